This design comes from an exercise in tuning for small area on the open sky130 flow, not from production work.
At most, simulation tests tie the RTL to the original design; equivalence was not proved.
Runs are listed by start time; runs that overlapped did not see each other's results, and the first one shown may already differ from the original design.
The series may have gaps, and a smaller design here may also do less where the tests do not look.
The RTL of runs 2 to 4 was laid out without a check of its function.
Power figures rest on the tool's default switching activity, not on a simulated workload.

===== config.mk =====
export PLATFORM = sky130hd
export DESIGN_NAME = mips
export DESIGN_NICKNAME = mips
export VERILOG_FILES = /design/flow/design.v
export SDC_FILE = /design/flow/constraint.sdc
export NUM_CORES = 4
export LEC_CHECK = 0
export CAP_MARGIN = 20
export CORE_MARGIN = 2
export CORE_UTILIZATION = 40
export SETUP_SLACK_MARGIN = 0.4
export SLEW_MARGIN = 20

===== constraint.sdc =====
create_clock -name core_clock -period 12.0 [get_ports {clk}]
set_input_delay 2.4000 -clock core_clock [delete_from_list [all_inputs] [get_ports {clk}]]
set_output_delay 2.4000 -clock core_clock [all_outputs]
set_load 0.01 [all_outputs]

===== design.v =====
module mips_control(clk, reset, instr, dmem_rdata, PC_val, WD_val, dmem_addr, dmem_wdata, dmem_we, dmem_re);
input clk;
input reset;
input [31:0] instr;
input [31:0] dmem_rdata;
output [31:0] PC_val;
output [31:0] WD_val;
output [31:0] dmem_addr;
output [31:0] dmem_wdata;
output dmem_we;
output dmem_re;
wire [31:0] PC, readData1, readData2, alu_data2, alu_result, readData, instr_imm, writeData, newpc;
wire regWrite, zero, regDst, aluSrc, branch, memWrite, memRead, jump;
wire [1:0] aluop;
wire [3:0] alucontrol;
wire [4:0] writeReg;
assign PC_val = PC;
assign WD_val = writeData;
assign dmem_addr = alu_result;
assign dmem_wdata = readData2;
assign dmem_we = memWrite;
assign dmem_re = memRead;
assign readData = (memRead == 1'b1) ? dmem_rdata : 32'b0;
registers		rm(reset, clk, regWrite, instr[25:21], instr[20:16], writeReg, writeData, readData1, readData2);
alu_control		ac(instr[5:0], aluop, alucontrol);
alu_mips		am(readData1, alu_data2, instr[10:6], alucontrol, alu_result, zero);
main_control	ct(instr[31:26], regWrite, regDst, aluSrc, branch, memWrite, memRead, jump, aluop);
sign_ex			se(instr[15:0], instr_imm);
pc_adder		pa(PC, instr[25:0], instr_imm, branch, zero, jump, newpc);
pc				pu(reset, clk, newpc, PC);
mux_5b			m1(instr[20:16],instr[15:11],regDst, writeReg);
mux_32b			m2(readData2, instr_imm, aluSrc, alu_data2);
mux_32b			m3(alu_result, readData, memRead, writeData);
endmodule
module alu_control(func, aluop, alucontrol);
input [5:0] func;
input [1:0] aluop;
output reg [3:0] alucontrol;
always @(aluop, func)
begin
	case(aluop)
		2'b00: alucontrol <= 4'b0010;   
		2'b01: alucontrol <= 4'b0110;   
		2'b11: alucontrol <= 4'b0001;	 
		2'b10: case(func)           
			6'b100000: alucontrol <= 4'b0010;  
			6'b100010: alucontrol <= 4'b0110;  
			6'b100100: alucontrol <= 4'b0000;  
			6'b100101: alucontrol <= 4'b0001;  
			6'b000000: alucontrol <= 4'b1010;  
			default:   alucontrol <= 4'bxxxx;  
		endcase
	endcase
end
endmodule
module alu_mips(a, b, shamt, control, outalu, zero);
input [31:0] a, b;
input [4:0] shamt;
input [3:0]	control;
output reg [31:0] outalu;
output zero;
assign zero = (outalu==0?1:0);
always@(*)
begin
	case(control)
		4'b0010: outalu = a + b;
		4'b0110: outalu = a - b;
		4'b0000: outalu = a & b;
		4'b0001: outalu = a | b;
		4'b1001: outalu = a ^ b;
		4'b1010: outalu = b << shamt;
		4'b1100: outalu = b >> shamt;
		default : outalu = 0;
	endcase
end
endmodule
module main_control(op, regwrite, regdst, alusrc, branch, memWrite, memRead, jump, aluop);
input [5:0] op;
output regwrite, regdst, alusrc, branch, memWrite, memRead, jump;
output [1:0] aluop;
reg [8:0] controls;
assign {regwrite, regdst, alusrc, branch, memWrite, memRead, jump, aluop} = controls;
always@(*)
begin
	case(op)
		6'b000000 : controls = 9'b110000010;	 
		6'b100011 : controls = 9'b101001000;	 
		6'b101011 : controls = 9'b001010000;	 
		6'b000100 : controls = 9'b000100001;	 
		6'b001000 : controls = 9'b101000000;	 
		6'b001101 : controls = 9'b101000011;	 
		6'b000010 : controls = 9'b0xx0001xx;	 
		default : controls = 9'bxxxxxxxxx;		 
	endcase
end
endmodule
module mux_5b(zero, one, S, out);
input [4:0] zero;
input [4:0] one;
input S;
output reg [4:0] out;
always@(*)
begin
	if(S) out = one;
	else out = zero;
end
endmodule
module mux_32b(zero, one, S, out);
input [31:0] zero;
input [31:0] one;
input S;
output reg [31:0] out;
always@(*)
begin
	if(S) out <= one;
	else out <= zero;
end
endmodule
module pc(rst, clk, newpc, pc);
input rst, clk;
input [31:0] newpc;
output reg [31:0] pc;
always@(negedge rst or posedge clk)
begin
	if(!rst)
		pc <= 0;
	else
		pc <= newpc;
end
endmodule
module pc_adder(pc, instr, instr_address, branch, zero, jump, newpc);
input [31:0] pc;
input [25:0] instr;
input [31:0] instr_address;
input branch, zero, jump;
output [31:0] newpc;
wire [31:0] jump_address;
wire [3:0] dump;
wire [31:0] pc4;
wire [31:0] instr_address4;
wire [31:0] a3;
wire [31:0] m1;
wire bnz;
assign pc4 = pc + 4;
assign jump_address[31:28] = pc4[31:28];
assign a3 = pc4 + instr_address4;
assign bnz = branch & zero;
shift_left_two	sl2_1(instr, jump_address[27:0]);
shift_left_two	sl2_2(instr_address, instr_address4);
mux_32b			mx1(pc4,a3,bnz, m1);
mux_32b			mx2(m1, jump_address, jump, newpc);
endmodule
module registers(rst, clk, regWrite, readReg1, readReg2, writeReg, writeData, readData1, readData2);
	input rst, clk;
	input regWrite;
	input  [4:0]  readReg1, readReg2, writeReg;
	input  [31:0] writeData; 
	output [31:0] readData1, readData2;
	wire [31:0] reg_mem[31:0];
	assign readData1 = (readReg1 != 0) ? reg_mem[readReg1] : 0;
	assign readData2 = (readReg2 != 0) ? reg_mem[readReg2] : 0;
	assign reg_mem[0] = 0;
	genvar gi;
	generate
	for (gi = 1; gi < 32; gi = gi + 1) begin : regs
		reg [31:0] r;
		assign reg_mem[gi] = r;
		always@(negedge rst, posedge clk)
		begin
		if(!rst)
			r <= 0;
		else if (regWrite)if(writeReg == gi)
			r <= writeData;
		end
	end
	endgenerate
endmodule
module shift_left_two(a, b);
	input  [31:0] a;
	output [31:0] b;
	assign b = {a[29:0], 2'b00};
endmodule
module sign_ex(in, out);
input [15:0] in;
output [31:0] out;
assign out = {{16{in[15]}} , in};
endmodule
module mips(clk, reset, instr, dmem_rdata, PC_val, WD_val, dmem_addr, dmem_wdata, dmem_we, dmem_re);
input clk;
input reset;
input [31:0] instr;
input [31:0] dmem_rdata;
output [31:0] PC_val;
output [31:0] WD_val;
output [31:0] dmem_addr;
output [31:0] dmem_wdata;
output dmem_we;
output dmem_re;
mips_control mc(clk, reset, instr, dmem_rdata, PC_val, WD_val, dmem_addr, dmem_wdata, dmem_we, dmem_re);
endmodule

===== run.sh =====
#!/bin/bash
# synth_recipe.tcl (not shown) runs the flow's synth.tcl, then flattens the netlist and writes it again
# the make line also repeats each setting of config.mk as NAME=value (left out here)
make -C /OpenROAD-flow-scripts/flow DESIGN_CONFIG=/design/flow/config.mk WORK_HOME=/design/flow/orfs CLKGATE_MAP_FILE= SYNTH_SCRIPT=/design/flow/synth_recipe.tcl finish

==> summary.md, run 1 <==
| Metric | Value |
|---|---|
| Status | no timing/DRC/antenna violations |
| Pwr dens | around 280 nW/um^2 |
| Clock Tree Root | clkbuf_16 |
| Peak VDD IR | roughly 0.28 mV |
| Combinational fraction of design power | 49.4% |
| Critical path's most frequent cell | buf_4 |
| Internal cell power | 10.94 mW |
| WL met3 | 53,060 microns |
| Startpoint types | input pin |
| Share of post-route cells with drive strength above 1 | 19.61% |
| RSZ-0062 raised after global routing | yes |
| Total gr overflow | 0 |
| Reg2reg path depth | 34 |
| Nets | 7,430 |
| Clock transition at the registers of the reported paths | 0.06 ns |
| First DRT Iteration DRCs | 10.80k |
| Slew HR | 2.302% |
| Vert. Die Dim | 387.6 microns |
| Final hold violations | 0 |
| WL met2 | 140,700 microns |
| DRT Pass-1 Iters | 12 |
| Top cells by area, synth | dfrtp_1 43%, o21ai_0 8.3%, nand2_1 6.8%, a22oi_1 5.4%, and3_1 5.2% |
| Total net switching power | ~9.4 mW |
| Max FO, Critical Path | 16 |
| Largest net degree at the start of global routing | 165 |
| WHS Path Cells | 2 |
| CTS tree | done |
| Clk buf depth | 3 |
| Tot GR Track Use | 45.61% |
| Core Rows | 140 |
| Area growth syn-to-layout | 25.07% |
| Fmax | 86.27 MHz |
| Synth area leader | dfrtp_1 |
| CTS Buf Count | 110 |
| Critical path endpoint category | output pin |
| Max-cap violations | 0 |
| Min-Delay Path Class | reg -> reg |
| Netlist Area Pre-Place | 58,840 sq um |
| Starting Density | 40.33% |
| Crit Path Class | in -> out |
| Post-synth ARST share | between 90% and 100% |
| Final Max Slew Viols | 0 |
| Adder-cell area share of the yosys netlist | 2.747% |
| Largest stage delay, worst path | 0.35 ns |
| Die area | between 150,000 and 200,000 sq um |
| Synthesized instance count | 6,716 |
| Place WS | -0.6666 ns |
| First-pass GRT wire length | 483,100 microns |
| Crit path DAT | ~9.2 ns |
| # H-tree levels | 3 |
| Core Footprint | 145,900 sq um |
| Initial antenna violation count | 25 |
| Post-route ant nets | 0 |
| Worst-skew pair later-pin latency | about 0.80 ns |
| Gpl congestion | 1.069 |
| Clk sinks | 1,022 |
| Total negative setup slack | 0 ns |
| Vias in the first global route | 59.67k |
| Post-synth top cells | 1,066 x nand2_1, 1,022 x dfrtp_1, 970 x o21ai_0, 574 x clkbuf_1, 487 x and3_1 |
| Combinational family with the most area after synthesis | compound AO/OA/AOI/OAI gates |
| Final min period | around 12 ns |
| Avg Inst Size Synth | 8.762 sq um |
| Number of synthesized flops with an enable pin | 0 |
| DRC Markers | 0 |
| Final setup fails | 0 |
| Port Buffer Count | 193 |
| YS warnings | 9 |
| Seq pwr share | 32.5% |
| Most common cell in the netlist | nand2_1 |
| Non-Filler Instances | between 9k and 10k |
| Data required time of the worst path | 9.60 ns |
| Yosys reg bits | 1,022 |
| Fin crit share | 96.60% |
| Post-Synth XOR/XNOR Area | 1.533% |
| Count of cell types in the netlist | 97 |
| Worst-Margin Slew | 1.460 ns |
| Mux cell area share after synthesis | 3.802% |
| HPWL after DPL | 239,300 microns |
| Post-Route WL | around 350,000 microns |
| Net Sw Frac | 46.14% |
| Clock network power share | between 10% and 20% |
| Slowest stage cell, crit path | nand4_1 |
| DR vias | 63.76k |
| Synth top area share | a little over two fifths |
| Simple-gate area share of the yosys netlist | 19.63% |
| Placed Cells | 8,996 |
| Final setup skew | 0.08876 ns |
| Register area share after synthesis | 43.46% |
| Leak Pwr | 35.11 nW |
| M1 WL | 127,500 microns |
| Vias/cell | 6.881 |
| Setup WS post-layout | between 0.4 and 0.5 ns |
| Top layer in use | met5 |
| I/O pin count | 196 |
| Prevailing post-synth register cell | dfrtp_1 |
| Die width | roughly 390 microns |
| DR WL/cell | 38.07 microns |
| Synth Area in Compound Gates | 23.73% |
area by class of cell:
cell class              instances  area, sq um
multi-input cells            4922        32040
well taps                    1917         2399
clock inverters                49        686.9
inverters                     154        578.1
diodes                         27        67.56
flip-flops and latches       1022        25570
fillers                     13730        72320
repair buffers               1026         9100
clock buffers                 149         3152
flip-flops by register name (all words and copies together) (netlist names):
name and cells:
mc.rm.regs.r 992, mc.pu.pc 30
placed cells by master, fill, tap and decap left out, drive strengths merged, types with 39 or more instances in the layout:
cell type,instances
buf,838
a2111oi,128
a21oi,98
nand3,168
xnor2,72
dfrtp,1022
a22oi,425
a221oi,119
ha,126
mux2,104
nand4,98
and3,487
inv,155
a222oi,39
a22o,69
nand2,1066
nand2b,48
nor4,59
o21ai,976
clkdlybuf4s50,170
clkbuf,149
mux2i,81
nor2,245
through the flow:
stage                     area [sq um]  util (%)  power, mW  hold WS, ns
final                            73590     50.44      20.32       0.5045
after global routing             73530     50.39      21.12       0.5205
after CTS                        72850     49.93      19.73       0.5030
after detailed placement         68570     46.99      15.93       0.4888
after global placement           68540     46.97      15.85       0.4792
after floorplan                  58850         -      10.24       0.4622
worst max-delay path: cells and delay by family:
kind	cells	cell delay [ns]
buf+inv	11	2.10
simple gates	11	1.67
fa+ha+maj	1	0.31
compound gates	10	2.16
mux	1	0.33
xor+xnor	1	0.13
final timing paths:
path / from / endpoint / slack (ns)
worst min register to register: mc.rm.regs[8].r[4]$_DFFE_PN0P_ / mc.rm.regs[8].r[4]$_DFFE_PN0P_ / 0.50
worst max register to register: mc.rm.regs[8].r[8]$_DFFE_PN0P_ / mc.pu.pc[3]$_DFF_PN0_ / 4.55
min in group asynchronous: reset / mc.rm.regs[3].r[5]$_DFFE_PN0P_ / 1.69
max in group asynchronous: reset / mc.pu.pc[16]$_DFF_PN0_ / 7.86
worst max-delay path: instr[17] / WD_val[29] / 0.41
worst min-delay path: mc.rm.regs[8].r[4]$_DFFE_PN0P_ / mc.rm.regs[8].r[4]$_DFFE_PN0P_ / 0.50
power groups by stage:
stage | registers [mW] | clock network, mW | logic (mW)
final | 6.60 | 3.68 | 10.0
after global routing | 6.69 | 3.82 | 10.6
after CTS | 6.48 | 3.67 | 9.57
after detailed placement | 6.52 | 0 | 9.42
after global placement | 6.52 | 0 | 9.33
after floorplan | 5.83 | 0 | 4.41
kinds of logic (layout without fill, tap and decap cells):
| kind of cell | Yosys count | after routing |
|---|---|---|
| buffers and inverters | 774 | 1378 |
| DFF | 1022 | 1022 |
| other | 1 | 29 |
| AOI/OAI and AO/OA | 2119 | 2119 |
| xor gates and xnor gates | 103 | 103 |
| adders and majority gates | 128 | 128 |
| and+or+nand+nor | 2373 | 2374 |
| muxes | 196 | 196 |
routing by layer:
metal | global-route usage (%) | vias to the layer above
met5 | 0.8931 | -
met4 | 32.91 | 34
met1 | 55.76 | 30840
met2 | 62.94 | 5423
met3 | 20.74 | 1694
li1 | - | 25770
timing repair:
action | CTS | global route
hold buffers | 0 | 0
buffers inserted | 18 | 25
resized for setup | 84 | 87
hold endpoints to repair | 0 | 0
pin swaps | 29 | 47
endpoints found under the setup margin | 38 | 34
cloned | 1 | 0
==> run 2, diff against run 1 <==
==> design.v (replaced) <==
module rf_hold(en, en_n, wd, q, d);
input en, en_n, wd, q;
output d;
assign d = (en & wd) | (en_n & q);
endmodule
module rf_aoi3(s0, d0, s1, d1, s2, d2, y);
input s0, d0, s1, d1, s2, d2;
output y;
assign y = ~((s0 & d0) | (s1 & d1) | (s2 & d2));
endmodule
module mips(clk, reset, instr, dmem_rdata, PC_val, WD_val, dmem_addr, dmem_wdata, dmem_we, dmem_re);
input clk;
input reset;
input [31:0] instr;
input [31:0] dmem_rdata;
output [31:0] PC_val;
output [31:0] WD_val;
output [31:0] dmem_addr;
output [31:0] dmem_wdata;
output dmem_we;
output dmem_re;
wire [5:0] op = instr[31:26];
wire [5:0] funct = instr[5:0];
wire [4:0] rs = instr[25:21];
wire [4:0] rt = instr[20:16];
wire immop  = op[5] | op[3];               
wire is_lw  = op[5] & ~op[3];
wire is_sw  = op[5] & op[3];
wire is_beq = ~op[5] & ~op[3] & op[2];
wire is_j   = ~op[5] & op[1];
wire rtype  = ~op[5] & ~op[3] & ~op[2];
wire reg_write = ~(is_sw | is_beq | is_j);
wire [4:0] wa = immop ? rt : rd_f;
wire [4:0] rd_f = instr[15:11];
wire [31:0] simm = {{16{instr[15]}}, instr[15:0]};
wire [31:0] wd;
wire [31:0] wsel = reg_write ? (32'd1 << wa) : 32'd0;
wire [31:0] vld;
wire [31:0] sel1 = (32'd1 << rs) & vld;
wire [31:0] sel2 = (32'd1 << rt) & vld;
wire [31:0] q [0:31];
assign q[0] = 32'd0;
assign vld[0] = 1'b0;
genvar i, j;
generate
for (i = 1; i < 32; i = i + 1) begin : regs
  reg [31:0] r;
  reg v;
  wire [31:0] d;
  wire en = wsel[i];
  wire en_n = ~wsel[i];
  for (j = 0; j < 32; j = j + 1) begin : b
    rf_hold h(.en(en), .en_n(en_n), .wd(wd[j]), .q(r[j]), .d(d[j]));
  end
  always @(posedge clk)
    r <= d;
  always @(posedge clk or negedge reset)
    if (!reset) v <= 1'b0;
    else if (en) v <= 1'b1;
  assign q[i] = r;
  assign vld[i] = v;
end
endgenerate
wire [31:0] rd1, rd2;
generate
for (j = 0; j < 32; j = j + 1) begin : rdb
  wire [10:0] n1, n2;
  for (i = 0; i < 10; i = i + 1) begin : g
    rf_aoi3 a1(.s0(sel1[3*i+1]), .d0(q[3*i+1][j]), .s1(sel1[3*i+2]), .d1(q[3*i+2][j]),
               .s2(sel1[3*i+3]), .d2(q[3*i+3][j]), .y(n1[i]));
    rf_aoi3 a2(.s0(sel2[3*i+1]), .d0(q[3*i+1][j]), .s1(sel2[3*i+2]), .d1(q[3*i+2][j]),
               .s2(sel2[3*i+3]), .d2(q[3*i+3][j]), .y(n2[i]));
  end
  assign n1[10] = ~(sel1[31] & q[31][j]);
  assign n2[10] = ~(sel2[31] & q[31][j]);
  assign rd1[j] = ~&n1;
  assign rd2[j] = ~&n2;
end
endgenerate
reg [29:0] pc;
wire [31:0] a = is_beq ? {2'b00, pc} : rd1;       
wire [31:0] b = (op[5] | op[3] | op[2]) ? simm : rd2;
wire sub = rtype & funct[1];
wire [31:0] sum = a + (b ^ {32{sub}}) + {31'd0, sub | is_beq};
wire [31:0] shl = b << instr[10:6];
wire do_shift = ~immop & ~funct[5];
wire do_logic = (~immop & funct[2]) | (op[3] & op[2]);
wire [31:0] logic_r = (funct[0] | op[3]) ? (a | b) : (a & b);
wire [31:0] res = do_shift ? shl : do_logic ? logic_r : sum;
wire eq = (rd1 == rd2);
assign wd = is_lw ? dmem_rdata : res;
assign WD_val = wd;
assign dmem_addr = res;
assign dmem_wdata = rd2;
assign dmem_we = is_sw;
assign dmem_re = is_lw;
wire [29:0] pc4 = pc + 30'd1;
wire [29:0] npc = is_j ? {pc4[29:26], instr[25:0]} : (is_beq & eq) ? sum[29:0] : pc4;
always @(posedge clk or negedge reset)
  if (!reset) pc <= 30'd0;
  else pc <= npc;
assign PC_val = {pc, 2'b00};
endmodule
--- a/config.mk
+++ b/config.mk
@@ -12 +12,2 @@
 export SLEW_MARGIN = 20
+export SYNTH_HIERARCHICAL = 1
==> run 2 against run 1 <==
  * Still clean on timing, DRC and antenna
  * Critical path type unchanged
  * Cell count decreased by 28%
  * Worst hold slack got worse by 0.025 ns
  * Fmax increased by 0.98%
==> summary.md, run 2 <==
| Metric | Value |
|---|---|
| Count of cell types in the netlist | 88 (-9.3%) |
| YS warnings | 7 (-2) |
| Area growth syn-to-layout | 23.93% |
| Final setup fails | 0 (unchanged) |
| Worst-skew pair later-pin latency | 0.75 ns (-0.05 ns) |
| Synth area leader | dfxtp_1 |
| Starting Density | 40.30% (about the same) |
| Clk buf depth | 3 (unchanged) |
| Clk sinks | 1,053 (+3.0%) |
| Place WS | 0.09393 ns (+0.7605 ns) |
| Largest stage delay, worst path | 0.54 ns (+0.19 ns) |
| Avg Inst Size Synth | 10.71 sq um (+22%) |
| Clock transition at the registers of the reported paths | 0.06 ns (about the same) |
| Number of synthesized flops with an enable pin | 0 (unchanged) |
| Status | no timing/DRC/antenna violations |
| Min-Delay Path Class | reg -> reg |
| Max FO, Critical Path | 13 (-3) |
| Biggest regs | regs.r (992), regs.v (31), pc (30) |
| Synthesized instance count | 4,442 (-34%) |
| Fmax | 87.11 MHz (+0.98%) |
| CTS tree | done |
| Vert. Die Dim | 348.9 microns (-10%) |
| Slew HR | 16.50% (+14 points) |
| Crit path DAT | 9.08 ns (-0.11 ns) |
| Die width | 348.9 microns (-10%) |
| Slowest stage cell, crit path | clkdlybuf4s50_1 |
| HPWL after DPL | 176,100 microns (-26%) |
| Post-synth top cells | 997 x a22o_1, 992 x dfxtp_1, 640 x a222oi_1, 200 x nor2_1, 194 x nand2_1 |
| Setup WS post-layout | 0.5208 ns (+0.1125 ns) |
| Post-synth ARST share | 5.793% (-94 points) |
| Final hold violations | 0 (unchanged) |
| Vias/cell | 7.617 (+11%) |
| Clock Tree Root | clkbuf_16 |
| Critical path's most frequent cell | buf_4 |
| DRC Markers | 0 (unchanged) |
| Max-cap violations | 0 (unchanged) |
| Data required time of the worst path | 9.60 ns (about the same) |
| DR WL/cell | 39.33 microns (+3.3%) |
| Peak VDD IR | 0.1332 mV (-53%) |
| Final setup skew | 0.06389 ns (-0.02487 ns) |
| RSZ-0062 raised after global routing | no |
| Met3 usage | 13.33% (-7.4 points) |
| Core Footprint | 118,100 sq um (-19%) |
| Share of post-route cells with drive strength above 1 | 16.26% (-3.4 points) |
| Nets | 5,168 (-30%) |
| Leak Pwr | 23.88 nW (-32%) |
| Largest net degree at the start of global routing | 62 (-62%) |
| Top delay family on crit path | compound AO/OA/AOI/OAI gates |
| Core Rows | 126 (-10%) |
| Critical path endpoint category | output pin |
| # H-tree levels | 3 (unchanged) |
| Fin crit share | 95.66% (-0.94 points) |
| Pwr dens | 211.0 nW/um^2 (-24%) |
| Met2 GRT Util | 59.22% (-3.7 points) |
| CTS Buf Count | 110 (unchanged) |
| Synth top area share | 41.73% (-1.7 points) |
| Max reg flops | 992 (unchanged) |
| Filler cells | 10.73k (-22%) |
| Netlist Area Pre-Place | 47,590 sq um (-19%) |
| Crit Path Class | in -> out |
| Tot GR Track Use | 41.38% (-4.2 points) |
| Total negative setup slack | 0 ns (unchanged) |
| Final min period | 11.48 ns (-0.1125 ns) |
| Commonest non-fill, non-tap cell in the layout | a22o_1 |
| Busiest layer in global routing | met2 |
| Post-Route WL | 264,000 microns (-25%) |
| Yosys reg bits | 1,053 (+3.0%) |
| Most frequent cells in the layout | 997 x a22o_1, 992 x dfxtp_1, 640 x a222oi_1 |
| First DRT Iteration DRCs | 12.19k (+13%) |
| Startpoint types | input pin |
| Most common cell in the netlist | a22o_1 |
| Total gr overflow | 0 (unchanged) |
| Final Max Slew Viols | 0 (unchanged) |
| Die area | 121,800 sq um (-19%) |
| Count of buffer and inverter cells on the critical path | 8 (-3) |
| Post-route ant nets | 0 (unchanged) |
| Top cells by area, synth | dfxtp_1 42%, a22o_1 18%, a222oi_1 13%, dfrtp_1 3.2%, nand4_1 1.9% |
| Gpl congestion | 1.040 (-2.7%) |
| DRT Pass-1 Iters | 13 (+1) |
| Vias in the first global route | 46.87k (-21%) |
| DR vias | 51.12k (-20%) |
| Worst-Margin Slew | 1.248 ns (-0.2121 ns) |
| Prevailing post-synth register cell | dfxtp_1 |
| First-pass GRT wire length | 363,800 microns (-25%) |
| Port Buffer Count | 191 (-1.0%) |
| Biggest register | regs.r |
| Initial antenna violation count | 9 (-64%) |
| Met1 Usage GRT | 52.56% (-3.2 points) |
| Register area share after synthesis | 44.94% (+1.5 points) |
| I/O pin count | 196 (unchanged) |
run 2: changes by cell type after synthesis, sizes merged, moves of 107 or more:
cell	previous run	this run
a221oi	119	8
a222oi	39	640
a22o	69	997
a22oi	425	12
and3	487	76
clkbuf	576	76
dfrtp	1022	61
dfxtp	0	992
nand2	1066	194
nand3	168	61
o21ai	976	105
run 2: Yosys stat by module, one instance, submodules excluded:
| module | flip-flops and latches | cells inside |
|---|---|---|
| mips | 1053 | 2810 |
| rf_aoi3 | 0 | 1 |
| rf_hold | 0 | 1 |
run 2: area by class of cell:
type	instances	area [sq um]	share of cell area, %
clock buffers	160	3202	5.429
diodes	16	40.04	0.06788
repair buffers	626	5688	9.644
inverters	55	206.4	0.3500
clock inverters	43	544.3	0.9228
flip-flops and latches	1053	21390	36.26
multi-input cells	3223	25990	44.07
well taps	1536	1922	3.258
run 2: cell families (layout without fill, tap and decap cells):
group / count (synthesis) / in the layout / synth area share [%]
buf+inv: 167 / 884 / 1.535
mux: 90 / 90 / 2.329
xor+xnor: 116 / 116 / 2.135
other cells: 1 / 18 / 0.007879
compound gates: 2089 / 2089 / 38.50
fa+ha+maj: 56 / 56 / 1.383
simple gates: 870 / 870 / 9.173
flops: 1053 / 1053 / 44.94
run 2: timing repair:
action / 4_1_cts / 5_1_grt
resized for setup: 14 / 31
pin swaps: 3 / 15
buffers inserted: 0 / 2
hold buffers: 0 / 0
endpoints found under the setup margin: 15 / 31
run 2: through the flow:
step	cells	hold WS (ns)	util, %	power [mW]	cell area (sq um)
2_1_floorplan	4443	0.4403	-	6.973	47600
3_5_place_dp	6491	0.4599	46.62	8.711	55050
3_3_place_gp	6491	0.4552	46.62	8.652	55050
6_report	6712	0.4798	49.95	12.44	58980
4_1_cts	6694	0.4768	49.82	12.24	58830
5_1_grt	6698	0.4950	49.92	12.79	58950
run 2: per-layer routing:
| layer | share of wire [%] | wire, microns |
|---|---|---|
| met1 | 37 | 96570 |
| met2 | 40 | 106600 |
| met3 | 14 | 38190 |
| met4 | 8.5 | 22540 |
| met5 | 0.018 | 48 |
run 2: worst paths after layout:
path	start	to	slack [ns]	cells after the start
min in group asynchronous	reset	pc[29]$_DFF_PN0_	1.89	2
setup reg to reg	regs[12].v$_DFFE_PN0P_	regs[4].r[31]$_DFF_P_	5.33	23
hold / removal	regs[25].v$_DFFE_PN0P_	regs[25].v$_DFFE_PN0P_	0.48	1
max in group asynchronous	reset	regs[29].v$_DFFE_PN0P_	9.51	2
setup / recovery	instr[17]	WD_val[29]	0.52	25
hold reg to reg	regs[25].v$_DFFE_PN0P_	regs[25].v$_DFFE_PN0P_	0.48	1
run 2: power by group:
part / total (mW) / leakage (nW) / switching (mW) / internal [mW]
combinational: 3.42 / 13.1 / 1.89 / 1.53
sequential: 5.45 / 8.92 / 0.910 / 4.54
clock: 3.57 / 1.86 / 1.55 / 2.02
==> run 3, diff against run 2 <==
--- a/design.v
+++ b/design.v
@@ -1,5 +1,5 @@
-module rf_hold(en, en_n, wd, q, d);
-input en, en_n, wd, q;
+module rf_cell(en, en_n, w, q, d);
+input en, en_n, w, q;
 output d;
-assign d = (en & wd) | (en_n & q);
+assign d = ~((q | en) & (w | en_n));
 endmodule
@@ -9,2 +9,74 @@
 assign y = ~((s0 & d0) | (s1 & d1) | (s2 & d2));
+endmodule
+module rf_or11(n, x, y);
+input [10:0] n;
+input x;
+output y;
+assign y = (~&n) ^ x;
+endmodule
+module rf_dec(we, wa, ra1, ra2, vld, wsel, sel1, sel2, any1, any2);
+input we;
+input [4:0] wa, ra1, ra2;
+input [31:0] vld;
+output [31:0] wsel, sel1, sel2;
+output any1, any2;
+wire [3:0] wl, l1, l2;
+wire [7:0] wh, h1, h2;
+predec2 pw(.a(wa[1:0]), .e(we), .y(wl));
+predec2 p1(.a(ra1[1:0]), .e(1'b1), .y(l1));
+predec2 p2(.a(ra2[1:0]), .e(1'b1), .y(l2));
+predec3 qw(.a(wa[4:2]), .y(wh));
+predec3 q1(.a(ra1[4:2]), .y(h1));
+predec3 q2(.a(ra2[4:2]), .y(h2));
+genvar i;
+generate
+for (i = 0; i < 32; i = i + 1) begin : w
+  assign wsel[i] = wl[i % 4] & wh[i / 4];
+  assign sel1[i] = l1[i % 4] & h1[i / 4] & vld[i];
+  assign sel2[i] = l2[i % 4] & h2[i / 4] & vld[i];
+end
+endgenerate
+assign any1 = |sel1;
+assign any2 = |sel2;
+endmodule
+module predec2(a, e, y);
+input [1:0] a;
+input e;
+output [3:0] y;
+assign y = e ? (4'd1 << a) : 4'd0;
+endmodule
+module predec3(a, y);
+input [2:0] a;
+output [7:0] y;
+assign y = 8'd1 << a;
+endmodule
+module alu(op, funct, shamt, simm, pc, rd1, rd2, res, sum, eq);
+input [5:0] op, funct;
+input [4:0] shamt;
+input [15:0] simm;
+input [29:0] pc;
+input [31:0] rd1, rd2;
+output [31:0] res, sum;
+output eq;
+wire immop  = op[5] | op[3];
+wire is_beq = ~op[5] & ~op[3] & op[2];
+wire rtype  = ~op[5] & ~op[3] & ~op[2];
+wire [31:0] a = is_beq ? {2'b00, pc} : rd1;
+wire [31:0] b = (op[5] | op[3] | op[2]) ? {{16{simm[15]}}, simm} : rd2;
+wire sub = rtype & funct[1];
+assign sum = a + (b ^ {32{sub}}) + {31'd0, sub | is_beq};
+wire [31:0] shl = b << shamt;
+wire do_shift = ~immop & ~funct[5];
+wire do_logic = (~immop & funct[2]) | (op[3] & op[2]);
+wire [31:0] logic_r = (funct[0] | op[3]) ? (a | b) : (a & b);
+assign res = do_shift ? shl : do_logic ? logic_r : sum;
+assign eq = (rd1 == rd2);
+endmodule
+module pcnext(pc, target, jt, is_j, taken, npc);
+input [29:0] pc, target;
+input [25:0] jt;
+input is_j, taken;
+output [29:0] npc;
+wire [29:0] pc4 = pc + 30'd1;
+assign npc = is_j ? {pc4[29:26], jt} : taken ? target : pc4;
 endmodule
@@ -25,2 +97,3 @@
 wire [4:0] rt = instr[20:16];
+wire [4:0] rd_f = instr[15:11];
 wire immop  = op[5] | op[3];               
@@ -30,12 +103,14 @@
 wire is_j   = ~op[5] & op[1];
-wire rtype  = ~op[5] & ~op[3] & ~op[2];
 wire reg_write = ~(is_sw | is_beq | is_j);
 wire [4:0] wa = immop ? rt : rd_f;
-wire [4:0] rd_f = instr[15:11];
-wire [31:0] simm = {{16{instr[15]}}, instr[15:0]};
 wire [31:0] wd;
-wire [31:0] wsel = reg_write ? (32'd1 << wa) : 32'd0;
+reg ph;
+always @(posedge clk)
+  ph <= ~ph;
+wire [31:0] wsel, sel1, sel2;
 wire [31:0] vld;
-wire [31:0] sel1 = (32'd1 << rs) & vld;
-wire [31:0] sel2 = (32'd1 << rt) & vld;
+wire any1, any2;
+rf_dec dec(.we(reg_write), .wa(wa), .ra1(rs), .ra2(rt), .vld(vld),
+           .wsel(wsel), .sel1(sel1), .sel2(sel2), .any1(any1), .any2(any2));
+wire [31:0] wx = wd ^ {32{ph}};
 wire [31:0] q [0:31];
@@ -52,3 +127,3 @@
   for (j = 0; j < 32; j = j + 1) begin : b
-    rf_hold h(.en(en), .en_n(en_n), .wd(wd[j]), .q(r[j]), .d(d[j]));
+    rf_cell c(.en(en), .en_n(en_n), .w(wx[j]), .q(r[j]), .d(d[j]));
   end
@@ -63,3 +138,3 @@
 endgenerate
-wire [31:0] rd1, rd2;
+wire [31:0] rx1, rx2;
 generate
@@ -75,17 +150,13 @@
   assign n2[10] = ~(sel2[31] & q[31][j]);
-  assign rd1[j] = ~&n1;
-  assign rd2[j] = ~&n2;
+  rf_or11 o1(.n(n1), .x(ph & any1), .y(rx1[j]));
+  rf_or11 o2(.n(n2), .x(ph & any2), .y(rx2[j]));
 end
 endgenerate
+wire [31:0] rd1 = rx1;
+wire [31:0] rd2 = rx2;
 reg [29:0] pc;
-wire [31:0] a = is_beq ? {2'b00, pc} : rd1;       
-wire [31:0] b = (op[5] | op[3] | op[2]) ? simm : rd2;
-wire sub = rtype & funct[1];
-wire [31:0] sum = a + (b ^ {32{sub}}) + {31'd0, sub | is_beq};
-wire [31:0] shl = b << instr[10:6];
-wire do_shift = ~immop & ~funct[5];
-wire do_logic = (~immop & funct[2]) | (op[3] & op[2]);
-wire [31:0] logic_r = (funct[0] | op[3]) ? (a | b) : (a & b);
-wire [31:0] res = do_shift ? shl : do_logic ? logic_r : sum;
-wire eq = (rd1 == rd2);
+wire [31:0] res, sum;
+wire eq;
+alu u(.op(op), .funct(funct), .shamt(instr[10:6]), .simm(instr[15:0]), .pc(pc),
+      .rd1(rd1), .rd2(rd2), .res(res), .sum(sum), .eq(eq));
 assign wd = is_lw ? dmem_rdata : res;
@@ -96,4 +167,4 @@
 assign dmem_re = is_lw;
-wire [29:0] pc4 = pc + 30'd1;
-wire [29:0] npc = is_j ? {pc4[29:26], instr[25:0]} : (is_beq & eq) ? sum[29:0] : pc4;
+wire [29:0] npc;
+pcnext pn(.pc(pc), .target(sum[29:0]), .jt(instr[25:0]), .is_j(is_j), .taken(is_beq & eq), .npc(npc));
 always @(posedge clk or negedge reset)
==> flow/run.sh (new file) <==
#!/bin/bash
# Standard layout, with small port buffers and no CTS dummy loads.
set -euo pipefail
cat >> config.mk <<'EOC'
export BUFFER_PORTS_ARGS = -buffer_cell sky130_fd_sc_hd__buf_2
export CTS_ARGS = -sink_clustering_enable -repair_clock_nets -dont_use_dummy_load -buf_list {sky130_fd_sc_hd__clkbuf_4 sky130_fd_sc_hd__clkbuf_8}
EOC
bash standard.sh > standard.log 2>&1
==> standard.sh (new file) <==
#!/bin/bash
# synth_recipe.tcl (not shown) runs the flow's synth.tcl, then flattens the netlist and writes it again
# the make line also repeats each setting of config.mk as NAME=value (left out here)
make -C /OpenROAD-flow-scripts/flow DESIGN_CONFIG=/design/flow/config.mk WORK_HOME=/design/flow/orfs CLKGATE_MAP_FILE= SYNTH_SCRIPT=/design/flow/synth_recipe.tcl "${@:-finish}"
--- a/config.mk
+++ b/config.mk
@@ -10,4 +10,8 @@
 export CORE_UTILIZATION = 40
-export SETUP_SLACK_MARGIN = 0.4
+export CTS_BUF_LIST = sky130_fd_sc_hd__clkbuf_4 sky130_fd_sc_hd__clkbuf_8
+export GPL_TIMING_DRIVEN = 0
+export SETUP_SLACK_MARGIN = 0
 export SLEW_MARGIN = 20
 export SYNTH_HIERARCHICAL = 1
+export BUFFER_PORTS_ARGS = -buffer_cell sky130_fd_sc_hd__buf_2
+export CTS_ARGS = -sink_clustering_enable -repair_clock_nets -dont_use_dummy_load -buf_list {sky130_fd_sc_hd__clkbuf_4 sky130_fd_sc_hd__clkbuf_8}
removed: run.sh
==> run 3 against run 2 <==
  * The layout now fails its checks (setup timing)
  * Die area decreased by 2.2%
  * Core utilization decreased by 1.5 points
  * Critical path depth decreased by 3
  * Design area decreased by 5.0%
  * Non-clock buffer count decreased by 177
  * Clock-buffer cell count increased by 13
  * Cell count decreased by 3.2%
  * Largest cell class unchanged
==> summary.md, run 3 <==
| Metric | Value |
|---|---|
| Total gr overflow | 0 (unchanged) |
| Worst-skew pair later-pin latency | 0.94 ns (+0.19 ns) |
| DRT Pass-1 Iters | 22 (+9) |
| Reg area | 21,410 sq um (about the same) |
| Worst-Margin Slew | 1.220 ns (-0.02840 ns) |
| DRC Markers | 0 (unchanged) |
| Worst-path cell chain | buf_2, and3_2, clkbuf_1, and3_2, buf_16, a222oi_1, nand4_1, nor3_2, xnor2_2, xnor2_1, a21oi_1, ha_1, a211oi_1, o21ai_1, a31oi_2, o311ai_4, a21oi_1, nor2_1, mux2i_1, or4_1, mux2_4, buf_2 |
| Filler cells | 10.79k (+0.48%) |
| Max FO, Critical Path | 19 (+6) |
| DR WL/cell | 37.32 microns (-5.1%) |
| Slew HR | 18.11% (+1.6 points) |
| First DRT Iteration DRCs | 11.11k (-8.8%) |
| Synthesized instance count | 4,443 (+0.023%) |
| Status | failed layout checks |
| Non-Filler Instances | 6,496 (-3.2%) |
| Data required time of the worst path | 9.60 ns (about the same) |
| Startpoint types | input pin |
| Crit path DAT | 9.62 ns (+0.54 ns) |
| SO Viols | setup timing |
| Clk buf depth | 3 (unchanged) |
| Clock Tree Root | clkbuf_8 |
| Biggest register | regs.r |
| Clock transition at the registers of the reported paths | 0.06 ns (about the same) |
| Min-Delay Path Class | reg -> reg |
| Post-CTS Repair Setup Buffers | 0 (unchanged) |
| Nets | 5,071 (-1.9%) |
| Share of post-route cells with drive strength above 1 | 19.13% (+2.9 points) |
| I/O pin count | 196 (unchanged) |
| Final min period | 12.02 ns (+0.5401 ns) |
| Gpl congestion | 1.056 (+1.5%) |
| Post-route ant nets | 0 (unchanged) |
| Critical path endpoint category | output pin |
| DR vias | 49.88k (-2.4%) |
| Placed Cells | 6,321 (-2.6%) |
| First-pass GRT wire length | 339,100 microns (-6.8%) |
| Area growth syn-to-layout | 20.47% |
| Max-cap violations | 0 (unchanged) |
| Final hold violations | 0 (unchanged) |
| Starting Density | 40.20% (-0.10 points) |
| # H-tree levels | 4 (+1) |
| Port Buffer Count | 191 (unchanged) |
| Commonest non-fill, non-tap cell in the layout | o22ai_1 |
| CTS Buf Count | 173 (+57%) |
| Setup WS post-layout | -0.01930 ns (-0.5401 ns) |
| Pwr dens | 223.6 nW/um^2 (+6.0%) |
| Footprint of the multi-input gates | 25,070 sq um (-3.5%) |
| YS warnings | 7 (unchanged) |
| RSZ-0062 raised after global routing | no |
| HPWL after DPL | 165,500 microns (-6.1%) |
| Largest net degree at the start of global routing | 34 (-45%) |
| Vias/cell | 7.679 (+0.82%) |
| Clk sinks | 1,054 (+0.095%) |
| Slowest stage cell, crit path | or4_1 |
| Post-Route WL | 242,400 microns (-8.2%) |
| Fin crit share | 100.2% (+4.5 points) |
| Final Max Slew Viols | 0 (unchanged) |
| Avg Inst Size Synth | 10.47 sq um (-2.3%) |
| Netlist Area Pre-Place | 46,530 sq um (-2.2%) |
| Most frequent cells in the layout | 1,013 x o22ai_1, 993 x dfxtp_1, 645 x a222oi_1 |
| Largest stage delay, worst path | 0.65 ns (+0.11 ns) |
| Initial antenna violation count | 6 (-3) |
| Die area | 119,100 sq um (-2.2%) |
| Biggest regs | regs.r (992), regs.v (31), pc (30) |
| Leak Pwr | 20.68 nW (-13%) |
| Worst hold margin | 0.4662 ns (-0.01369 ns) |
| CTS tree | done |
| Core Rows | 125 (-0.79%) |
| Vias in the first global route | 47.09k (+0.45%) |
| Final setup fails | 2 (+2) |
| Peak VDD IR | 0.1144 mV (-14%) |
| Final setup skew | 0.1471 ns (+0.08322 ns) |
| Die width | 345.1 microns (-1.1%) |
| Core Footprint | 115,700 sq um (-2.0%) |
| Crit Path Class | in -> out |
| Max reg flops | 992 (unchanged) |
| Tot GR Track Use | 38.50% (-2.9 points) |
| Fmax | 83.20 MHz (-4.5%) |
| Vert. Die Dim | 345.1 microns (-1.1%) |
## run 3: cell types whose count changed in the layout (fill, tap and decap cells not counted), moves of 48 or more
cell | before | now
a22o_1 | 997 | 10
nor2_1 | 169 | 98
nor3_2 | 7 | 66
clkbuf_16 | 111 | 0
buf_16 | 0 | 79
clkbuf_8 | 24 | 173
clkdlybuf4s50_1 | 176 | 0
buf_4 | 396 | 4
xnor2_1 | 65 | 113
o22ai_1 | 7 | 1013
buf_2 | 3 | 205
## run 3: repair_timing
item                       CTS  global route
hold buffers                 0             0
setup endpoints to repair    7            13
resized for setup            8            20
## run 3: path summary, 6_finish.rpt
| path | cells after the start | end | slack, ns | start |
|---|---|---|---|---|
| worst min register to register | 1 | regs[2].r[1]$_DFF_P_ | 0.47 | regs[2].r[1]$_DFF_P_ |
| worst max-delay path | 22 | WD_val[27] | -0.02 | instr[17] |
| worst max register to register | 22 | regs[7].r[17]$_DFF_P_ | 4.31 | regs[29].v$_DFFE_PN0P_ |
| worst min-delay path | 1 | regs[2].r[1]$_DFF_P_ | 0.47 | regs[2].r[1]$_DFF_P_ |
| max in group asynchronous | 2 | regs[2].v$_DFFE_PN0P_ | 9.86 | reset |
| min in group asynchronous | 1 | pc[27]$_DFF_PN0_ | 1.49 | reset |
## run 3: worst max-delay path, delay by kind of cell
kind,cells,cell delay (ns)
xor+xnor,2,0.44
simple gates,6,2.71
mux,2,0.49
fa+ha+maj,1,0.31
buf+inv,4,0.96
compound gates,7,2.25
## run 3: metrics by stage
stage / setup slack (ns) / setup TNS (ns) / total power, mW / instance area, sq um / utilization [%]
5_1_grt: 0.009248 / 0 / 12.98 / 56060 / 48.44
3_3_place_gp: -2.273 / -954.21 / 9.236 / 49430 / 42.71
6_report: -0.01930 / -0.02929 / 12.53 / 56060 / 48.44
3_5_place_dp: -0.3056 / -0.5577 / 9.748 / 53510 / 46.23
2_1_floorplan: 1.316 / 0 / 8.041 / 46570 / -
4_1_cts: 0.04382 / 0 / 12.31 / 55930 / 48.32
## run 3: layout make-up
class | count | area share [%]
Inverter | 48 | 0.3214
Sequential cell | 1054 | 38.18
Clock buffer | 173 | 4.247
Antenna cell | 2 | 0.008928
Tap cell | 1524 | 3.402
Timing Repair Buffer | 344 | 8.151
Multi-Input combinational cell | 3246 | 44.72
Buffer | 105 | 0.9598
## run 3: routing by layer
metal / GRT usage [%] / share of wire [%] / vias up
met5: 0.6002 / 0.028 / -
met3: 13.04 / 15 / 923
met1: 47.42 / 36 / 24170
met2: 55.95 / 42 / 4349
met4: 27.77 / 7.9 / 6
li1: - / - / 20440
## run 3: report_power, final
part	leakage [nW]	switching (mW)	internal, mW
clock network	1.24	1.34	1.26
logic	10.2	2.09	1.64
registers	9.23	1.18	5.01
==> run 4, diff against run 3 <==
==> run.sh (new file) <==
#!/bin/bash
# synth_recipe.tcl (not shown) runs the flow's synth.tcl, then flattens the netlist and writes it again
# the make line also repeats each setting of config.mk as NAME=value (left out here)
make -C /OpenROAD-flow-scripts/flow DESIGN_CONFIG=/design/flow/config.mk WORK_HOME=/design/flow/orfs CLKGATE_MAP_FILE= SYNTH_SCRIPT=/design/flow/synth_recipe.tcl finish
--- a/config.mk
+++ b/config.mk
@@ -15,3 +15 @@
 export SYNTH_HIERARCHICAL = 1
-export BUFFER_PORTS_ARGS = -buffer_cell sky130_fd_sc_hd__buf_2
-export CTS_ARGS = -sink_clustering_enable -repair_clock_nets -dont_use_dummy_load -buf_list {sky130_fd_sc_hd__clkbuf_4 sky130_fd_sc_hd__clkbuf_8}
removed: flow/run.sh
removed: standard.sh
==> run 4 against run 3 <==
  * Still fails the layout checks on setup timing
  * Sequential power barely moved
  * Worst hold slack improved by 0.0011 ns
  * Sequential cell count did not move
  * Die area did not move
  * Critical path depth did not move
  * Fmax fell by 0.38%
  * Design area rose by 4.8%
  * Clock power rose by 33%
  * Core utilization rose by 2.3 points
  * Via count rose by 1.0%
  * Cell count rose by 2.4%
  * Combinational power rose by 4%
  * Critical path type unchanged
  * Critical endpoint is now WD_val[18]
  * Highest routed layer unchanged
==> summary.md, run 4 <==
| Metric | Value |
|---|---|
| Commonest non-fill, non-tap cell in the layout | o22ai_1 |
| Met2 GRT Util | 56.16% (+0.21 points) |
| Post-Route WL | 244,200 microns (+0.74%) |
| Die width | 345.1 microns (unchanged) |
| Total negative setup slack | -0.1255 ns (-0.09625 ns) |
| R2r setup slk | 4.30 ns (about the same) |
| Busiest layer in global routing | met2 |
| Non-Filler Instances | 6,651 (+2.4%) |
| Core Rows | 125 (unchanged) |
| # H-tree levels | 4 (unchanged) |
| Min-Delay Path Class | reg -> reg |
| Critical path endpoint category | output pin |
| Tot GR Track Use | 38.51% (about the same) |
| Nets | 5,090 (+0.37%) |
| Worst hold margin | 0.4672 ns (+0.001061 ns) |
| Vias in the first global route | 47.53k (+0.93%) |
| Final setup skew | 0.07657 ns (-0.07055 ns) |
| Peak VDD IR | 0.1182 mV (+3.4%) |
| Clock transition at the registers of the reported paths | 0.06 ns (about the same) |
| Met3 usage | 13.77% (+0.72 points) |
| Biggest regs | regs.r (992), regs.v (31), pc (30) |
| Final setup fails | 3 (+1) |
| I/O pin count | 196 (unchanged) |
| Largest net degree at the start of global routing | 34 (unchanged) |
| Final min period | 12.06 ns (+0.04537 ns) |
| Fin crit share | 100.5% (+0.38 points) |
| Max FO, Critical Path | 21 (+2) |
| Clock Tree Root | clkbuf_8 |
| Vert. Die Dim | 345.1 microns (unchanged) |
| Fmax | 82.89 MHz (-0.38%) |
| DP Area | 54,480 sq um (+1.8%) |
| Data required time of the worst path | 9.60 ns (about the same) |
| CTS Buf Count | 174 (+0.58%) |
| Clk buf depth | 3 (unchanged) |
| Gpl congestion | 1.085 (+2.8%) |
| First DRT Iteration DRCs | 11.35k (+2.1%) |
| Total gr overflow | 0 (unchanged) |
| Max-cap violations | 0 (unchanged) |
| Status | failed layout checks |
| Overall Power | 13.55 mW (+8.1%) |
| Worst-skew pair later-pin latency | 0.94 ns (about the same) |
| Netlist Area Pre-Place | 46,530 sq um (unchanged) |
| Crit path DAT | 9.66 ns (+0.04 ns) |
| Final hold violations | 0 (unchanged) |
| Leak Pwr | 21.53 nW (+4.1%) |
| DRT Pass-1 Iters | 14 (-36%) |
| Area growth syn-to-layout | 26.20% |
| Most frequent cells in the layout | 1,013 x o22ai_1, 993 x dfxtp_1, 645 x a222oi_1 |
| HPWL after DPL | 164,300 microns (-0.71%) |
| Initial antenna violation count | 11 (+5) |
| Met1 Usage GRT | 47.01% (-0.41 points) |
| Startpoint types | input pin |
| Die area | 119,100 sq um (unchanged) |
| Pwr dens | 230.7 nW/um^2 (+3.2%) |
| Starting Density | 40.20% (unchanged) |
| DR vias | 50.40k (+1.0%) |
| Filler cells | 10.50k (-2.7%) |
| Setup WS post-layout | -0.06467 ns (-0.04537 ns) |
| Port Buffer Count | 191 (unchanged) |
| Post-route ant nets | 0 (unchanged) |
| First-pass GRT wire length | 339,300 microns (about the same) |
| Crit Path Class | in -> out |
| Final Max Slew Viols | 0 (unchanged) |
| Biggest register | regs.r |
| Core Footprint | 115,700 sq um (unchanged) |
| SO Viols | setup timing |
| Max reg flops | 992 (unchanged) |
| DR WL/cell | 36.72 microns (-1.6%) |
| Clk sinks | 1,054 (unchanged) |
| Avg Inst Size Synth | 10.47 sq um (unchanged) |
| Placed Cells | 6,325 (+0.063%) |
| CTS tree | done |
| Synthesized instance count | 4,443 (unchanged) |
| DRC Markers | 0 (unchanged) |
| YS warnings | 7 (unchanged) |
| Worst-Margin Slew | 1.265 ns (+0.04538 ns) |
| Post-route cell area | 58,720 sq um (+4.8%) |
| CTS Hold Bufs | 0 (unchanged) |
| Share of post-route cells with drive strength above 1 | 18.31% (-0.83 points) |
| Vias/cell | 7.578 (-1.3%) |
| Slew HR | 15.06% (-3.0 points) |
run 4: cell count changes in the layout (fill, tap and decap cells not counted), moves of 8 or more:
cell             change
clkbuf_2             +8
clkbuf_8            +50
buf_4               +11
buf_2              -188
clkinv_2            +14
and3_4              +13
clkdlybuf4s50_1    +180
clkbuf_4            +55
and3_2               -9
buf_12              +11
run 4: worst paths after layout:
path / start / to / depth (start not counted)
max: instr[16] / WD_val[18] / 22
max reg2reg: regs[29].v$_DFFE_PN0P_ / regs[2].r[31]$_DFF_P_ / 23
min: regs[29].r[20]$_DFF_P_ / regs[29].r[20]$_DFF_P_ / 1
max in group asynchronous: reset / regs[6].v$_DFFE_PN0P_ / 2
min in group asynchronous: reset / pc[29]$_DFF_PN0_ / 1
min reg2reg: regs[29].r[20]$_DFF_P_ / regs[29].r[20]$_DFF_P_ / 1
run 4: through the flow:
stage	util [%]	setup slack [ns]
2_1_floorplan	-	1.316
3_3_place_gp	43.54	-3.041
3_5_place_dp	47.08	-1.381
4_1_cts	50.52	0.01320
5_1_grt	50.73	-0.006672
6_report	50.74	-0.06467
run 4: worst max-delay path, cell delays in order:
cell and delay, ns:
clkdlybuf4s18_2 0.38, nor3b_4 0.54, clkbuf_1 0.47, and3_2 0.51, buf_12 0.25, a222oi_1 0.10, nand4_1 0.55, nor3_4 0.08
xnor2_2 0.45, xnor2_1 0.18, a21oi_1 0.11, ha_1 0.45, nand2_1 0.15, or3_1 0.46, nor3b_1 0.21, o41ai_2 0.40
xor2_1 0.30, nor2_1 0.09, a311o_1 0.42, o221ai_1 0.25, mux2_4 0.32, clkdlybuf4s50_1 0.54
run 4: power breakdown:
part           switching [mW]  internal [mW]  total, mW
registers                1.20           5.01       6.21
logic                    2.09           1.78       3.87
clock network            1.58           1.90       3.47
total                    4.87           8.68       13.5
run 4: area by class of cell:
class / count / area, sq um / area share [%]
tap: 1524 / 1907 / 3.247
sequential: 1054 / 21410 / 36.45
buffer: 104 / 540.5 / 0.9205
clock inverter: 31 / 324.1 / 0.5519
multi-input combinational: 3250 / 25270 / 43.03
timing repair buffer: 359 / 5607 / 9.548
inverter: 48 / 180.2 / 0.3068
antenna: 3 / 7.507 / 0.01278
clock buffer: 278 / 3482 / 5.930
run 4: per-layer routing:
layer / share of wire, % / vias to the layer above
met5: 0.13 / -
li1: - / 20650
met3: 15 / 920
met4: 7.8 / 12
met1: 36 / 24510
met2: 42 / 4314
run 4: what timing repair did:
action / 4_1_cts / 5_1_grt
cloned: 0 / 4
gates resized for setup: 61 / 49
setup endpoints to repair: 53 / 27
pin swaps: 4 / 21
setup buffers: 0 / 11
==> run 5, diff against run 4 <==
--- a/design.v
+++ b/design.v
@@ -14,16 +14,38 @@
 output y;
-assign y = (~&n) ^ x;
-endmodule
-module rf_dec(we, wa, ra1, ra2, vld, wsel, sel1, sel2, any1, any2);
-input we;
+wire t0, t1, t2, o;
+g_nand4 a(.a(n[0]), .b(n[1]), .c(n[2]), .d(n[3]), .y(t0));
+g_nand4 b(.a(n[4]), .b(n[5]), .c(n[6]), .d(n[7]), .y(t1));
+g_nand3 c(.a(n[8]), .b(n[9]), .c(n[10]), .y(t2));
+g_or3 d(.a(t0), .b(t1), .c(t2), .y(o));
+rf_xor e(.a(o), .b(x), .y(y));
+endmodule
+module g_nand4(a, b, c, d, y);
+input a, b, c, d;
+output y;
+assign y = ~(a & b & c & d);
+endmodule
+module g_nand3(a, b, c, y);
+input a, b, c;
+output y;
+assign y = ~(a & b & c);
+endmodule
+module g_or3(a, b, c, y);
+input a, b, c;
+output y;
+assign y = a | b | c;
+endmodule
+module rf_dec(we, wa, ra1, ra2, vld, ph, inv2, pwl, pwh, sel1a, sel1b, sel2a, sel2b, m1, m2);
+input we, ph, inv2;
 input [4:0] wa, ra1, ra2;
 input [31:0] vld;
-output [31:0] wsel, sel1, sel2;
-output any1, any2;
-wire [3:0] wl, l1, l2;
-wire [7:0] wh, h1, h2;
-predec2 pw(.a(wa[1:0]), .e(we), .y(wl));
+output [3:0] pwl;
+output [7:0] pwh;
+output [31:0] sel1a, sel1b, sel2a, sel2b;
+output [1:0] m1, m2;
+wire [3:0] l1, l2;
+wire [7:0] h1, h2;
+predec2 pw(.a(wa[1:0]), .e(we), .y(pwl));
 predec2 p1(.a(ra1[1:0]), .e(1'b1), .y(l1));
 predec2 p2(.a(ra2[1:0]), .e(1'b1), .y(l2));
-predec3 qw(.a(wa[4:2]), .y(wh));
+predec3 qw(.a(wa[4:2]), .y(pwh));
 predec3 q1(.a(ra1[4:2]), .y(h1));
@@ -33,9 +55,40 @@
 for (i = 0; i < 32; i = i + 1) begin : w
-  assign wsel[i] = wl[i % 4] & wh[i / 4];
-  assign sel1[i] = l1[i % 4] & h1[i / 4] & vld[i];
-  assign sel2[i] = l2[i % 4] & h2[i / 4] & vld[i];
-end
-endgenerate
-assign any1 = |sel1;
-assign any2 = |sel2;
+  rf_and3 s1a(.a(l1[i % 4]), .b(h1[i / 4]), .c(vld[i]), .y(sel1a[i]));
+  rf_and3 s1b(.a(l1[i % 4]), .b(h1[i / 4]), .c(vld[i]), .y(sel1b[i]));
+  rf_and3 s2a(.a(l2[i % 4]), .b(h2[i / 4]), .c(vld[i]), .y(sel2a[i]));
+  rf_and3 s2b(.a(l2[i % 4]), .b(h2[i / 4]), .c(vld[i]), .y(sel2b[i]));
+end
+endgenerate
+wire any1 = |(sel1a);
+wire any2 = |(sel2a);
+rf_and2 ma0(.a(ph), .b(any1), .y(m1[0]));
+rf_and2 ma1(.a(ph), .b(any1), .y(m1[1]));
+rf_andxor mb0(.a(ph), .b(any2), .c(inv2), .y(m2[0]));
+rf_andxor mb1(.a(ph), .b(any2), .c(inv2), .y(m2[1]));
+endmodule
+module rf_and3(a, b, c, y);
+input a, b, c;
+output y;
+assign y = a & b & c;
+endmodule
+module rf_andxor(a, b, c, y);
+input a, b, c;
+output y;
+assign y = (a & b) ^ c;
+endmodule
+module rf_and2(a, b, y);
+input a, b;
+output y;
+assign y = a & b;
+endmodule
+module rf_xor(a, b, y);
+input a, b;
+output y;
+assign y = a ^ b;
+endmodule
+module rf_wen(l, h, en, en_n);
+input l, h;
+output en, en_n;
+assign en = l & h;
+assign en_n = ~(l & h);
 endmodule
@@ -63,12 +116,162 @@
 wire rtype  = ~op[5] & ~op[3] & ~op[2];
-wire [31:0] a = is_beq ? {2'b00, pc} : rd1;
-wire [31:0] b = (op[5] | op[3] | op[2]) ? {{16{simm[15]}}, simm} : rd2;
+wire bimm = op[5] | op[3] | op[2];
+wire is_beq_n = ~is_beq;
+wire bimm_n = ~bimm;
+wire [31:0] a, b;
+wire [31:0] sx = {{16{simm[15]}}, simm};
+genvar i;
+generate
+for (i = 0; i < 32; i = i + 1) begin : m
+  if (i < 30) begin : a30
+    g_ao22 am(.s(is_beq), .s_n(is_beq_n), .a(pc[i]), .b(rd1[i]), .y(a[i]));
+  end else begin : a2
+    assign a[i] = is_beq_n & rd1[i];
+  end
+  g_ao22 bm(.s(bimm), .s_n(bimm_n), .a(sx[i]), .b(rd2[i]), .y(b[i]));
+end
+endgenerate
 wire sub = rtype & funct[1];
-assign sum = a + (b ^ {32{sub}}) + {31'd0, sub | is_beq};
-wire [31:0] shl = b << shamt;
+add32 ad(.a(a), .b(b), .cin(sub | is_beq), .s(sum));
+wire [31:0] shl;
+shl32 sh(.x(rd2), .n(shamt), .y(shl));
 wire do_shift = ~immop & ~funct[5];
 wire do_logic = (~immop & funct[2]) | (op[3] & op[2]);
-wire [31:0] logic_r = (funct[0] | op[3]) ? (a | b) : (a & b);
-assign res = do_shift ? shl : do_logic ? logic_r : sum;
-assign eq = (rd1 == rd2);
+alu_res rs(.a(a), .b(b), .sum(sum), .shl(shl), .do_shift(do_shift), .do_logic(do_logic),
+           .do_or(funct[0] | op[3]), .res(res));
+eq32 ec(.a(rd1), .b(rd2), .eq(eq));
+endmodule
+module add32(a, b, cin, s);
+input [31:0] a, b;
+input cin;
+output [31:0] s;
+wire [32:0] g0, p0;
+assign g0 = {a & b, cin};
+assign p0 = {a ^ b, 1'b0};
+reg [32:0] G, P;
+integer i, d;
+always @(*) begin
+  G = g0; P = p0;
+  for (d = 1; d < 33; d = d * 2)
+    for (i = 2*d - 1; i < 33; i = i + 2*d) begin
+      G[i] = G[i] | (P[i] & G[i-d]);
+      P[i] = P[i] & P[i-d];
+    end
+  for (d = 16; d >= 1; d = d / 2)
+    for (i = 3*d - 1; i < 33; i = i + 2*d) begin
+      G[i] = G[i] | (P[i] & G[i-d]);
+      P[i] = P[i] & P[i-d];
+    end
+end
+assign s = p0[32:1] ^ G[31:0];
+endmodule
+module shl32(x, n, y);
+input [31:0] x;
+input [4:0] n;
+output [31:0] y;
+reg d3;
+reg [2:0] e, f, g;
+always @(*)
+  case (n)
+    5'd0: {d3, g, f, e} = 10'b0_001_001_001;
+    5'd1: {d3, g, f, e} = 10'b0_001_001_010;
+    5'd2: {d3, g, f, e} = 10'b0_001_001_100;
+    5'd3: {d3, g, f, e} = 10'b0_001_010_001;
+    5'd4: {d3, g, f, e} = 10'b0_001_010_010;
+    5'd5: {d3, g, f, e} = 10'b0_001_010_100;
+    5'd6: {d3, g, f, e} = 10'b0_001_100_001;
+    5'd7: {d3, g, f, e} = 10'b0_001_100_010;
+    5'd8: {d3, g, f, e} = 10'b0_001_100_100;
+    5'd9: {d3, g, f, e} = 10'b0_010_001_001;
+    5'd10: {d3, g, f, e} = 10'b0_010_001_010;
+    5'd11: {d3, g, f, e} = 10'b0_010_001_100;
+    5'd12: {d3, g, f, e} = 10'b0_010_010_001;
+    5'd13: {d3, g, f, e} = 10'b0_010_010_010;
+    5'd14: {d3, g, f, e} = 10'b0_010_010_100;
+    5'd15: {d3, g, f, e} = 10'b0_010_100_001;
+    5'd16: {d3, g, f, e} = 10'b0_010_100_010;
+    5'd17: {d3, g, f, e} = 10'b0_010_100_100;
+    5'd18: {d3, g, f, e} = 10'b0_100_001_001;
+    5'd19: {d3, g, f, e} = 10'b0_100_001_010;
+    5'd20: {d3, g, f, e} = 10'b0_100_001_100;
+    5'd21: {d3, g, f, e} = 10'b0_100_010_001;
+    5'd22: {d3, g, f, e} = 10'b0_100_010_010;
+    5'd23: {d3, g, f, e} = 10'b0_100_010_100;
+    5'd24: {d3, g, f, e} = 10'b0_100_100_001;
+    5'd25: {d3, g, f, e} = 10'b0_100_100_010;
+    5'd26: {d3, g, f, e} = 10'b0_100_100_100;
+    5'd27: {d3, g, f, e} = 10'b1_001_001_001;
+    5'd28: {d3, g, f, e} = 10'b1_001_001_010;
+    5'd29: {d3, g, f, e} = 10'b1_001_001_100;
+    5'd30: {d3, g, f, e} = 10'b1_001_010_001;
+    5'd31: {d3, g, f, e} = 10'b1_001_010_010;
+    default: {d3, g, f, e} = 10'b0_001_001_001;
+  endcase
+wire [31:0] y1n, y2, y3n;
+genvar i;
+generate
+for (i = 0; i < 32; i = i + 1) begin : s
+  if (i >= 2)      begin : a rf_aoi3 c(.s0(e[0]), .d0(x[i]), .s1(e[1]), .d1(x[i-1]), .s2(e[2]), .d2(x[i-2]), .y(y1n[i])); end
+  else if (i == 1) begin : a g_aoi22 c(.a1(e[0]), .a2(x[i]), .b1(e[1]), .b2(x[i-1]), .y(y1n[i])); end
+  else             begin : a g_nand2 c(.a(e[0]), .b(x[i]), .y(y1n[i])); end
+  if (i >= 6)      begin : b rf_aoi3 c(.s0(f[0]), .d0(y1n[i]), .s1(f[1]), .d1(y1n[i-3]), .s2(f[2]), .d2(y1n[i-6]), .y(y2[i])); end
+  else if (i >= 3) begin : b g_aoi221 c(.a1(f[0]), .a2(y1n[i]), .b1(f[1]), .b2(y1n[i-3]), .c(f[2]), .y(y2[i])); end
+  else             begin : b g_aoi211 c(.a1(f[0]), .a2(y1n[i]), .b(f[1]), .c(f[2]), .y(y2[i])); end
+  if (i >= 18)     begin : c rf_aoi3 c(.s0(g[0]), .d0(y2[i]), .s1(g[1]), .d1(y2[i-9]), .s2(g[2]), .d2(y2[i-18]), .y(y3n[i])); end
+  else if (i >= 9) begin : c g_aoi22 c(.a1(g[0]), .a2(y2[i]), .b1(g[1]), .b2(y2[i-9]), .y(y3n[i])); end
+  else             begin : c g_nand2 c(.a(g[0]), .b(y2[i]), .y(y3n[i])); end
+  if (i >= 27)     begin : d g_aoi22 c(.a1(~d3), .a2(y3n[i]), .b1(d3), .b2(y3n[i-27]), .y(y[i])); end
+  else             begin : d g_nor2 c(.a(y3n[i]), .b(d3), .y(y[i])); end
+end
+endgenerate
+endmodule
+module g_nand2(a, b, y);
+input a, b;
+output y;
+assign y = ~(a & b);
+endmodule
+module g_nor2(a, b, y);
+input a, b;
+output y;
+assign y = ~(a | b);
+endmodule
+module g_aoi22(a1, a2, b1, b2, y);
+input a1, a2, b1, b2;
+output y;
+assign y = ~((a1 & a2) | (b1 & b2));
+endmodule
+module g_aoi221(a1, a2, b1, b2, c, y);
+input a1, a2, b1, b2, c;
+output y;
+assign y = ~((a1 & a2) | (b1 & b2) | c);
+endmodule
+module g_aoi211(a1, a2, b, c, y);
+input a1, a2, b, c;
+output y;
+assign y = ~((a1 & a2) | b | c);
+endmodule
+module alu_res(a, b, sum, shl, do_shift, do_logic, do_or, res);
+input [31:0] a, b, sum, shl;
+input do_shift, do_logic, do_or;
+output [31:0] res;
+wire ssum = ~do_shift & ~do_logic;
+wire slog = ~do_shift & do_logic;
+wire [31:0] lr, rn;
+genvar i;
+generate
+for (i = 0; i < 32; i = i + 1) begin : rb
+  g_maj3 m(.a(a[i]), .b(b[i]), .c(do_or), .y(lr[i]));
+  rf_aoi3 s(.s0(do_shift), .d0(shl[i]), .s1(slog), .d1(lr[i]), .s2(ssum), .d2(sum[i]), .y(rn[i]));
+end
+endgenerate
+assign res = ~rn;
+endmodule
+module g_maj3(a, b, c, y);
+input a, b, c;
+output y;
+assign y = (a & b) | (c & (a | b));
+endmodule
+module eq32(a, b, eq);
+input [31:0] a, b;
+output eq;
+assign eq = (a == b);
 endmodule
@@ -80,3 +283,22 @@
 wire [29:0] pc4 = pc + 30'd1;
-assign npc = is_j ? {pc4[29:26], jt} : taken ? target : pc4;
+wire sj = is_j;
+wire st = taken & ~is_j;
+wire sp = ~taken & ~is_j;
+wire [29:0] nn;
+genvar i;
+generate
+for (i = 0; i < 30; i = i + 1) begin : b
+  if (i < 26) begin : l
+    rf_aoi3 a(.s0(sj), .d0(jt[i]), .s1(st), .d1(target[i]), .s2(sp), .d2(pc4[i]), .y(nn[i]));
+  end else begin : h
+    assign nn[i] = ~(taken ? target[i] : pc4[i]);
+  end
+end
+endgenerate
+assign npc = ~nn;
+endmodule
+module g_ao22(s, s_n, a, b, y);
+input s, s_n, a, b;
+output y;
+assign y = (s & a) | (s_n & b);
 endmodule
@@ -107,10 +329,21 @@
 reg ph;
-always @(posedge clk)
-  ph <= ~ph;
-wire [31:0] wsel, sel1, sel2;
+always @(posedge clk or negedge reset)
+  if (!reset) ph <= 1'b0;
+  else ph <= ~ph;
+wire [3:0] pwl;
+wire [7:0] pwh;
+wire [31:0] wl, wh;
+wire [31:0] sel1a, sel1b, sel2a, sel2b;
 wire [31:0] vld;
-wire any1, any2;
-rf_dec dec(.we(reg_write), .wa(wa), .ra1(rs), .ra2(rt), .vld(vld),
-           .wsel(wsel), .sel1(sel1), .sel2(sel2), .any1(any1), .any2(any2));
-wire [31:0] wx = wd ^ {32{ph}};
+wire [1:0] m1, m2;
+wire inv2 = ~op[5] & ~op[3] & ~op[2] & funct[1];
+rf_dec dec(.we(reg_write), .wa(wa), .ra1(rs), .ra2(rt), .vld(vld), .ph(ph), .inv2(inv2),
+           .pwl(pwl), .pwh(pwh), .sel1a(sel1a), .sel1b(sel1b), .sel2a(sel2a), .sel2b(sel2b),
+           .m1(m1), .m2(m2));
+wire [31:0] wxa, wxb;
+genvar k;
+generate for (k = 0; k < 32; k = k + 1) begin : wdec
+  assign wl[k] = pwl[k % 4];
+  assign wh[k] = pwh[k / 4];
+end endgenerate
 wire [31:0] q [0:31];
@@ -120,2 +353,6 @@
 generate
+for (j = 0; j < 32; j = j + 1) begin : wx
+  rf_xor xa(.a(wd[j]), .b(ph), .y(wxa[j]));
+  rf_xor xb(.a(wd[j]), .b(ph), .y(wxb[j]));
+end
 for (i = 1; i < 32; i = i + 1) begin : regs
@@ -124,6 +361,11 @@
   wire [31:0] d;
-  wire en = wsel[i];
-  wire en_n = ~wsel[i];
+  wire ena, ena_n, enb, enb_n;
+  rf_wen wa(.l(wl[i]), .h(wh[i]), .en(ena), .en_n(ena_n));
+  rf_wen wb(.l(wl[i]), .h(wh[i]), .en(enb), .en_n(enb_n));
   for (j = 0; j < 32; j = j + 1) begin : b
-    rf_cell c(.en(en), .en_n(en_n), .w(wx[j]), .q(r[j]), .d(d[j]));
+    if (j < 16) begin : lo
+      rf_cell c(.en(ena), .en_n(ena_n), .w(i < 16 ? wxa[j] : wxb[j]), .q(r[j]), .d(d[j]));
+    end else begin : hi
+      rf_cell c(.en(enb), .en_n(enb_n), .w(i < 16 ? wxa[j] : wxb[j]), .q(r[j]), .d(d[j]));
+    end
   end
@@ -133,3 +375,3 @@
     if (!reset) v <= 1'b0;
-    else if (en) v <= 1'b1;
+    else if (wl[i] & wh[i]) v <= 1'b1;
   assign q[i] = r;
@@ -141,13 +383,15 @@
 for (j = 0; j < 32; j = j + 1) begin : rdb
+  wire [31:0] s1 = (j < 16) ? sel1a : sel1b;
+  wire [31:0] s2 = (j < 16) ? sel2a : sel2b;
   wire [10:0] n1, n2;
   for (i = 0; i < 10; i = i + 1) begin : g
-    rf_aoi3 a1(.s0(sel1[3*i+1]), .d0(q[3*i+1][j]), .s1(sel1[3*i+2]), .d1(q[3*i+2][j]),
-               .s2(sel1[3*i+3]), .d2(q[3*i+3][j]), .y(n1[i]));
-    rf_aoi3 a2(.s0(sel2[3*i+1]), .d0(q[3*i+1][j]), .s1(sel2[3*i+2]), .d1(q[3*i+2][j]),
-               .s2(sel2[3*i+3]), .d2(q[3*i+3][j]), .y(n2[i]));
+    rf_aoi3 a1(.s0(s1[3*i+1]), .d0(q[3*i+1][j]), .s1(s1[3*i+2]), .d1(q[3*i+2][j]),
+               .s2(s1[3*i+3]), .d2(q[3*i+3][j]), .y(n1[i]));
+    rf_aoi3 a2(.s0(s2[3*i+1]), .d0(q[3*i+1][j]), .s1(s2[3*i+2]), .d1(q[3*i+2][j]),
+               .s2(s2[3*i+3]), .d2(q[3*i+3][j]), .y(n2[i]));
   end
-  assign n1[10] = ~(sel1[31] & q[31][j]);
-  assign n2[10] = ~(sel2[31] & q[31][j]);
-  rf_or11 o1(.n(n1), .x(ph & any1), .y(rx1[j]));
-  rf_or11 o2(.n(n2), .x(ph & any2), .y(rx2[j]));
+  assign n1[10] = ~(s1[31] & q[31][j]);
+  assign n2[10] = ~(s2[31] & q[31][j]);
+  rf_or11 o1(.n(n1), .x(j < 16 ? m1[0] : m1[1]), .y(rx1[j]));
+  rf_or11 o2(.n(n2), .x(j < 16 ? m2[0] : m2[1]), .y(rx2[j]));
 end
@@ -161,3 +405,6 @@
       .rd1(rd1), .rd2(rd2), .res(res), .sum(sum), .eq(eq));
-assign wd = is_lw ? dmem_rdata : res;
+wire is_lw_n = ~is_lw;
+generate for (k = 0; k < 32; k = k + 1) begin : wdm
+  g_ao22 w(.s(is_lw), .s_n(is_lw_n), .a(dmem_rdata[k]), .b(res[k]), .y(wd[k]));
+end endgenerate
 assign WD_val = wd;
==> flow/run.sh (new file) <==
#!/bin/bash
# Standard layout (standard.sh), with small port buffers and clock-tree sink
# clusters of at most 14 flip-flops, without dummy loads. make's output goes
# to standard.log; each ORFS step keeps its own log under orfs/logs.
set -euo pipefail
cat >> config.mk <<'EOC'
export BUFFER_PORTS_ARGS = -buffer_cell sky130_fd_sc_hd__buf_1
export CTS_ARGS = -sink_clustering_enable -repair_clock_nets -dont_use_dummy_load -buf_list {sky130_fd_sc_hd__clkbuf_4 sky130_fd_sc_hd__clkbuf_8} -sink_clustering_size 14 -sink_clustering_max_diameter 60
EOC
bash standard.sh > standard.log 2>&1
==> standard.sh (new file) <==
#!/bin/bash
# synth_recipe.tcl (not shown) runs the flow's synth.tcl, then flattens the netlist and writes it again
# the make line also repeats each setting of config.mk as NAME=value (left out here)
make -C /OpenROAD-flow-scripts/flow DESIGN_CONFIG=/design/flow/config.mk WORK_HOME=/design/flow/orfs CLKGATE_MAP_FILE= SYNTH_SCRIPT=/design/flow/synth_recipe.tcl "${@:-finish}"
==> config.mk (replaced) <==
export PLATFORM = sky130hd
export DESIGN_NAME = mips
export DESIGN_NICKNAME = mips
export VERILOG_FILES = /design/flow/design.v
export SDC_FILE = /design/flow/constraint.sdc
export NUM_CORES = 4
export LEC_CHECK = 0
export CAP_MARGIN = 10
export CORE_MARGIN = 2
export CORE_UTILIZATION = 55
export GPL_TIMING_DRIVEN = 0
export SETUP_SLACK_MARGIN = 0.3
export SLEW_MARGIN = 10
export SYNTH_HIERARCHICAL = 1
export BUFFER_PORTS_ARGS = -buffer_cell sky130_fd_sc_hd__buf_1
export CTS_ARGS = -sink_clustering_enable -repair_clock_nets -dont_use_dummy_load -buf_list {sky130_fd_sc_hd__clkbuf_4 sky130_fd_sc_hd__clkbuf_8} -sink_clustering_size 14 -sink_clustering_max_diameter 60
removed: run.sh
==> run 5 against run 4 <==
  * The run now finishes clean
  * First-iteration DRC count up 4.8%
  * Sequential cell count unchanged
  * Setup slack better by 0.35 ns
  * Synthesized cell count down 3.7%
  * Sequential power about the same
  * Sequential share of layout area up 5.5 points
  * Synthesized area down 2.6%
  * Critical path depth down 1
  * Critical path type unchanged
  * Critical endpoint is now WD_val[30]
  * Largest cell class unchanged
  * Largest power group unchanged
==> summary.md, run 5 <==
| Metric | Value |
|---|---|
| Status | no timing/DRC/antenna violations |
| Critical path endpoint category | output pin |
| CTS Buf Count | 93 (-47%) |
| Net Sw Frac | 40.70% (+4.8 points) |
| RSZ-0062 raised after global routing | no |
| Initial antenna violation count | 13 (+2) |
| Vert. Die Dim | 291.1 microns (-16%) |
| Final Max Slew Viols | 0 (unchanged) |
| Fin crit share | 97.65% (-2.9 points) |
| Crit Path Class | in -> out |
| Post-Route WL | 212,900 microns (-13%) |
| RR Endpoint | regs[9].r[30]$_DFF_P_ |
| Worst hold margin | 0.4723 ns (+0.005049 ns) |
| WHS Path Cells | 1 (unchanged) |
| Share of post-route cells with drive strength above 1 | 10.38% (-7.9 points) |
| Hold_sp | regs[8].r[27]$_DFF_P_ |
| Worst-skew pair later-pin latency | 0.81 ns (-0.13 ns) |
| # H-tree levels | 3 (-1) |
| Die area | 84,720 sq um (-29%) |
| Clk sinks | 1,054 (unchanged) |
| Biggest register | regs.r |
| DRC Markers | 0 (unchanged) |
| Netlist Area Pre-Place | 45,320 sq um (-2.6%) |
| DRT Pass-1 Iters | 17 (+3) |
| Clock transition at the registers of the reported paths | 0.09 ns (+0.03 ns) |
| Leak Pwr | 18.89 nW (-12%) |
| Most frequent cells in the layout | 992 x o22ai_1, 992 x dfxtp_1, 768 x a222oi_1 |
| Reg2reg path depth | 20 (-13%) |
| YS warnings | 9 (+2) |
| Reg2reg start | regs[8].v$_DFFE_PN0P_ |
| Synthesized instance count | 4,277 (-3.7%) |
| CTS tree | done |
| Met1 Usage GRT | 61.17% (+14 points) |
| Largest net degree at the start of global routing | 35 (+2.9%) |
| Core Rows | 105 (-16%) |
| Gpl congestion | 1.014 (-6.6%) |
| Startpoint types | input pin |
| Total net switching power | 5.046 mW (+3.7%) |
| CTS Hold Bufs | 0 (unchanged) |
| Worst-Margin Slew | 1.352 ns (+0.08670 ns) |
| First DRT Iteration DRCs | 11.90k (+4.8%) |
| I/O pin count | 196 (unchanged) |
| Vias/cell | 8.504 (+12%) |
| Busiest layer in global routing | met2 |
| Max reg flops | 992 (unchanged) |
| Vias in the first global route | 43.86k (-7.7%) |
| Area growth syn-to-layout | 12.68% |
| Avg Inst Size Synth | 10.60 sq um (+1.2%) |
| Tot GR Track Use | 47.64% (+9.1 points) |
| Met2 GRT Util | 70.60% (+14 points) |
| Seq pwr share | 50.3% (+4.5 points) |
| Clock network power share | 15.1% (-11 points) |
| Total gr overflow | 0 (unchanged) |
| Port Buffer Count | 191 (unchanged) |
| Clk buf depth | 3 (unchanged) |
| Post-route cell area | 51,070 sq um (-13%) |
| Pwr dens | 242.7 nW/um^2 (+5.2%) |
| Min-Delay Path Class | reg -> reg |
| Clock Tree Root | clkbuf_8 |
| Crit path DAT | 9.32 ns (-0.34 ns) |
| Final setup skew | 0.1352 ns (+0.05863 ns) |
| Internal cell power | 7.352 mW (-15%) |
| HPWL after DPL | 142,900 microns (-13%) |
| Starting Density | 55.38% (+15 points) |
| Slew HR | 9.585% (-5.5 points) |
| Met3 usage | 13.33% (-0.43 points) |
| Hold endpoint | regs[8].r[27]$_DFF_P_ |
| Fmax | 85.34 MHz (+3.0%) |
| Final min period | 11.72 ns (-0.3470 ns) |
| Final setup fails | 0 (-3) |
| Final hold violations | 0 (unchanged) |
| Biggest regs | regs.r (992), regs.v (31), pc (30) |
| DR vias | 48.63k (-3.5%) |
| Max-cap violations | 0 (unchanged) |
| Data required time of the worst path | 9.60 ns (about the same) |
| Combinational fraction of design power | 34.5% (+5.9 points) |
| Core Footprint | 81,850 sq um (-29%) |
| Post-route ant nets | 0 (unchanged) |
| Total negative setup slack | 0 ns (+0.1255 ns) |
| Nets | 4,761 (-6.5%) |
| Finished Core Util | 62.40% (+12 points) |
| DP Area | 48,670 sq um (-11%) |
| Overall Power | 12.40 mW (-8.5%) |
| Die width | 291.1 microns (-16%) |
| R2r setup slk | 4.26 ns (-0.04 ns) |
| Max FO, Critical Path | 17 (-19%) |
| DR WL/cell | 37.24 microns (+1.4%) |
| First-pass GRT wire length | 303,700 microns (-10%) |
| Peak VDD IR | 0.1422 mV (+20%) |
## run 5: power by group through the flow
stage / Clock, mW / Sequential, mW / Combinational [mW]
2_1_floorplan: 0 / 5.93 / 2.54
3_3_place_gp: 0 / 6.17 / 3.73
3_5_place_dp: 0 / 6.22 / 3.96
4_1_cts: 1.87 / 6.16 / 3.98
5_1_grt: 1.99 / 6.40 / 4.46
6_report: 1.88 / 6.24 / 4.28
## run 5: metal layers
metal | part of all wire [%] | routed length (microns)
met1 | 35 | 75330
met2 | 42 | 89320
met3 | 14 | 30500
met4 | 8.3 | 17740
met5 | 0.024 | 51
## run 5: worst max path at each step
stage | slack (ns) | cells past startpoint | to | start
6_report | 0.28 | 21 | WD_val[30] | instr[22]
5_1_grt | 0.22 | 25 | WD_val[30] | instr[17]
4_1_cts | 0.28 | 21 | WD_val[15] | instr[17]
3_5_place_dp | -1.39 | 24 | WD_val[15] | instr[20]
3_3_place_gp | -2.76 | 16 | WD_val[15] | instr[31]
2_1_floorplan | 1.26 | 21 | WD_val[21] | instr[16]
## run 5: final cells by class
type | instances | area (sq um)
Antenna cell | 6 | 15.01
Buffer | 21 | 118.9
Clock buffer | 93 | 1280
Fill cell | 7059 | 30770
Inverter | 107 | 401.6
Multi-Input combinational cell | 3105 | 24800
Sequential cell | 1054 | 21410
Tap cell | 1070 | 1339
Timing Repair Buffer | 262 | 1702
## run 5: timing repair
item	CTS	global route
hold endpoints to repair	0	0
pin swaps	6	31
gates resized for setup	101	89
setup buffers	3	15
endpoints found under the setup margin	54	24
## run 5: stage by stage
stage | std cells | setup slack [ns]
final | 5718 | 0.2823
after global placement | 5548 | -2.765
after CTS | 5696 | 0.2837
after global routing | 5713 | 0.2242
after detailed placement | 5600 | -1.385
after floorplan | 4287 | 1.258
## run 5: critical path, cell delays in order
cell and delay [ns]:
buf_2 0.21, and3b_4 0.33, and3_2 0.42, a222oi_1 0.81, nand4_1 0.50, or3_1 0.56
xor2_1 0.37, a22o_1 0.23, ha_1 0.29, nand2_1 0.22, o21ai_1 0.12, a22oi_1 0.38
and2_1 0.22, a21o_1 0.15, o21ai_1 0.09, fa_1 0.39, xor2_1 0.17, a222oi_1 0.66
inv_1 0.16, a22o_1 0.41, buf_1 0.21
==> run 6, diff against run 5 <==
--- a/design.v
+++ b/design.v
@@ -91,4 +91,4 @@
 output en, en_n;
-assign en = l & h;
-assign en_n = ~(l & h);
+g_nand2 a(.a(l), .b(h), .y(en_n));
+g_inv b(.a(en_n), .y(en));
 endmodule
@@ -304,2 +304,7 @@
 endmodule
+module g_inv(a, y);
+input a;
+output y;
+assign y = ~a;
+endmodule
 module mips(clk, reset, instr, dmem_rdata, PC_val, WD_val, dmem_addr, dmem_wdata, dmem_we, dmem_re);
--- a/config.mk
+++ b/config.mk
@@ -11,3 +11,3 @@
 export GPL_TIMING_DRIVEN = 0
-export SETUP_SLACK_MARGIN = 0.3
+export SETUP_SLACK_MARGIN = 0.4
 export SLEW_MARGIN = 10
==> run 6 against run 5 <==
  * Clock-buffer cell count shrank 3
  * Largest power group unchanged
  * First-iteration DRC count shrank 4.5%
  * Register-to-register slack lost 0.23 ns
  * Critical endpoint is now WD_val[21]
  * Critical path depth shrank 1
  * Design area shrank 0.19%
  * Wire length grew 1.8%
  * Total power grew 0.25%
==> summary.md, run 6 <==
| Metric | Value |
|---|---|
| RSZ-0062 raised after global routing | yes |
| Total net switching power | 5.112 mW (+1.3%) |
| Worst-path cell chain | clkbuf_4, and3b_4, and3_4, a222oi_1, nand4_1, or3_1, xor2_2, a22o_1, ha_1, nand2_1, o21ai_1, a21oi_1, o31ai_4, a21oi_1, o21ai_1, fa_1, a222oi_1, inv_1, a22o_2, buf_1 |
| Critical path endpoint category | output pin |
| Top delay family on crit path | compound AO/OA/AOI/OAI gates |
| Largest stage delay, worst path | 0.82 ns (about the same) |
| Total gr overflow | 0 (unchanged) |
| Max FO, Critical Path | 17 (unchanged) |
| CTS Buf Count | 90 (-3.2%) |
| HPWL after DPL | 144,500 microns (+1.2%) |
| Reg2reg path depth | 19 (-5.0%) |
| Reg area | 21,410 sq um (unchanged) |
| Peak VDD IR | 0.1545 mV (+8.7%) |
| Max-cap violations | 0 (unchanged) |
| Area growth syn-to-layout | 12.86% |
| Hold_sp | regs[14].r[18]$_DFF_P_ |
| I/O pin count | 196 (unchanged) |
| Total negative setup slack | 0 ns (unchanged) |
| Initial antenna violation count | 10 (-3) |
| Vert. Die Dim | 290.6 microns (-0.17%) |
| Netlist Area Pre-Place | 45,170 sq um (-0.34%) |
| RR Endpoint | regs[28].r[21]$_DFF_P_ |
| Footprint of the multi-input gates | 24,510 sq um (-1.2%) |
| Place WS | -1.467 ns (-0.08209 ns) |
| Crit Path Class | in -> out |
| Post-route ant nets | 0 (unchanged) |
| Tot GR Track Use | 48.32% (+0.68 points) |
| Biggest regs | regs.r (992), regs.v (31), pc (30) |
| Share of post-route cells with drive strength above 1 | 10.40% (+0.015 points) |
| Starting Density | 55.27% (-0.10 points) |
| Net Sw Frac | 41.13% (+0.43 points) |
| Synthesized instance count | 4,277 (unchanged) |
| Startpoint types | input pin |
| Worst-skew pair later-pin latency | 0.80 ns (about the same) |
| R2r setup slk | 4.03 ns (-0.23 ns) |
| Gpl congestion | 1.003 (-1.1%) |
| Slowest stage cell, crit path | a222oi_1 |
| Status | no timing/DRC/antenna violations |
| Filler cells | 7,033 (-0.37%) |
| Final Max Slew Viols | 0 (unchanged) |
| Clock transition at the registers of the reported paths | 0.07 ns (-0.02 ns) |
| Clk buf depth | 3 (unchanged) |
| Core Rows | 105 (unchanged) |
| Fmax | 85.23 MHz (-0.13%) |
| Crit path DAT | 9.33 ns (about the same) |
| CTS tree | done |
| Core Footprint | 81,720 sq um (-0.16%) |
| DR WL/cell | 37.90 microns (+1.8%) |
| Biggest register | regs.r |
| First DRT Iteration DRCs | 11.37k (-4.5%) |
| Largest net degree at the start of global routing | 36 (+2.9%) |
| First-pass GRT wire length | 305,700 microns (+0.66%) |
| Overall Power | 12.43 mW (+0.25%) |
| Leak Pwr | 19.34 nW (+2.4%) |
| Die area | 84,430 sq um (-0.34%) |
| Setup WS post-layout | 0.2676 ns (-0.01474 ns) |
| Reg2reg start | regs[2].v$_DFFE_PN0P_ |
| Clk sinks | 1,054 (unchanged) |
| Port Buffer Count | 191 (unchanged) |
| Vias in the first global route | 43.82k (-0.089%) |
| WHS Path Cells | 1 (unchanged) |
| Final hold violations | 0 (unchanged) |
| Final setup fails | 0 (unchanged) |
| Nets | 4,764 (+0.063%) |
| Critical Path Stages | 20 (-4.8%) |
| Data required time of the worst path | 9.60 ns (about the same) |
| Final min period | 11.73 ns (+0.01474 ns) |
| DRC Markers | 0 (unchanged) |
| Clock network power share | 14.9% (-0.2 points) |
| Worst-Margin Slew | 1.407 ns (+0.05567 ns) |
| Pwr dens | 243.8 nW/um^2 (+0.43%) |
| Final setup skew | 0.1071 ns (-0.02806 ns) |
| Fin crit share | 97.77% (+0.12 points) |
| Placed Cells | 5,596 (-0.071%) |
| DR vias | 48.58k (-0.095%) |
| YS warnings | 9 (unchanged) |
| Hold endpoint | regs[14].r[18]$_DFF_P_ |
| Post-Route WL | 216,800 microns (+1.8%) |
| Min-Delay Path Class | reg -> reg |
| Slew HR | 4.858% (-4.7 points) |
| Most frequent cells in the layout | 992 x o22ai_1, 992 x dfxtp_1, 768 x a222oi_1 |
| # H-tree levels | 3 (unchanged) |
| DRT Pass-1 Iters | 14 (-3) |
| Non-Filler Instances | 5,720 (+0.035%) |
| Vias/cell | 8.493 (-0.13%) |
| Internal cell power | 7.317 mW (-0.47%) |
| Max reg flops | 992 (unchanged) |
| Die width | 290.6 microns (-0.17%) |
| Avg Inst Size Synth | 10.56 sq um (-0.34%) |
| Seq pwr share | 50.2% (about the same) |
| Clock Tree Root | clkbuf_8 |
| Count of buffer and inverter cells on the critical path | 3 (unchanged) |
| Combinational fraction of design power | 34.9% (+0.4 points) |
[run 6: layout make-up]
type / count / area share, %
Antenna cell: 5 / 0.02454
Buffer: 21 / 0.2332
Clock buffer: 90 / 2.430
Inverter: 169 / 1.244
Multi-Input combinational cell: 3046 / 48.09
Sequential cell: 1054 / 42.01
Tap cell: 1070 / 2.626
Timing Repair Buffer: 265 / 3.348
[run 6: power groups by stage]
stage | clock [mW] | sequential, mW | combinational (mW)
after global routing | 1.96 | 6.39 | 4.47
after global placement | 0 | 6.17 | 3.77
final | 1.86 | 6.24 | 4.34
after floorplan | 0 | 5.93 | 2.54
after detailed placement | 0 | 6.22 | 4.02
after CTS | 1.84 | 6.16 | 4.04
[run 6: worst max path at each step]
stage	startpoint	endpoint	slack (ns)
finish	instr[17]	WD_val[21]	0.27
detailed placement	instr[20]	WD_val[15]	-1.47
global placement	instr[31]	WD_val[15]	-3.10
global route	instr[16]	WD_val[21]	0.36
CTS	instr[17]	WD_val[29]	0.37
floorplan	instr[16]	WD_val[21]	1.26
[run 6: metrics by stage]
| step | util, % | area [sq um] | hold WS [ns] |
|---|---|---|---|
| global placement | 57.84 | 47260 | 0.4495 |
| floorplan | - | 45210 | 0.4415 |
| detailed placement | 59.40 | 48540 | 0.4589 |
| CTS | 61.41 | 50180 | 0.4703 |
| global route | 62.37 | 50970 | 0.4841 |
| finish | 62.38 | 50980 | 0.4687 |
[run 6: timing repair]
action / CTS / global route
gates cloned: 0 / 3
setup endpoints to repair: 57 / 30
resized for setup: 117 / 87
pin swaps: 8 / 29
setup buffers: 6 / 19
hold endpoints to repair: 0 / 0
hold buffers: 0 / 0
[run 6: worst reg2reg max path: cells and delay by family (launching register included)]
family	cells	cell delay, ns
xor+xnor	2	1.54
fa+ha+maj	2	0.78
buf+inv	1	0.14
simple gates	4	1.72
compound gates	10	3.11
flops	1	0.46
[run 6: layer usage]
| metal | vias to the layer above | wire length [microns] | GRT usage, % |
|---|---|---|---|
| li1 | 19700 | - | - |
| met2 | 4267 | 89620 | 69.84 |
| met3 | 957 | 30660 | 14.10 |
| met4 | 8 | 20680 | 36.31 |
| met1 | 23650 | 75790 | 61.06 |
| met5 | - | 57 | 0 |
==> run 7, diff against run 6 <==
--- a/config.mk
+++ b/config.mk
@@ -9,4 +9,5 @@
 export CORE_MARGIN = 2
-export CORE_UTILIZATION = 55
+export CORE_UTILIZATION = 65
 export GPL_TIMING_DRIVEN = 0
+export PLACE_DENSITY = 0.72
 export SETUP_SLACK_MARGIN = 0.4
==> run 7 against run 6 <==
  * Now fails the layout checks on capacitance limit, slew limit
  * Critical path type unchanged
  * Critical path depth rose by 1
  * Clock-buffer cell count is 1 lower
  * Sequential cell count stayed put
  * Register-to-register slack better by 0.03 ns
  * Combinational power down 3%
  * Fmax decreased by 0.98%
  * Synthesized area did not move
  * Die area fell by 15%
  * Largest cell class unchanged
  * Synthesized cell count stayed put
  * Total power decreased by 1.1%
==> summary.md, run 7 <==
| Metric | Value |
|---|---|
| Top delay family on crit path | compound AO/OA/AOI/OAI gates |
| Fin crit share | 98.74% (+0.97 points) |
| DR WL/cell | 35.88 microns (-5.3%) |
| Nets | 4,743 (-0.44%) |
| Post-route ant nets | 0 (unchanged) |
| Avg Inst Size Synth | 10.56 sq um (unchanged) |
| DRC Markers | 0 (unchanged) |
| Share of post-route cells with drive strength above 1 | 9.559% (-0.84 points) |
| Biggest regs | regs.r (992), regs.v (31), pc (30) |
| SO Viols | capacitance limit, slew limit |
| Max-cap violations | 1 (+1) |
| # H-tree levels | 3 (unchanged) |
| Worst-path cell chain | buf_1, and3b_2, and3_2, a222oi_1, nand4_1, or3_1, xor2_2, a22o_1, ha_1, a21oi_2, o21ai_1, a21oi_1, o31ai_4, a21oi_1, o21ai_1, fa_1, xor2_1, a222oi_1, inv_1, a22o_1, buf_1 |
| Clock network power share | 14.8% (about the same) |
| Setup crit start | instr[21] |
| Largest stage delay, worst path | 0.78 ns (-0.04 ns) |
| Vert. Die Dim | 267.6 microns (-7.9%) |
| Total gr overflow | 0 (unchanged) |
| Slowest stage cell, crit path | a222oi_1 |
| Die area | 71,620 sq um (-15%) |
| Most frequent cells in the layout | 992 x o22ai_1, 992 x dfxtp_1, 768 x a222oi_1 |
| Combinational fraction of design power | 34.5% (-0.4 points) |
| Peak VDD IR | 0.1613 mV (+4.4%) |
| Clock Tree Root | clkbuf_8 |
| Startpoint types | input pin |
| Clock transition at the registers of the reported paths | 0.07 ns (about the same) |
| Crit path DAT | 9.45 ns (+0.12 ns) |
| Worst-skew pair later-pin latency | 0.79 ns (about the same) |
| Final setup fails | 0 (unchanged) |
| Post-Route WL | 199,500 microns (-8.0%) |
| First DRT Iteration DRCs | 14.20k (+25%) |
| Netlist Area Pre-Place | 45,170 sq um (unchanged) |
| Max reg flops | 992 (unchanged) |
| DP Area | 48,070 sq um (-0.96%) |
| Largest net degree at the start of global routing | 37 (+2.8%) |
| Critical path endpoint category | output pin |
| DR vias | 48.92k (+0.70%) |
| Core Rows | 96 (-8.6%) |
| Min-Delay Path Class | reg -> reg |
| Status | failed layout checks |
| RSZ-0062 raised after global routing | yes |
| Area growth syn-to-layout | 11.08% |
| Die width | 267.6 microns (-7.9%) |
| CTS Buf Count | 89 (-1.1%) |
| Pwr dens | 244.9 nW/um^2 (+0.46%) |
| Worst-Margin Slew | 1.503 ns (+0.09567 ns) |
| Tot GR Track Use | 52.72% (+4.4 points) |
| Place WS | -0.8818 ns (+0.5854 ns) |
| YS warnings | 9 (unchanged) |
| Clk buf depth | 3 (unchanged) |
| Data required time of the worst path | 9.60 ns (about the same) |
| Fmax | 84.40 MHz (-0.98%) |
| Core Footprint | 68,710 sq um (-16%) |
| DRT Pass-1 Iters | 22 (+8) |
| Leak Pwr | 19.19 nW (-0.78%) |
| Vias/cell | 8.797 (+3.6%) |
| First-pass GRT wire length | 283,800 microns (-7.2%) |
| Slew HR | -1.122% (-6.0 points) |
| Gpl congestion | 1.074 (+7.1%) |
| Vias in the first global route | 43.11k (-1.6%) |
| Post-route cell area | 50,170 sq um (-1.6%) |
| Net Sw Frac | 40.84% (-0.29 points) |
| Synthesized instance count | 4,277 (unchanged) |
| I/O pin count | 196 (unchanged) |
| Final setup skew | 0.1245 ns (+0.01734 ns) |
| Biggest register | regs.r |
| Crit Path Class | in -> out |
| Seq pwr share | 50.8% (+0.6 points) |
| Total net switching power | 5.018 mW (-1.8%) |
| Internal cell power | 7.270 mW (-0.64%) |
| Hold_sp | regs[14].r[9]$_DFF_P_ |
| Clk sinks | 1,054 (unchanged) |
| Final min period | 11.85 ns (+0.1158 ns) |
| Final Max Slew Viols | 6 (+6) |
| Setup WS post-layout | 0.1517 ns (-0.1158 ns) |
| Reg2reg start | regs[12].v$_DFFE_PN0P_ |
| Starting Density | 65.74% (+10 points) |
| Port Buffer Count | 191 (unchanged) |
| Max FO, Critical Path | 17 (unchanged) |
| Final hold violations | 0 (unchanged) |
| HPWL after DPL | 134,600 microns (-6.9%) |
| Initial antenna violation count | 17 (+7) |
| CTS Hold Bufs | 0 (unchanged) |
| Count of buffer and inverter cells on the critical path | 3 (unchanged) |
| CTS tree | done |
run 7: power groups by stage:
stage          logic [mW]  clock network (mW)  registers [mW]
2_1_floorplan        2.54                   0            5.93
3_3_place_gp         3.64                   0            6.14
3_5_place_dp         3.87                   0            6.21
4_1_cts              3.88                1.79            6.15
5_1_grt              4.37                1.91            6.39
6_report             4.23                1.81            6.24
run 7: what timing repair did:
action                     in CTS  in global routing
setup buffers                   7                  7
setup endpoints to repair      52                 27
resized for setup              81                 64
pin swaps                       3                 17
hold endpoints to repair        0                  0
gates cloned                    0                  0
run 7: final cells by class:
class | count | area [sq um]
diodes | 6 | 15.01
clock buffers | 89 | 1225
repair buffers | 248 | 1489
plain buffers | 21 | 118.9
flip-flops and latches | 1054 | 21410
inverters | 169 | 634.4
fillers | 5220 | 18530
multi-input cells | 3043 | 24110
well taps | 931 | 1165
run 7: worst paths after layout:
check / to / slack, ns / depth (start not counted)
worst min-delay path: regs[14].r[9]$_DFF_P_ / 0.47 / 1
worst max-delay path: WD_val[22] / 0.15 / 21
worst min register to register: regs[14].r[9]$_DFF_P_ / 0.47 / 1
max in group asynchronous: regs[18].v$_DFFE_PN0P_ / 9.83 / 3
min in group asynchronous: pc[9]$_DFF_PN0_ / 1.49 / 1
worst max register to register: regs[13].r[24]$_DFF_P_ / 4.06 / 19
run 7: metrics by stage:
| stage | power (mW) | utilization, % | std cells | hold slack, ns | TNS, ns |
|---|---|---|---|---|---|
| 6_report | 12.29 | 73.03 | 5561 | 0.4720 | 0 |
| 5_1_grt | 12.66 | 73.01 | 5557 | 0.4855 | 0 |
| 4_1_cts | 11.82 | 72.13 | 5547 | 0.4718 | 0 |
| 3_5_place_dp | 10.08 | 69.97 | 5451 | 0.4586 | -13.07 |
| 3_3_place_gp | 9.774 | 68.54 | 5409 | 0.4495 | -538.80 |
| 2_1_floorplan | 8.467 | - | 4287 | 0.4415 | 0 |
run 7: layer usage:
metal | vias up | GRT usage, % | wire [microns]
met1 | 23350 | 68.77 | 68600
met5 | - | 0.6930 | 184
met3 | 942 | 26.46 | 39560
met2 | 4973 | 71.66 | 78060
met4 | 16 | 25.55 | 13140
li1 | 19640 | - | -
==> run 8, diff against run 7 <==
--- a/config.mk
+++ b/config.mk
@@ -7,3 +7,3 @@
 export LEC_CHECK = 0
-export CAP_MARGIN = 10
+export CAP_MARGIN = 20
 export CORE_MARGIN = 2
@@ -13,3 +13,3 @@
 export SETUP_SLACK_MARGIN = 0.4
-export SLEW_MARGIN = 10
+export SLEW_MARGIN = 20
 export SYNTH_HIERARCHICAL = 1
==> run 8 against run 7 <==
  * The run now finishes clean
  * Total power is essentially flat
  * Fmax rose by 1.1%
  * Cell count hardly changed
  * Non-clock buffer count is 1 higher
  * Wire length is essentially flat
  * Synthesized cell count unchanged
  * Die area unchanged
  * Sequential power is essentially flat
  * Setup slack gained 0.13 ns
  * Clock skew up 0.0019 ns
  * Design area increased by 0.45%
  * Clock-buffer cell count unchanged
  * Critical endpoint is now WD_val[29]
  * Highest routed layer unchanged
==> summary.md, run 8 <==
| Metric | Value |
|---|---|
| Status | no timing/DRC/antenna violations |
| Critical path endpoint category | output pin |
| Core Rows | 96 (unchanged) |
| RR Endpoint | regs[25].r[25]$_DFF_P_ |
| Crit Path Class | in -> out |
| Clk buf depth | 3 (unchanged) |
| Initial antenna violation count | 12 (-5) |
| Leak Pwr | 19.23 nW (+0.21%) |
| Final hold violations | 0 (unchanged) |
| Final setup skew | 0.1264 ns (+0.001921 ns) |
| Final Max Slew Viols | 0 (-6) |
| Hold endpoint | regs[14].r[8]$_DFF_P_ |
| Met2 GRT Util | 71.26% (-0.40 points) |
| Share of post-route cells with drive strength above 1 | 10.08% (+0.52 points) |
| Worst-Margin Slew | 1.244 ns (-0.2593 ns) |
| Biggest regs | regs.r (992), regs.v (31), pc (30) |
| Max FO, Critical Path | 17 (unchanged) |
| Slew HR | 17.09% (+18 points) |
| Total gr overflow | 0 (unchanged) |
| Clock transition at the registers of the reported paths | 0.08 ns (about the same) |
| HPWL after DPL | 135,000 microns (+0.33%) |
| CTS tree | done |
| I/O pin count | 196 (unchanged) |
| Fmax | 85.31 MHz (+1.1%) |
| Critical Path Stages | 20 (-4.8%) |
| Port Buffer Count | 191 (unchanged) |
| Vias/cell | 8.809 (+0.13%) |
| Clk sinks | 1,054 (unchanged) |
| Crit path DAT | 9.32 ns (-0.13 ns) |
| Busiest layer in global routing | met2 |
| DR vias | 49.00k (+0.17%) |
| Startpoint types | input pin |
| Max reg flops | 992 (unchanged) |
| WHS Path Cells | 1 (unchanged) |
| DR WL/cell | 35.87 microns (about the same) |
| Vert. Die Dim | 267.6 microns (unchanged) |
| CTS Buf Count | 89 (unchanged) |
| CTS Hold Bufs | 0 (unchanged) |
| R2r setup slk | 4.38 ns (+0.32 ns) |
| RSZ-0062 raised after global routing | no |
| Post-route ant nets | 0 (unchanged) |
| Largest stage delay, worst path | 0.86 ns (+0.08 ns) |
| Reg2reg path depth | 19 (unchanged) |
| Final min period | 11.72 ns (-0.1259 ns) |
| Met3 usage | 26.63% (+0.17 points) |
| Met1 Usage GRT | 69.05% (+0.27 points) |
| Final setup fails | 0 (unchanged) |
| Total negative setup slack | 0 ns (unchanged) |
| Most frequent cells in the layout | 992 x o22ai_1, 992 x dfxtp_1, 768 x a222oi_1 |
| YS warnings | 9 (unchanged) |
| Hold_sp | regs[14].r[8]$_DFF_P_ |
| Peak VDD IR | 0.1617 mV (+0.29%) |
| Netlist Area Pre-Place | 45,170 sq um (unchanged) |
| Data required time of the worst path | 9.60 ns (about the same) |
| Worst-path cell chain | buf_1, and3b_2, and3_2, a222oi_1, nand4_1, or3_1, xor2_1, a22o_1, ha_1, nand4_1, a2111oi_2, o211ai_1, and2_1, a21o_1, o21ai_1, fa_1, a222oi_1, inv_1, a22o_2, buf_1 |
| Avg Inst Size Synth | 10.56 sq um (unchanged) |
| Core Footprint | 68,710 sq um (unchanged) |
| Fin crit share | 97.69% (-1.0 points) |
| Max-cap violations | 0 (-1) |
| Die width | 267.6 microns (unchanged) |
| Post-Route WL | 199,600 microns (about the same) |
| Die area | 71,620 sq um (unchanged) |
| Gpl congestion | 1.074 (unchanged) |
| Biggest register | regs.r |
| Reg2reg start | regs[7].v$_DFFE_PN0P_ |
| First-pass GRT wire length | 283,700 microns (about the same) |
| Vias in the first global route | 43.08k (-0.074%) |
| Clock Tree Root | clkbuf_8 |
| DRT Pass-1 Iters | 20 (-9.1%) |
| # H-tree levels | 3 (unchanged) |
| DP Area | 48,410 sq um (+0.69%) |
| Count of buffer and inverter cells on the critical path | 3 (unchanged) |
| First DRT Iteration DRCs | 14.32k (+0.83%) |
| Min-Delay Path Class | reg -> reg |
| Nets | 4,744 (+0.021%) |
| Slowest stage cell, crit path | a222oi_1 |
| Worst-skew pair later-pin latency | 0.78 ns (about the same) |
| Post-route cell area | 50,400 sq um (+0.45%) |
| DRC Markers | 0 (unchanged) |
| Largest net degree at the start of global routing | 34 (-8.1%) |
| Synthesized instance count | 4,277 (unchanged) |
| Starting Density | 65.74% (unchanged) |
| Top delay family on crit path | compound AO/OA/AOI/OAI gates |
| Pwr dens | 243.7 nW/um^2 (-0.48%) |
| Tot GR Track Use | 52.68% (about the same) |
| Area growth syn-to-layout | 11.58% |
-- run 8: routing by layer --
layer / part of all wire, % / up-vias
met5: 0.084 / -
met4: 6.5 / 16
met3: 20 / 914
met2: 39 / 4950
met1: 35 / 23450
li1: - / 19670
-- run 8: what timing repair did --
action / in CTS / in global routing
buffers inserted: 6 / 6
endpoints found under the setup margin: 53 / 30
pin swaps: 3 / 17
resized for setup: 82 / 80
-- run 8: power breakdown --
| part | internal [mW] | switching (mW) |
|---|---|---|
| sequential | 5.02 | 1.22 |
| combinational | 1.59 | 2.64 |
| clock | 0.661 | 1.16 |
| total | 7.27 | 5.02 |
-- run 8: worst max path at each step --
stage	start	end	slack, ns
finish	instr[21]	WD_val[29]	0.28
global route	instr[17]	WD_val[30]	0.39
CTS	instr[17]	WD_val[21]	0.34
detailed placement	instr[19]	WD_val[21]	-0.95
global placement	instr[31]	WD_val[21]	-2.15
floorplan	instr[16]	WD_val[21]	1.26
-- run 8: area by class of cell --
type	count	area (sq um)
antenna	7	17.52
buffer	21	118.9
clock buffer	89	1225
fill	5202	18310
inverter	169	634.4
multi-input combinational	3043	24270
sequential	1054	21410
tap	931	1165
timing repair buffer	249	1551
-- run 8: through the flow --
stage / util (%) / instances / setup WS, ns / total power, mW / hold slack [ns]
6_report: 73.35 / 5563 / 0.2777 / 12.28 / 0.4742
5_1_grt: 73.33 / 5558 / 0.3852 / 12.66 / 0.4838
4_1_cts: 72.57 / 5549 / 0.3420 / 11.84 / 0.4722
3_5_place_dp: 70.45 / 5454 / -0.9477 / 10.10 / 0.4587
3_3_place_gp: 68.54 / 5409 / -2.152 / 9.774 / 0.4495
2_1_floorplan: - / 4287 / 1.258 / 8.467 / 0.4415
==> run 9, diff against run 8 <==
==> flow/run.sh (replaced) <==
#!/bin/bash
# Standard layout (standard.sh), with small port buffers and clock-tree sink
# clusters of at most 16 flip-flops, without dummy loads. make's output goes
# to standard.log; each ORFS step keeps its own log under orfs/logs.
set -euo pipefail
cat >> config.mk <<'EOC'
export BUFFER_PORTS_ARGS = -buffer_cell sky130_fd_sc_hd__buf_1
export CTS_ARGS = -sink_clustering_enable -repair_clock_nets -dont_use_dummy_load -buf_list {sky130_fd_sc_hd__clkbuf_4 sky130_fd_sc_hd__clkbuf_8} -sink_clustering_size 16 -sink_clustering_max_diameter 60
EOC
bash standard.sh > standard.log 2>&1
==> config.mk (replaced) <==
export PLATFORM = sky130hd
export DESIGN_NAME = mips
export DESIGN_NICKNAME = mips
export VERILOG_FILES = /design/flow/design.v
export SDC_FILE = /design/flow/constraint.sdc
export NUM_CORES = 4
export LEC_CHECK = 0
export CAP_MARGIN = 10
export CORE_MARGIN = 2
export CORE_UTILIZATION = 55
export GPL_TIMING_DRIVEN = 0
export SETUP_SLACK_MARGIN = 0.3
export SLEW_MARGIN = 10
export SYNTH_HIERARCHICAL = 1
export BUFFER_PORTS_ARGS = -buffer_cell sky130_fd_sc_hd__buf_1
export CTS_ARGS = -sink_clustering_enable -repair_clock_nets -dont_use_dummy_load -buf_list {sky130_fd_sc_hd__clkbuf_4 sky130_fd_sc_hd__clkbuf_8} -sink_clustering_size 16 -sink_clustering_max_diameter 60
==> run 9 against run 8 <==
  * Largest power group unchanged
  * Sequential share of layout area down 0.23 points
  * Core utilization is 11 points lower
  * Still clean on timing, DRC and antenna
  * Worst hold slack got worse by 0.0046 ns
  * Combinational power grew 2%
  * Wire length increased by 8.2%
  * Clock power is essentially flat
  * Sequential cell count unchanged
  * Setup slack got worse by 0.085 ns
  * Via count shrank 1.4%
  * Synthesized area stayed put
  * Total power increased by 0.51%
==> summary.md, run 9 <==
| Metric | Value |
|---|---|
| Netlist Area Pre-Place | 45,170 sq um (unchanged) |
| Setup crit start | instr[17] |
| Peak VDD IR | 0.1480 mV (-8.5%) |
| Max reg flops | 992 (unchanged) |
| Startpoint types | input pin |
| Clock network power share | 14.6% (-0.2 points) |
| CTS tree | done |
| Overall Power | 12.35 mW (+0.51%) |
| Gpl congestion | 1.003 (-6.6%) |
| Min-Delay Path Class | reg -> reg |
| M1 WL | 75,290 microns (+8.4%) |
| Post-route ant nets | 0 (unchanged) |
| Net Sw Frac | 41.16% (+0.33 points) |
| Status | no timing/DRC/antenna violations |
| HPWL after DPL | 144,500 microns (+7.1%) |
| Crit Path Class | in -> out |
| Fmax | 84.70 MHz (-0.72%) |
| Top delay family on crit path | compound AO/OA/AOI/OAI gates |
| Share of post-route cells with drive strength above 1 | 9.847% (-0.23 points) |
| Slew HR | 3.440% (-14 points) |
| Most frequent cells in the layout | 992 x o22ai_1, 992 x dfxtp_1, 768 x a222oi_1 |
| Die area | 84,430 sq um (+18%) |
| DR WL/cell | 37.85 microns (+5.5%) |
| Finished Core Util | 62.00% (-11 points) |
| Max FO, Critical Path | 16 (-1) |
| Count of buffer and inverter cells on the critical path | 5 (+2) |
| DRT Pass-1 Iters | 17 (-15%) |
| Worst-skew pair later-pin latency | 0.80 ns (+0.02 ns) |
| Largest net degree at the start of global routing | 36 (+5.9%) |
| Filler cells | 7,070 (+36%) |
| DR vias | 48.30k (-1.4%) |
| DP Area | 48,540 sq um (+0.27%) |
| CTS Hold Bufs | 0 (unchanged) |
| Leak Pwr | 19.24 nW (about the same) |
| Final hold violations | 0 (unchanged) |
| Worst-path cell chain | buf_2, nor3b_4, buf_12, buf_4, and3_1, a222oi_1, nand4_1, or3_1, xor2_1, a22o_1, ha_1, nand4_1, nor2_2, a2111oi_4, o21ai_1, fa_1, xor2_1, a222oi_1, inv_1, a22o_1, buf_1 |
| Vias in the first global route | 43.82k (+1.7%) |
| Post-Route WL | 215,900 microns (+8.2%) |
| Total net switching power | 5.082 mW (+1.3%) |
| WL met2 | 89,350 microns (+15%) |
| Synthesized instance count | 4,277 (unchanged) |
| R2r setup slk | 3.95 ns (-0.43 ns) |
| RR Endpoint | regs[31].r[21]$_DFF_P_ |
| Crit path DAT | 9.41 ns (+0.09 ns) |
| Non-Filler Instances | 5,705 (+2.6%) |
| Core Rows | 105 (+9.4%) |
| Tot GR Track Use | 48.24% (-4.4 points) |
| Seq pwr share | 50.5% (-0.3 points) |
| Final Max Slew Viols | 0 (unchanged) |
| CTS Buf Count | 85 (-4.5%) |
| RSZ-0062 raised after global routing | yes |
| Die width | 290.6 microns (+8.6%) |
| Core Footprint | 81,720 sq um (+19%) |
| Reg2reg path depth | 19 (unchanged) |
| Vias/cell | 8.466 (-3.9%) |
| First DRT Iteration DRCs | 11.26k (-21%) |
| Reg2reg start | regs[4].v$_DFFE_PN0P_ |
| Initial antenna violation count | 7 (-5) |
| Worst-Margin Slew | 1.428 ns (+0.1846 ns) |
| Clock Tree Root | clkbuf_8 |
| Vert. Die Dim | 290.6 microns (+8.6%) |
| Critical path endpoint category | output pin |
| # H-tree levels | 3 (unchanged) |
| Largest stage delay, worst path | 0.91 ns (+0.05 ns) |
| Data required time of the worst path | 9.60 ns (about the same) |
| Clk buf depth | 3 (unchanged) |
| I/O pin count | 196 (unchanged) |
| Slowest stage cell, crit path | a222oi_1 |
| Area growth syn-to-layout | 12.17% |
| Placed Cells | 5,596 (+2.6%) |
| Final setup skew | 0.1151 ns (-0.01129 ns) |
| Biggest regs | regs.r (992), regs.v (31), pc (30) |
| Pwr dens | 243.7 nW/um^2 (about the same) |
| DRC Markers | 0 (unchanged) |
| Max-cap violations | 0 (unchanged) |
| Combinational fraction of design power | 34.9% (+0.5 points) |
| Post-route cell area | 50,670 sq um (+0.54%) |
| Hold_sp | regs[5].r[14]$_DFF_P_ |
| Total negative setup slack | 0 ns (unchanged) |
| Port Buffer Count | 191 (unchanged) |
| Clk sinks | 1,054 (unchanged) |
| First-pass GRT wire length | 305,300 microns (+7.6%) |
| Final setup fails | 0 (unchanged) |
| Biggest register | regs.r |
| Starting Density | 55.27% (-10 points) |
| Clock transition at the registers of the reported paths | 0.07 ns (about the same) |
| WL met3 | 30,900 microns (-21%) |
| Fin crit share | 98.39% (+0.71 points) |
| Hold endpoint | regs[5].r[14]$_DFF_P_ |
| Total gr overflow | 0 (unchanged) |
| Nets | 4,750 (+0.13%) |
| Avg Inst Size Synth | 10.56 sq um (unchanged) |
| YS warnings | 9 (unchanged) |
| Top layer in use | met5 |
| WHS Path Cells | 1 (unchanged) |
| Internal cell power | 7.264 mW (about the same) |
| Final min period | 11.81 ns (+0.08469 ns) |
## run 9: worst max-delay path by stage
stage | to | cells past startpoint
floorplan | WD_val[21] | 21
global placement | WD_val[15] | 16
detailed placement | WD_val[15] | 24
CTS | WD_val[21] | 24
global route | WD_val[21] | 21
finish | WD_val[30] | 21
## run 9: through the flow
step	hold slack (ns)	setup slack, ns
after floorplan	0.4415	1.258
after global placement	0.4495	-3.103
after detailed placement	0.4589	-1.467
after CTS	0.4726	0.3091
after global routing	0.4840	0.2768
final	0.4697	0.1930
## run 9: cell type report
cell class | count | area (sq um) | share of cell area, %
Multi-Input combinational cell | 3045 | 24370 | 48.11
Sequential cell | 1054 | 21410 | 42.26
Timing Repair Buffer | 257 | 1607 | 3.171
Tap cell | 1070 | 1339 | 2.642
Clock buffer | 85 | 1170 | 2.309
Inverter | 169 | 634.4 | 1.252
Buffer | 21 | 118.9 | 0.2346
Antenna cell | 4 | 10.01 | 0.01976
## run 9: timing repair
item / in CTS / in global routing
gates cloned: 0 / 2
pin swaps: 9 / 17
setup buffers: 5 / 13
gates resized for setup: 99 / 83
endpoints found under the setup margin: 56 / 27
## run 9: routing by layer
layer / GRT usage (%) / up-vias
li1: - / 19680
met1: 61.04 / 23490
met2: 70.35 / 4196
met3: 13.89 / 924
met4: 34.92 / 10
met5: 0.4538 / -
## run 9: power by group through the flow
stage	combinational (mW)	sequential (mW)	clock, mW
floorplan	2.54	5.93	0
global placement	3.77	6.17	0
detailed placement	4.02	6.22	0
CTS	4.04	6.16	1.79
global route	4.44	6.39	1.91
finish	4.31	6.24	1.80
==> run 10, diff against run 9 <==
--- a/config.mk
+++ b/config.mk
@@ -9,3 +9,3 @@
 export CORE_MARGIN = 2
-export CORE_UTILIZATION = 55
+export CORE_UTILIZATION = 60
 export GPL_TIMING_DRIVEN = 0
==> run 10 against run 9 <==
  * Still clean on timing, DRC and antenna
  * Non-clock buffer count shrank 13
  * Core utilization up 5.3 points
  * Sequential cell count is the same
  * Worst hold slack worse by 0.0035 ns
  * Fmax shrank 0.44%
  * Combinational power shrank 3%
  * Sequential share of layout area increased by 0.47 points
  * Critical path type unchanged
==> summary.md, run 10 <==
| Metric | Value |
|---|---|
| Status | no timing/DRC/antenna violations |
| Critical path endpoint category | output pin |
| Die area | 77,490 sq um (-8.2%) |
| Reg2reg path depth | 20 (+1) |
| Final setup skew | 0.1210 ns (+0.005883 ns) |
| Area growth syn-to-layout | 10.95% |
| DRT Pass-1 Iters | 14 (-3) |
| Clk buf depth | 3 (unchanged) |
| DR WL/cell | 35.66 microns (-5.8%) |
| Final min period | 11.86 ns (+0.05215 ns) |
| Final hold violations | 0 (unchanged) |
| Clock Tree Root | clkbuf_8 |
| Hold_sp | regs[5].r[25]$_DFF_P_ |
| Pwr dens | 242.1 nW/um^2 (-0.63%) |
| RR Endpoint | regs[5].r[30]$_DFF_P_ |
| DR vias | 48.34k (+0.095%) |
| Netlist Area Pre-Place | 45,170 sq um (unchanged) |
| Vert. Die Dim | 278.4 microns (-4.2%) |
| Placed Cells | 5,483 (-2.0%) |
| Post-route ant nets | 0 (unchanged) |
| Clk sinks | 1,054 (unchanged) |
| Slew HR | 4.012% (+0.57 points) |
| Non-Filler Instances | 5,583 (-2.1%) |
| Largest net degree at the start of global routing | 35 (-2.8%) |
| Core Footprint | 74,450 sq um (-8.9%) |
| Peak VDD IR | 0.1476 mV (-0.31%) |
| Setup crit start | instr[16] |
| Startpoint types | input pin |
| Data required time of the worst path | 9.60 ns (about the same) |
| Tot GR Track Use | 48.49% (+0.24 points) |
| Post-route cell area | 50,110 sq um (-1.1%) |
| Leak Pwr | 19.08 nW (-0.83%) |
| Initial antenna violation count | 9 (+2) |
| Total gr overflow | 0 (unchanged) |
| Worst-skew pair later-pin latency | 0.76 ns (-0.04 ns) |
| Min-Delay Path Class | reg -> reg |
| Post-Route WL | 199,100 microns (-7.8%) |
| Crit path DAT | 9.46 ns (+0.05 ns) |
| Fin crit share | 98.83% (+0.43 points) |
| Biggest regs | regs.r (992), regs.v (31), pc (30) |
| HPWL after DPL | 133,200 microns (-7.8%) |
| Synthesized instance count | 4,277 (unchanged) |
| Fmax | 84.32 MHz (-0.44%) |
| Vias/cell | 8.659 (+2.3%) |
| # H-tree levels | 3 (unchanged) |
| First DRT Iteration DRCs | 10.87k (-3.4%) |
| Biggest register | regs.r |
| WHS Path Cells | 1 (unchanged) |
| Core Rows | 100 (-4.8%) |
| CTS tree | done |
| Final Max Slew Viols | 0 (unchanged) |
| Crit Path Class | in -> out |
| Gpl congestion | 1.086 (+8.3%) |
| I/O pin count | 196 (unchanged) |
| Share of post-route cells with drive strength above 1 | 9.495% (-0.35 points) |
| Avg Inst Size Synth | 10.56 sq um (unchanged) |
| Final setup fails | 0 (unchanged) |
| Die width | 278.4 microns (-4.2%) |
| DP Area | 47,990 sq um (-1.1%) |
| Vias in the first global route | 42.93k (-2.0%) |
| YS warnings | 9 (unchanged) |
| R2r setup slk | 4.05 ns (+0.10 ns) |
| Clock transition at the registers of the reported paths | 0.05 ns (-0.02 ns) |
| RSZ-0062 raised after global routing | no |
| Max reg flops | 992 (unchanged) |
| CTS Buf Count | 82 (-3.5%) |
| Starting Density | 60.67% (+5.4 points) |
| Max FO, Critical Path | 17 (+1) |
| Hold endpoint | regs[5].r[25]$_DFF_P_ |
| Port Buffer Count | 191 (unchanged) |
| DRC Markers | 0 (unchanged) |
| Nets | 4,732 (-0.38%) |
| Max-cap violations | 0 (unchanged) |
| Most frequent cells in the layout | 992 x o22ai_1, 992 x dfxtp_1, 768 x a222oi_1 |
| Reg2reg start | regs[12].v$_DFFE_PN0P_ |
| First-pass GRT wire length | 285,800 microns (-6.4%) |
| Worst-Margin Slew | 1.440 ns (+0.01154 ns) |
[run 10: report_power, final]
group / internal, mW / switching, mW / total, mW
logic: 1.58 / 2.59 / 4.17
registers: 5.02 / 1.19 / 6.20
clock network: 0.612 / 1.15 / 1.76
total: 7.21 / 4.93 / 12.1
[run 10: worst max-delay path by stage]
stage	endpoint	slack, ns	cells after the start
after floorplan	WD_val[21]	1.26	21
after global placement	WD_val[15]	-2.49	16
after detailed placement	WD_val[15]	-1.13	24
after CTS	WD_val[30]	0.29	24
after global routing	WD_val[15]	0.28	24
final	WD_val[28]	0.14	21
[run 10: area by class of cell]
type	count	area [sq um]
fill	6109	24330
timing repair buffer	244	1379
multi-input combinational	3043	24220
sequential	1054	21410
tap	969	1212
clock buffer	82	1129
antenna	1	2.502
inverter	169	634.4
buffer	21	118.9
[run 10: metrics by stage]
stage	util [%]	setup slack (ns)	TNS, ns	power [mW]	hold slack (ns)
3_3_place_gp	63.31	-2.493	-756.37	9.788	0.4492
2_1_floorplan	-	1.258	0	8.467	0.4415
3_5_place_dp	64.46	-1.133	-18.38	10.03	0.4589
6_report	67.32	0.1408	0	12.13	0.4662
5_1_grt	67.32	0.2775	0	12.55	0.4835
4_1_cts	66.46	0.2931	0	11.72	0.4679
[run 10: worst max-delay path: stages]
cell	delay, ns
buf_2	0.26
and3b_2	0.42
and3_4	0.35
a222oi_1	0.97
nand4_1	0.55
or3_4	0.58
xor2_4	0.33
a22o_1	0.24
ha_1	0.26
nand4_1	0.22
nor2_1	0.12
a22oi_2	0.33
nand4_1	0.14
nand4_1	0.11
nand2_1	0.07
fa_1	0.38
xor2_1	0.21
a222oi_1	0.73
inv_1	0.14
a22o_1	0.42
buf_1	0.21
[run 10: repair_timing]
item	CTS	global route
hold buffers	0	0
resized for setup	115	59
buffers inserted	4	10
pin swaps	5	27
setup endpoints to repair	50	23
[run 10: per-layer routing]
metal	routed length [microns]	global-route usage, %	vias to the layer above
met3	35280	19.27	892
li1	-	-	19650
met5	241	1.126	-
met1	70570	64.07	23220
met4	12290	21.95	10
met2	80700	69.46	4569
==> run 11, diff against run 10 <==
--- a/config.mk
+++ b/config.mk
@@ -9,4 +9,5 @@
 export CORE_MARGIN = 2
-export CORE_UTILIZATION = 60
+export CORE_UTILIZATION = 62
 export GPL_TIMING_DRIVEN = 0
+export PLACE_DENSITY = 0.66
 export SETUP_SLACK_MARGIN = 0.3
==> run 11 against run 10 <==
  * Non-clock buffer count is 5 lower
  * Largest power group unchanged
  * Wire length is 0.77% higher
  * Register-to-register slack better by 0.07 ns
  * Still clean on timing, DRC and antenna
  * First-iteration DRC count is 19% higher
  * Synthesized area stayed put
  * Critical endpoint is now WD_val[30]
==> summary.md, run 11 <==
| Metric | Value |
|---|---|
| Status | no timing/DRC/antenna violations |
| Peak VDD IR | 0.1749 mV (+19%) |
| Max-cap violations | 0 (unchanged) |
| Biggest register | regs.r |
| Biggest regs | regs.r (992), regs.v (31), pc (30) |
| Critical path endpoint category | output pin |
| YS warnings | 9 (unchanged) |
| Max reg flops | 992 (unchanged) |
| RR Endpoint | regs[20].r[26]$_DFF_P_ |
| Reg2reg path depth | 20 (unchanged) |
| Slew HR | 12.19% (+8.2 points) |
| Critical Path Sink | WD_val[30] |
| Share of post-route cells with drive strength above 1 | 9.113% (-0.38 points) |
| Placed Cells | 5,467 (-0.29%) |
| Startpoint types | input pin |
| Die area | 75,030 sq um (-3.2%) |
| Netlist Area Pre-Place | 45,170 sq um (unchanged) |
| Fin crit share | 98.51% (-0.32 points) |
| Final hold violations | 0 (unchanged) |
| Tot GR Track Use | 50.48% (+2.0 points) |
| Setup crit start | instr[16] |
| Data required time of the worst path | 9.60 ns (about the same) |
| Vert. Die Dim | 273.9 microns (-1.6%) |
| Fmax | 84.60 MHz (+0.33%) |
| Initial antenna violation count | 13 (+4) |
| Vias/cell | 8.745 (+1.0%) |
| HPWL after DPL | 134,700 microns (+1.1%) |
| First-pass GRT wire length | 285,700 microns (about the same) |
| DRC Markers | 0 (unchanged) |
| Vias in the first global route | 43.34k (+0.95%) |
| Non-Filler Instances | 5,561 (-0.39%) |
| Synthesized instance count | 4,277 (unchanged) |
| Max FO, Critical Path | 17 (unchanged) |
| Final setup skew | 0.1175 ns (-0.003540 ns) |
| Final Max Slew Viols | 0 (unchanged) |
| Leak Pwr | 19.07 nW (about the same) |
| DR vias | 48.63k (+0.60%) |
| DP Area | 48,010 sq um (about the same) |
| DR WL/cell | 36.08 microns (+1.2%) |
| Clk buf depth | 3 (unchanged) |
| Area growth syn-to-layout | 10.53% |
| Final setup fails | 0 (unchanged) |
| Finished Core Util | 69.48% (+2.2 points) |
| Reg2reg start | regs[28].v$_DFFE_PN0P_ |
| Pwr dens | 242.8 nW/um^2 (+0.29%) |
| Most frequent cells in the layout | 992 x o22ai_1, 992 x dfxtp_1, 768 x a222oi_1 |
| Post-route cell area | 49,930 sq um (-0.38%) |
| Final min period | 11.82 ns (-0.03848 ns) |
| # H-tree levels | 3 (unchanged) |
| CTS tree | done |
| Gpl congestion | 1.057 (-2.7%) |
| Overall Power | 12.12 mW (about the same) |
| Clk sinks | 1,054 (unchanged) |
| Crit path DAT | 9.42 ns (-0.04 ns) |
| Min-Delay Path Class | reg -> reg |
| Largest net degree at the start of global routing | 35 (unchanged) |
| RSZ-0062 raised after global routing | yes |
| R2r setup slk | 4.12 ns (+0.07 ns) |
| Nets | 4,728 (-0.085%) |
| Starting Density | 62.86% (+2.2 points) |
| Core Footprint | 71,850 sq um (-3.5%) |
| First DRT Iteration DRCs | 12.99k (+19%) |
| Total gr overflow | 0 (unchanged) |
| Crit Path Class | in -> out |
| Post-Route WL | 200,600 microns (+0.77%) |
| Post-route ant nets | 0 (unchanged) |
| Clock transition at the registers of the reported paths | 0.08 ns (+0.03 ns) |
| Die width | 273.9 microns (-1.6%) |
| Port Buffer Count | 191 (unchanged) |
| Clock Tree Root | clkbuf_8 |
| Worst hold margin | 0.4738 ns (+0.007642 ns) |
| Core Rows | 98 (-2.0%) |
| I/O pin count | 196 (unchanged) |
| CTS Hold Bufs | 0 (unchanged) |
| Worst-Margin Slew | 1.313 ns (-0.1272 ns) |
| DRT Pass-1 Iters | 16 (+2) |
| CTS Buf Count | 83 (+1.2%) |
| Avg Inst Size Synth | 10.56 sq um (unchanged) |
| Worst-skew pair later-pin latency | 0.77 ns (about the same) |
run 11: worst min-delay path by stage:
stage | startpoint | endpoint | slack (ns) | cells after the start
floorplan | regs[10].r[0]$_DFF_P_ | regs[10].r[0]$_DFF_P_ | 0.44 | 1
global placement | regs[10].r[17]$_DFF_P_ | regs[10].r[17]$_DFF_P_ | 0.45 | 1
detailed placement | regs[1].r[31]$_DFF_P_ | regs[1].r[31]$_DFF_P_ | 0.46 | 1
CTS | regs[17].r[26]$_DFF_P_ | regs[17].r[26]$_DFF_P_ | 0.47 | 1
global route | regs[6].r[21]$_DFF_P_ | regs[6].r[21]$_DFF_P_ | 0.48 | 1
finish | regs[2].r[1]$_DFF_P_ | regs[2].r[1]$_DFF_P_ | 0.47 | 1
run 11: area by class of cell:
class / count / area, sq um
antenna: 2 / 5.005
buffer: 21 / 118.9
clock buffer: 83 / 1142
fill: 5757 / 21930
inverter: 169 / 634.4
multi-input combinational: 3043 / 24100
sequential: 1054 / 21410
tap: 950 / 1189
timing repair buffer: 239 / 1324
run 11: through the flow:
step                setup TNS, ns  worst slack (ns)
detailed placement         -20.76            -1.097
CTS                             0            0.3120
floorplan                       0             1.258
finish                          0            0.1793
global route                    0            0.2495
global placement          -659.51            -2.331
run 11: critical path, stage by stage:
cell and delay, ns:
clkbuf_2 0.24, and3b_2 0.46, and3_4 0.36, a222oi_1 0.57, nand4_1 0.34, or3_1 0.62
xor2_1 0.77, a22o_1 0.28, ha_1 0.27, a21oi_1 0.19, nand2_1 0.12, o211ai_1 0.41
and2_1 0.22, a21o_1 0.16, o21ai_1 0.10, fa_1 0.40, xor2_1 0.17, a222oi_1 0.48
inv_1 0.14, a22o_1 0.45, buf_1 0.23
run 11: routing by layer:
layer	part of all wire [%]	routed length (microns)	track usage, %	up-vias
li1	-	-	-	19620
met1	35	70660	67.86	23250
met2	39	79210	69.89	4847
met3	19	38080	21.18	896
met4	6.2	12510	23.76	14
met5	0.084	169	0	-
run 11: what timing repair did:
action,CTS,global route
pin swaps,1,6
resized for setup,81,63
setup endpoints to repair,52,21
buffers inserted,3,4
run 11: where the power goes:
group          leakage (nW)  total, mW  switching, mW  internal [mW]
combinational          9.27       4.14           2.57           1.57
clock                 0.597       1.76           1.14          0.619
sequential             9.21       6.23           1.21           5.02

separate check: timing with driven ports:
The flow's constraints put no driver on any port. The routed layouts listed below were extracted and timed again, unchanged, in two steps. Step 1 (the two cells are an assumption about what drives the block):
set clk [get_ports {clk}]
set_driving_cell -lib_cell sky130_fd_sc_hd__clkbuf_16 $clk
set_driving_cell -lib_cell sky130_fd_sc_hd__buf_2 [delete_from_list [all_inputs] $clk]
Step 2 also shifts input and output timing later by t, the mid clock arrival at the registers, as if the neighbouring blocks saw the same clock. a / b / c = ideal ports / drivers / drivers and shift; a / b = the first two.
run | t, ns | setup slack, ns | worst setup path after step 2 | latest minus earliest clock arrival (ns) | worst register clock-pin slew, ns
run 1 | 0.839 | 0.408 / 0.381 / 0.381 | input to output | 0.089 / 0.089 | 0.07 / 0.07
run 2 | 0.792 | 0.521 / 0.470 / 0.470 | input to output | 0.064 / 0.064 | 0.07 / 0.07
run 3 | 0.932 | -0.019 / -0.047 / -0.047 | input to output | 0.147 / 0.147 | 0.07 / 0.07
run 4 | 0.966 | -0.065 / -0.093 / -0.093 | input to output | 0.076 / 0.076 | 0.07 / 0.07
run 5 | 0.816 | 0.282 / 0.256 / 0.256 | input to output | 0.135 / 0.135 | 0.10 / 0.10
run 6 | 0.809 | 0.268 / 0.240 / 0.240 | input to output | 0.107 / 0.107 | 0.10 / 0.10
run 7 | 0.796 | 0.152 / 0.125 / 0.125 | input to output | 0.125 / 0.125 | 0.10 / 0.10
run 8 | 0.790 | 0.278 / 0.251 / 0.251 | input to output | 0.127 / 0.127 | 0.10 / 0.10
run 9 | 0.814 | 0.193 / 0.168 / 0.168 | input to output | 0.115 / 0.115 | 0.11 / 0.11
run 10 | 0.761 | 0.141 / 0.105 / 0.105 | input to output | 0.121 / 0.121 | 0.11 / 0.11
run 11 | 0.774 | 0.179 / 0.144 / 0.144 | input to output | 0.117 / 0.117 | 0.11 / 0.11
The setup slack of run 2, which loses most, moves by -0.051 ns with the drivers and by -0.051 ns with both steps.
